This design comes from an exercise in tuning for small area on the open sky130 flow, not from production work. RTL that was checked went through simulation tests only; none was proved equivalent to the original. The runs stand in the order in which they began. Some may have run side by side, so a run need not build on the results above it, and the first need not be the original design. Not every run is shown, and edits may drop behaviour that the tests do not exercise. Function not checked in run 1: the RTL went through the layout flow alone. The clock cells of runs 11 to 13 come from the design's own scripts or RTL, not from TritonCTS. No driver is modelled on the clock port, so clock power and skew are understated where the tree is cut down; a real chip needs a root buffer or a tree. Power is estimated from default activity; no workload was simulated.

[flow/config.mk]
export PLATFORM = sky130hd
export DESIGN_NAME = nunchuk_driver_top
export DESIGN_NICKNAME = nunchuk_driver_top
export VERILOG_FILES = /design/flow/design.v
export SDC_FILE = /design/flow/constraint.sdc
export NUM_CORES = 4
export LEC_CHECK = 0
export CAP_MARGIN = 20
export CORE_MARGIN = 2
export CORE_UTILIZATION = 40
export SLEW_MARGIN = 20
[flow/constraint.sdc]
create_clock -name core_clock -period 12.0 [get_ports {clk}]
set_input_delay 2.4000 -clock core_clock [delete_from_list [all_inputs] [get_ports {clk}]]
set_output_delay 2.4000 -clock core_clock [all_outputs]
set_load 0.01 [all_outputs]
[flow/design.v]
module IOBuffer(
	input in,
	input enable,
	output out,
	output pad_out,
	output pad_oe,
	input pad_in
);
	assign pad_out = in;
	assign pad_oe = enable;
	assign out = ~enable ? pad_in : 1'b0;
endmodule
module clockDivider #(BASE_SPEED=50000000, SPEED=100) (
	input inClock,
	input reset,
	output reg outClock
);
	reg outClock_d;
	reg [31:0] counter;
	reg [31:0] counter_d;
	localparam [31:0] threshold = BASE_SPEED / SPEED;
	always@(posedge inClock) begin
		counter <= counter_d;
		outClock <= outClock_d;
	end
	always_comb begin
		if (reset || counter == (threshold / 2) - 1) begin
			counter_d = 0;
		end else begin
			counter_d = counter + 1;
		end
		if (reset) begin
			outClock_d = 0;
		end else if (counter == (threshold / 2) - 1 || counter == threshold) begin
			outClock_d = ~outClock;
		end else begin
			outClock_d = outClock;
		end
	end
endmodule
module i2c_driver_new(
	input clk, 								  
	input rst,								  
	input polling_clk, 					  
	input [47:0] commands,				  
	input [47:0] data_write,			  
	output reg done,						  
	output reg [47:0] data_read,		  
	output reg scl,						  
	output sda_o,							  
	output sda_oe,							  
	input sda_i								  
);
	reg  sda_in;
	wire sda_out;
	reg  sda_write_enable;
	IOBuffer sdaTristateBuffer(sda_in, sda_write_enable, sda_out, sda_o, sda_oe, sda_i);
	localparam IDLE       = 0;
	localparam RUNNING    = 1;
	reg state;
	reg next_state;
	localparam IDLE_CMD       = 0;
	localparam START          = 1;
	localparam STOP           = 2;
	localparam WRITE_BYTE     = 3;
	localparam READ_BYTE_ACK  = 4;
	localparam READ_BYTE_NACK = 5;
	localparam NACK_STOP      = 6;
	reg [2:0] current_command;
	reg [2:0] next_command;
	reg [3:0] commands_done;
	reg [3:0] commands_done_d;
	reg [1:0] polling_clk_sr;
	reg [1:0] subbit;
	reg [1:0] subbit_d;
	reg [2:0] bytes_written;
	reg [2:0] bytes_written_d;
	reg [8:0] current_byte_to_write;
	reg [2:0] bytes_read;
	reg [2:0] bytes_read_d;
	reg [7:0] current_byte_being_read;
	reg bit_ready;
	reg byte_read;
	reg [3:0] bit_cnt;
	reg [3:0] bit_cnt_d;
	reg [1:0] state_sr;
	reg failed;
	reg failed_d;
	reg acked;
	reg acked_d;
	always @(posedge clk) begin
		if (rst) begin
			subbit <= 0;
			polling_clk_sr <= 2'b00;
			state <= IDLE;
			state_sr <= 2'b00;
			commands_done <= 0;
			current_command <= START;
			bit_cnt <= 0;
			bytes_written <= 0;
			acked <= 0;
			bytes_read <= 0;
			failed <= 0;
		end else begin
		subbit <= subbit_d;
		polling_clk_sr <= { polling_clk_sr[0], polling_clk };
		state <= next_state;
		state_sr <= { state_sr[0], next_state };
		commands_done <= commands_done_d;
		current_command <= next_command;
		bit_cnt <= bit_cnt_d;
		bytes_written <= bytes_written_d;
		acked <= acked_d;
		bytes_read <= bytes_read_d;
		failed <= failed_d;
		end
		if (bit_ready) begin
			current_byte_being_read[bit_cnt - 1] <= sda_out;
		end
		if (rst) begin
			data_read <= 0;
		end else if (byte_read) begin
			data_read[8*bytes_read +: 8] <= current_byte_being_read;
		end
	end
	always_comb begin	
		if (state == IDLE || current_command == IDLE_CMD) subbit_d = 0;
		else subbit_d = subbit + 1;
		done = state_sr[1] == RUNNING && state_sr[0] == IDLE && ~failed;
		scl = (subbit == 1 || subbit == 2);
		current_byte_to_write = data_write[8*bytes_written +: 8];
		bit_ready =
			state == RUNNING &&
			(current_command == READ_BYTE_ACK || current_command == READ_BYTE_NACK) &&
			subbit == 2 &&
			bit_cnt != 0;
		byte_read = 
			state == RUNNING &&
			(current_command == READ_BYTE_ACK || current_command == READ_BYTE_NACK) &&
			subbit == 3 &&
			bit_cnt == 0;
		if (state == IDLE) begin
			acked_d = 0;
			commands_done_d = 0;
			sda_in = 1;
			sda_write_enable = 0;
			bit_cnt_d = 0;
			bytes_written_d = 0;
			bytes_read_d = 0;
			next_command = START;
			if (polling_clk_sr == 2'b01) begin
				next_state = RUNNING;
				failed_d = 0;
			end else begin
				next_state = state;
				failed_d = failed;
			end
		end else begin
			if (current_command == IDLE_CMD) next_state = IDLE;
			else next_state = state;
			case (current_command)
				IDLE_CMD: begin
					acked_d = acked;
					commands_done_d = 0;
					next_command = IDLE_CMD;
					bit_cnt_d = 0;
					bytes_written_d = 0;
					bytes_read_d = 0;
					sda_in = 1;
					sda_write_enable = 0;
					failed_d = failed;
				end
				START: begin
					acked_d = acked;
					bytes_written_d = bytes_written;
					bytes_read_d = bytes_read;
					failed_d = failed;
					sda_write_enable = 1;
					if (subbit == 0 || subbit == 1) begin
						sda_in = 1;
					end else begin
						sda_in = 0;
					end
					if (subbit == 3) begin
						commands_done_d = commands_done + 1;
						next_command = commands[3*commands_done_d +: 3];
						if (
							next_command == WRITE_BYTE ||
							next_command == READ_BYTE_ACK ||
							next_command == READ_BYTE_NACK
						) begin
							bit_cnt_d = 8;
						end else begin
							bit_cnt_d = bit_cnt;
						end
					end else begin
						next_command = current_command;
						commands_done_d = commands_done;
						bit_cnt_d = bit_cnt;
					end
				end
				STOP: begin
					acked_d = acked;					
					bytes_written_d = bytes_written;
					bytes_read_d = bytes_read;
					failed_d = failed;
					sda_write_enable = 1;
					if (subbit == 0 || subbit == 1) begin
						sda_in = 0;
					end else begin
						sda_in = 1;
					end
					if (subbit == 3) begin
						commands_done_d = commands_done + 1;
						next_command = commands[3*commands_done_d +: 3];
						if (
							next_command == WRITE_BYTE ||
							next_command == READ_BYTE_ACK ||
							next_command == READ_BYTE_NACK
						) begin
							bit_cnt_d = 8;
						end else begin
							bit_cnt_d = bit_cnt;
						end
					end else begin
						next_command = current_command;
						commands_done_d = commands_done;
						bit_cnt_d = bit_cnt;
					end
				end
				WRITE_BYTE: begin
					bytes_read_d = bytes_read;
					if (bit_cnt == 0) begin
						sda_write_enable = 0;
					end else begin
						sda_write_enable = 1;
					end
					sda_in = current_byte_to_write[bit_cnt - 1];
					if (subbit == 2 && bit_cnt == 0) begin
						acked_d = (sda_out == 0);
					end else begin
						acked_d = acked;
					end
					if (subbit == 3) begin
						if (bit_cnt == 0) begin
							commands_done_d = commands_done + 1;
							bytes_written_d = bytes_written + 1;
							if (acked) begin
								next_command = commands[3*(commands_done + 1) +: 3];
								failed_d = failed;
								if (
									next_command == WRITE_BYTE ||
									next_command == READ_BYTE_ACK ||
									next_command == READ_BYTE_NACK
								) begin
									bit_cnt_d = 8;
								end else begin
									bit_cnt_d = bit_cnt;
								end
							end else begin
								bit_cnt_d = 0;
								next_command = STOP;
								failed_d = 1;
							end
						end else begin
							bit_cnt_d = bit_cnt - 1;
							bytes_written_d = bytes_written;
							commands_done_d = commands_done;
							next_command = current_command;
							failed_d = failed;
						end
					end else begin
						bit_cnt_d = bit_cnt;
						commands_done_d = commands_done;
						next_command = current_command;
						bytes_written_d = bytes_written;
						failed_d = failed;
					end
				end
				READ_BYTE_ACK: begin
					acked_d = acked;
					bytes_written_d = bytes_written;
					failed_d = failed;
					if (bit_cnt == 0) begin
						sda_write_enable = 1;
					end else begin
						sda_write_enable = 0;
					end
					sda_in = 0;
					if (subbit == 3) begin
						if (bit_cnt == 0) begin
							commands_done_d = commands_done + 1;
							bytes_read_d = bytes_read + 1;
							next_command = commands[3*(commands_done + 1) +: 3];
							if (
								next_command == WRITE_BYTE ||
								next_command == READ_BYTE_ACK ||
								next_command == READ_BYTE_NACK
							) begin
								bit_cnt_d = 8;
							end else begin
								bit_cnt_d = bit_cnt;
							end
						end else begin
							bit_cnt_d = bit_cnt - 1;
							bytes_read_d = bytes_read;
							commands_done_d = commands_done;
							next_command = current_command;
						end
					end else begin
						bit_cnt_d = bit_cnt;
						commands_done_d = commands_done;
						next_command = current_command;
						bytes_read_d = bytes_read;
					end
				end
				READ_BYTE_NACK: begin
					acked_d = acked;
					if (bit_cnt == 0) begin
						sda_write_enable = 1;
					end else begin
						sda_write_enable = 0;
					end
					sda_in = 1;
					bytes_written_d = bytes_written;
					failed_d = failed;
					if (subbit == 3) begin
						if (bit_cnt == 0) begin
							bit_cnt_d = bit_cnt;
							next_command = STOP;
							commands_done_d = commands_done + 1;
							bytes_read_d = bytes_read + 1;
						end else begin
							bit_cnt_d = bit_cnt - 1;
							bytes_read_d = bytes_read;
							commands_done_d = commands_done;
							next_command = current_command;
						end
					end else begin
						bit_cnt_d = bit_cnt;
						commands_done_d = commands_done;
						next_command = current_command;
						bytes_read_d = bytes_read;
					end
				end
				default: begin
					acked_d = acked;
					commands_done_d = 0;
					next_command = commands[2:0];
					sda_in = 1;
					sda_write_enable = 0;
					bit_cnt_d = 0;
					bytes_written_d = 0;
					bytes_read_d = 0;
					failed_d = 0;
				end
			endcase
		end
	end
endmodule
module nunchuk_driver(
	input clk,
	input rst,
	input polling_clk,
	output reg [47:0] data_read_regs,  
	output scl,
	output sda_o,
	output sda_oe,
	input sda_i
);
	localparam IDLE = 0;
	localparam HANDSHAKE1 = 1;
	localparam HANDSHAKE2 = 2;
	localparam READING = 3;
	localparam DUMMY_WRITING = 4;
	localparam [2:0] IDLE_CMD       = 0;
	localparam [2:0] START          = 1;
	localparam [2:0] STOP           = 2;
	localparam [2:0] WRITE_BYTE     = 3;
	localparam [2:0] READ_BYTE_ACK  = 4;
	localparam [2:0] READ_BYTE_NACK = 5;
	localparam [7:0] DEVICE_ADDR_WRITE = { 7'h52, 1'b0 };
	localparam [7:0] DEVICE_ADDR_READ = { 7'h52, 1'b1 };
	reg [2:0] state;
	reg [2:0] next_state;
	reg [47:0] commands;
	reg [47:0] data_write;
	wire done;
	wire [47:0] data_read;
	i2c_driver_new I2C(
		clk,
		rst,
		polling_clk,
		commands,
		data_write,
		done,
		data_read,
		scl,
		sda_o,
		sda_oe,
		sda_i
	);
	always @(posedge clk) begin
		if (rst) begin
			state <= HANDSHAKE1;
			data_read_regs <= 0;
		end else if (done) begin
			state <= next_state;
			data_read_regs <= data_read;
		end
	end
	always_comb begin
		case (state)
			HANDSHAKE1: begin
				next_state = HANDSHAKE2;
				commands =
					{ IDLE_CMD, IDLE_CMD, IDLE_CMD, IDLE_CMD, IDLE_CMD, IDLE_CMD, IDLE_CMD,
					  IDLE_CMD, IDLE_CMD, IDLE_CMD, IDLE_CMD, STOP, WRITE_BYTE, WRITE_BYTE, WRITE_BYTE, START };
				data_write = { 8'd0, 8'd0, 8'h00, 8'h55, 8'hF0, DEVICE_ADDR_WRITE };
			end
			HANDSHAKE2: begin
				next_state = DUMMY_WRITING;
				commands =
					{ IDLE_CMD, IDLE_CMD, IDLE_CMD, IDLE_CMD, IDLE_CMD, IDLE_CMD, IDLE_CMD,
					  IDLE_CMD, IDLE_CMD, IDLE_CMD, IDLE_CMD, STOP, WRITE_BYTE, WRITE_BYTE, WRITE_BYTE, START };
				data_write = { 8'd0, 8'd0, 8'd0, 8'h00, 8'hFB, DEVICE_ADDR_WRITE };
			end
			READING: begin
				next_state = DUMMY_WRITING;
				commands =
					{ IDLE_CMD, IDLE_CMD, IDLE_CMD, IDLE_CMD, IDLE_CMD, IDLE_CMD, IDLE_CMD,
					  STOP, READ_BYTE_NACK, READ_BYTE_ACK, READ_BYTE_ACK, READ_BYTE_ACK,
					  READ_BYTE_ACK, READ_BYTE_ACK, WRITE_BYTE, START };
				data_write = { 8'd0, 8'd0, 8'd0, 8'd0, 8'd0, DEVICE_ADDR_READ };
			end
			DUMMY_WRITING: begin
				next_state = READING;
				commands =
					{ IDLE_CMD, IDLE_CMD, IDLE_CMD, IDLE_CMD, IDLE_CMD, IDLE_CMD, IDLE_CMD, IDLE_CMD,
					  IDLE_CMD, IDLE_CMD, IDLE_CMD, IDLE_CMD, STOP, WRITE_BYTE, WRITE_BYTE, START };
				data_write = { 8'd0, 8'd0, 8'd0, 8'd0, 8'h00, DEVICE_ADDR_WRITE };
			end
			default: begin
				next_state = IDLE;
				commands =
					{ IDLE_CMD, IDLE_CMD, IDLE_CMD, IDLE_CMD, IDLE_CMD, IDLE_CMD, IDLE_CMD, IDLE_CMD,
					  IDLE_CMD, IDLE_CMD, IDLE_CMD, IDLE_CMD, IDLE_CMD, IDLE_CMD, IDLE_CMD, IDLE_CMD };
				data_write = { 8'd0, 8'd0, 8'd0, DEVICE_ADDR_READ, 8'h00, DEVICE_ADDR_WRITE };
			end
		endcase
	end
endmodule
module nunchuck_translator(data_in, stick_x, stick_y, accel_x, accel_y, accel_z, z, c);
	input[47:0] data_in;  
	output[7:0] stick_x, stick_y;
	output[9:0] accel_x, accel_y, accel_z;
	output z, c;
	wire [7:0] b0 = data_in[7:0];
	wire [7:0] b1 = data_in[15:8];
	wire [7:0] b2 = data_in[23:16];
	wire [7:0] b3 = data_in[31:24];
	wire [7:0] b4 = data_in[39:32];
	wire [7:0] b5 = data_in[47:40];
	assign stick_x = b0;
	assign stick_y = b1;
	assign accel_x[9:2] = b2;
	assign accel_x[1:0] = b5[1:0];
	assign accel_y[9:2] = b3;
	assign accel_y[1:0] = b5[5:4];
	assign accel_z[9:2] = b4;
	assign accel_z[1:0] = b5[3:2];
	assign z = ~b5[1];
	assign c = ~b5[0];
endmodule
module sevenSegDigit(input [3:0] decimalNum, input onSwitch, input [7:0] extra, output reg [7:0] dispBits);
	always_comb begin
		if (onSwitch) begin
			dispBits = 8'b11111111;
		end
		else if (extra != 8'b0) begin
			dispBits = extra;
		end
		else begin
			case (decimalNum)
				4'b0000: begin
					dispBits = 8'b11000000;
				end
				4'b0001: begin
					dispBits = 8'b11111001;
				end
				4'b0010: begin
					dispBits = 8'b10100100;
				end
				4'b0011: begin
					dispBits = 8'b10110000;
				end
				4'b0100: begin
					dispBits = 8'b10011001;
				end
				4'b0101: begin
					dispBits = 8'b10010010;
				end
				4'b0110: begin
					dispBits = 8'b10000010;
				end
				4'b0111: begin
					dispBits = 8'b11111000;
				end
				4'b1000: begin
					dispBits = 8'b10000000;
				end
				4'b1001: begin
					dispBits = 8'b10010000;
				end
				4'b1010: begin
					dispBits = 8'b10001000;
				end
				4'b1011: begin
					dispBits = 8'b10000011;
				end
				4'b1100: begin
					dispBits = 8'b11000110;
				end
				4'b1101: begin
					dispBits = 8'b10100001;
				end
				4'b1110: begin
					dispBits = 8'b10000110;
				end
				4'b1111: begin
					dispBits = 8'b10001110;
				end
				default: begin
					dispBits = 8'b11111111;
				end
			endcase
		end
	end
endmodule
module nunchuk_driver_top(
	input clk,             
	input rst,             
	output scl,
	output sda_o,          
	output sda_oe,         
	input sda_i,           
	output [7:0] stick_x,
	output [7:0] stick_y,
	output [9:0] accel_x,
	output [9:0] accel_y,
	output [9:0] accel_z,
	output z,
	output c,
	output [47:0] segs
);
	wire polling_clock;
	clockDivider #(400000, 100) cd2(clk, rst, polling_clock);
	wire [47:0] data_read_regs;
	nunchuk_driver nd(
		clk,
		rst,
		polling_clock,
		data_read_regs,
		scl,
		sda_o,
		sda_oe,
		sda_i
	);
	nunchuck_translator nt(data_read_regs, stick_x, stick_y, accel_x, accel_y, accel_z, z, c);
	sevenSegDigit s1( (stick_x / 100) % 10, 1'b0, 8'd0, segs[47:40] );
	sevenSegDigit s2( (stick_x / 10) % 10, 1'b0, 8'd0, segs[39:32] );
	sevenSegDigit s3( (stick_x) % 10, 1'b0, 8'd0, segs[31:24] );
	sevenSegDigit s4( (stick_y / 100) % 10, 1'b0, 8'd0, segs[23:16] );
	sevenSegDigit s5( (stick_y / 10) % 10, 1'b0, 8'd0, segs[15:8] );
	sevenSegDigit s6( (stick_y) % 10, 1'b0, 8'd0, segs[7:0] );
endmodule
[flow/run.sh]
#!/bin/bash
# synth_recipe.tcl (not shown) runs the flow's synth.tcl, then flattens the netlist and writes it again
# the make line also repeats each setting of config.mk as NAME=value (left out here)
make -C /OpenROAD-flow-scripts/flow DESIGN_CONFIG=/design/flow/config.mk WORK_HOME=/design/flow/orfs CLKGATE_MAP_FILE= SYNTH_SCRIPT=/design/flow/synth_recipe.tcl finish
==> results of run 1 <==
[per-layer routing]
metal	wire length, um	vias up	part of all wire, %
met5	0	-	0
met4	675	0	2.3
met3	1192	51	4.1
met2	13110	270	45
met1	14200	4981	49
li1	-	5421	-
[critical path, cell delays in order (launching register included)]
cell and delay, ns:
dfxtp_1 0.77, inv_1 0.40, ha_1 0.32, nor2b_1 0.55, o21ai_0 0.17, ha_1 0.38, nand2b_1 0.22, nor4_1 0.43
or3_4 0.28, mux2_1 0.32, or4_1 0.63, nor4_4 0.75, o2111ai_1 0.25, a211oi_1 0.36, nor2_1 0.09, ha_1 0.32
a21oi_1 0.69, nor3b_1 0.18, or3_1 0.38, clkdlybuf4s50_1 0.48
[cell type report]
cell class	instances	area (um2)	share of cell area, %
Clock buffer	19	432.9	3.307
Clock inverter	13	117.6	0.8985
Inverter	77	289.0	2.208
Multi-Input combinational cell	1184	7486	57.19
Sequential cell	161	3303	25.23
Tap cell	384	480.5	3.670
Timing Repair Buffer	100	980.9	7.494
[synthesized netlist by cell type, drive strengths merged, types with 26 or more instances]
library cell,instances
inv,75
nand2,193
a32oi,26
nor3,42
buf,33
xor2,26
o21ai,68
clkbuf,68
dfxtp,153
nor2,193
ha,73
a22oi,29
nand3,47
xnor2,35
a21oi,120
[stage by stage]
step           std cells  utilization (%)  hold slack, ns  instance area (um2)  worst slack [ns]
6_report            1938            45.98          0.4524                13090             1.201
5_1_grt             1938            45.98          0.4679                13090            0.4793
4_1_cts             1938            45.97          0.4558                13090             1.262
3_5_place_dp        1906            44.04          0.4441                12540             1.733
3_3_place_gp        1906            44.04          0.4427                12540             1.938
2_1_floorplan       1523                -          0.4315                11520             3.698
[cell families (layout without fill, tap and decap cells)]
kind of cell / after synthesis / in the layout / synth area share (%)
AO/OA/AOI/OAI: 383 / 383 / 22.63
AND/OR/NAND/NOR: 618 / 618 / 25.32
other: 2 / 8 / 0.06533
multiplexers: 40 / 40 / 3.788
buffers and inverters: 178 / 209 / 6.411
XOR/XNOR: 61 / 61 / 5.007
adder cells (fa/ha/maj): 74 / 74 / 8.044
flip-flops: 161 / 161 / 28.74
[registers in the layout, summed over array words and instances (netlist names), 3 cells and up]
name	flops
nd.I2C.data_read	46
nd.data_read_regs	46
cd2.counter	32
nd.I2C.current_byte_being_read	8
nd.I2C.bit_cnt	4
nd.I2C.commands_done	4
nd.I2C.bytes_read	3
nd.I2C.bytes_written	3
nd.I2C.current_command	3
nd.state	3
[path summary, 6_finish.rpt]
kind	from	end	slack, ns	depth (start not counted)
max	nd.data_read_regs[4]	segs[32]	1.20	19
min	nd.I2C.data_read[7]	nd.data_read_regs[7]	0.45	2
max reg2reg	nd.I2C.commands_done[0]	nd.I2C.bit_cnt[1]	7.19	15
min reg2reg	nd.I2C.data_read[7]	nd.data_read_regs[7]	0.45	2
==> out/metrics.yaml, run 1 <==
global_routing:
  gr-usage-met2_pct: 30.83
  first_global_vias: 9921
  grt_use_met1_pct: 26.33
  met3_usage_pct: 2.127
  grtUsageTotal_pct: 19.06
  grt_max_degree: 79
  top_usage_layer: "met2"
  antenna_found_initial: 0
  grt_pass1_wl_um: 48890
  overflow: 0
place:
  hpwl_um: 20480
  place_congestion: 0.8744
  io_buffer_count: 93
logic_synthesis:
  synth_ff_type: "dfxtp_1"
  yosys-top-cells-area: "dfxtp_1, ha_1, nand2_1"
  synth_cell_types: 102
  synth_top_area_share_pct: 26.65
  syn_area_per_cell_um2: 7.577
  synthDominantAreaCellType: "dfxtp_1"
  synth-async-reset-ratio_pct: 0
  yosys_register_bits: 161
  synth_edf_count: 8
  syn_inst: 1517
  ys_warn_count: 10
  synth_area_um2: 11490
  seq_area_frac_synth_pct: 28.74
clock_tree:
  insertion_delay_ns: 0.43
  cts_buffers: 17
  cts_max_level: 4
  ctsResizeCount: 0
  cts.sinks: 161
  clkTransAtPathRegs_ns: 0.07
  cts_hold_buffers: 0
  cts_setup_buffers: 0
  cts_tree: "built"
  cts_root_buffer: "clkbuf_16"
  clk_path_buf_depth: 2
timing:
  hold_violations: 0
  fmax_ghz: 0.09260
  setup-tns-final_ns: 0
  rsz0062_at_grt: "false"
  fin_crit_ns: 10.80
  slew-limit-headroom_pct: 34.17
  tightest_slew_ns: 0.9804
  slew_viol_final: 0
  setup-violations-final: 0
  finClkSkew_ns: 0.01019
  fin_crit_sh_pct: 89.99
worst_setup_path:
  endpoint_kind: "primary output"
  critical_path_arrival_ns: 8.40
  critPathKind: "flip-flop to primary output"
  critPathRequiredTime_ns: 9.60
  start_kind: "flip-flop"
  cp_max_fo: 21
detailed_routing:
  drt_iter0_drc: 714
  viasPerCell: 5.533
  wl_per_cell_um: 15.05
  drc: 0
  wl_um: 29180
  via_count: 10720
  ant_nets: 0
  firstDrtPassIters: 5
floorplan:
  dieArea_um2: 30110
  die_width_um: 173.5
  rows: 62
  io_pins: 102
  die_h_um: 173.5
  coreArea_um2: 28470
  start_util_pct: 40.38
cells_and_area:
  final_common_cell: "nand2_1"
  drive_above_1_share_pct: 6.692
  mostFrequentLayoutCells: "nand2_1, nor2_1, dfxtp_1"
  syn_to_final_growth_pct: 13.88
  fin_nets: 1617
  num_antenna_cells: 0
  fillers: 2899
flow_run:
  maxCapViolations: 0
outcome:
  outcome: "complete, no violations"
hold_path:
  hold_class: "flip-flop to flip-flop"
Power of run 1 is not shown: the default activity estimate is doubtful for this run.
==> run 2, diff against run 1 <==
==> flow/design.v (replaced) <==
module nunchuk_driver_top(
	input clk,             
	input rst,             
	output scl,
	output sda_o,          
	output sda_oe,         
	input sda_i,           
	output [7:0] stick_x,
	output [7:0] stick_y,
	output [9:0] accel_x,
	output [9:0] accel_y,
	output [9:0] accel_z,
	output z,
	output c,
	output [47:0] segs
);
	localparam [2:0] C_I = 3'd0, C_S = 3'd1, C_P = 3'd2, C_W = 3'd3, C_R = 3'd4, C_N = 3'd5;
	reg [1:0] step;
	reg [11:0] q;
	reg [3:0] idx;
	reg [3:0] b;
	reg failed;
	reg acked;
	reg [45:0] sh;     
	reg [45:0] dat;    
	wire [1:0] ph = q[1:0];
	wire poll = (q == 12'd3999);
	reg [2:0] rom;
	always_comb begin
		if (step[1] == 1'b0) begin
			case (idx)
				4'd0: rom = C_S;
				4'd1, 4'd2, 4'd3: rom = C_W;
				4'd4: rom = C_P;
				default: rom = C_I;
			endcase
		end else if (step[0] == 1'b0) begin
			case (idx)
				4'd0: rom = C_S;
				4'd1, 4'd2: rom = C_W;
				4'd3: rom = C_P;
				default: rom = C_I;
			endcase
		end else begin
			case (idx)
				4'd0: rom = C_S;
				4'd1: rom = C_W;
				4'd2, 4'd3, 4'd4, 4'd5, 4'd6: rom = C_R;
				4'd7: rom = C_N;
				4'd8: rom = C_P;
				default: rom = C_I;
			endcase
		end
	end
	wire [2:0] cmd = (b == 4'd9) ? C_P : rom;
	wire is_w = (cmd == C_W);
	wire is_rd = (cmd == C_R) || (cmd == C_N);
	wire is_byte = is_w || is_rd;
	wire is_i = (cmd == C_I);
	wire b0 = (b == 4'd0);
	wire ending = is_i && (idx != 4'd15) && !failed;
	reg [7:0] wbyte;
	always_comb begin
		case ({step, idx[1:0], failed})
			5'b00_01_0, 5'b01_01_0, 5'b10_01_0: wbyte = 8'hA4;
			5'b11_01_0: wbyte = 8'hA5;
			5'b00_10_0, 5'b00_11_1: wbyte = 8'hF0;
			5'b01_10_0, 5'b01_11_1: wbyte = 8'hFB;
			5'b00_11_0: wbyte = 8'h55;
			default: wbyte = 8'h00;
		endcase
	end
	wire [3:0] bm1 = b - 4'd1;
	wire wbit = wbyte[bm1[2:0]];
	assign scl = !is_i && (ph == 2'd1 || ph == 2'd2);
	assign sda_oe = (cmd == C_S) || (cmd == C_P) || (is_w && !b0) || (is_rd && b0);
	assign sda_o = (cmd == C_S) ? !ph[1] :
	               (cmd == C_P) ? ph[1] :
	               is_w ? wbit :
	               (cmd == C_N);
	always @(posedge clk) begin
		if (rst) begin
			q <= 12'd1998;
			idx <= 4'd15;
			b <= 4'd8;
			step <= 2'd0;
			dat <= 46'd0;
		end else begin
			q <= poll ? 12'd0 : q + 12'd1;
			if (ending && ph == 2'd1 && step == 2'd3)
				dat <= sh;
			if (poll) begin
				idx <= 4'd0;
				b <= 4'd8;
				failed <= 1'b0;
			end else if (ph == 2'd3) begin
				if (is_i) begin
					idx <= 4'd15;
					if (ending)
						step <= {step[1] | step[0], ~step[0]};
				end else if (is_byte && !b0) begin
					b <= b - 4'd1;
				end else begin
					idx <= idx + 4'd1;
					if (is_w && !acked) begin
						b <= 4'd9;
						failed <= 1'b1;
					end else begin
						b <= 4'd8;
					end
				end
			end
		end
		if (is_w && b0 && ph == 2'd2)
			acked <= !sda_i;
		if (is_rd && !b0 && ph == 2'd2 && !(cmd == C_N && (b == 4'd8 || b == 4'd7)))
			sh <= {sh[44:0], sda_i};
	end
	assign stick_x = dat[45:38];
	assign stick_y = dat[37:30];
	assign accel_x = {dat[29:22], dat[1:0]};
	assign accel_y = {dat[21:14], dat[5:4]};
	assign accel_z = {dat[13:6], dat[3:2]};
	assign z = ~dat[1];
	assign c = ~dat[0];
	function automatic [7:0] seg7(input [3:0] d);
		case (d)
			4'd0: seg7 = 8'b11000000;
			4'd1: seg7 = 8'b11111001;
			4'd2: seg7 = 8'b10100100;
			4'd3: seg7 = 8'b10110000;
			4'd4: seg7 = 8'b10011001;
			4'd5: seg7 = 8'b10010010;
			4'd6: seg7 = 8'b10000010;
			4'd7: seg7 = 8'b11111000;
			4'd8: seg7 = 8'b10000000;
			default: seg7 = 8'b10010000;
		endcase
	endfunction
	function automatic [9:0] bcd(input [7:0] v);
		reg [17:0] s;
		integer i;
		begin
			s = {10'd0, v};
			for (i = 0; i < 8; i = i + 1) begin
				if (s[11:8] >= 5) s[11:8] = s[11:8] + 3;
				if (s[15:12] >= 5) s[15:12] = s[15:12] + 3;
				s = s << 1;
			end
			bcd = s[17:8];
		end
	endfunction
	wire [9:0] bx = bcd(stick_x);
	wire [9:0] by = bcd(stick_y);
	assign segs = {seg7({2'b0, bx[9:8]}), seg7(bx[7:4]), seg7(bx[3:0]), seg7({2'b0, by[9:8]}), seg7(by[7:4]), seg7(by[3:0])};
endmodule
--- a/flow/config.mk
+++ b/flow/config.mk
@@ -6,4 +6,5 @@
 export NUM_CORES = 4
 export LEC_CHECK = 0
+export ABC_AREA = 1
 export CAP_MARGIN = 20
 export CORE_MARGIN = 2
==> out/metrics.yaml, run 2 <==
worst_setup_path:
  critPathRequiredTime_ns: 9.60  # about the same
  ff2ff_setup_slack_ns: 8.89  # +1.70 ns
  endpoint_kind: "primary output"
  max_stage_delay_ns: 0.52  # -0.25 ns
  critPathKind: "flip-flop to primary output"
  cp_max_fo: 5  # -76%
  critical_path_arrival_ns: 5.39  # -3.01 ns
  cp_slowest_cell: "clkdlybuf4s50_1"
  start_kind: "flip-flop"
detailed_routing:
  via_count: 5833  # -46%
  firstDrtPassIters: 5  # unchanged
  drt_iter0_drc: 232  # -68%
  viasPerCell: 4.719  # -15%
  wl_per_cell_um: 11.67  # -23%
  wl_um: 14420  # -51%
  drc: 0  # unchanged
  ant_nets: 0  # unchanged
cells_and_area:
  final_cell_count_no_fill: 1236  # -36%
  fin_nets: 1039  # -36%
  final_common_cell: "nand2_1"
  reg_top3: "dat: 46 flops, sh: 46 flops, q: 12 flops"
  mostFrequentLayoutCells: "nand2_1, inv_1, clkdlybuf4s50_1"
  num_antenna_cells: 0  # unchanged
  utilization_pct: 51.08  # +5.1 points
  drive_above_1_share_pct: 16.52  # +9.8 points
  syn_to_final_growth_pct: 24.71
  design_area_um2: 8835  # -33%
global_routing:
  grt_pass1_wl_um: 23960  # -51%
  gr-usage-met2_pct: 25.32  # -5.5 points
  overflow: 0  # unchanged
  antenna_found_initial: 0  # unchanged
  grt_use_met1_pct: 21.03  # -5.3 points
  grt_max_degree: 64  # -19%
  first_global_vias: 5254  # -47%
  grtUsageTotal_pct: 15.79  # -3.3 points
  met3_usage_pct: 3.852  # +1.7 points
  top_usage_layer: "met2"
floorplan:
  die_h_um: 137.1  # -21%
  coreArea_um2: 17300  # -39%
  io_pins: 102  # unchanged
  rows: 48  # -23%
  start_util_pct: 40.96  # +0.58 points
  dieArea_um2: 18790  # -38%
  die_width_um: 137.1  # -21%
timing:
  fin_crit_sh_pct: 64.93  # -25 points
  hold_violations: 0  # unchanged
  fin_crit_ns: 7.791  # -3.008 ns
  fin_ws_ns: 4.209  # +3.008 ns
  holdWs_ns: 0.4377  # -0.01464 ns
  rsz0062_at_grt: "false"
  tightest_slew_ns: 0.9857  # +0.005330 ns
  slew_viol_final: 0  # unchanged
  setup-violations-final: 0  # unchanged
  fmax_ghz: 0.1283  # +39%
  slew-limit-headroom_pct: 34.28  # +0.11 points
  finClkSkew_ns: 0.007091  # -0.003098 ns
  setup-tns-final_ns: 0  # unchanged
outcome:
  outcome: "complete, no violations"
clock_tree:
  insertion_delay_ns: 0.41  # -0.02 ns
  cts_buffers: 17  # unchanged
  ctsResizeCount: 0  # unchanged
  cts_setup_buffers: 0  # unchanged
  cts_tree: "built"
  cts_hold_buffers: 0  # unchanged
  clkTransAtPathRegs_ns: 0.06  # about the same
  cts_max_level: 4  # unchanged
  clk_path_buf_depth: 2  # unchanged
  cts.sinks: 119  # -26%
  cts_root_buffer: "clkbuf_16"
logic_synthesis:
  synth-async-reset-ratio_pct: 0  # unchanged
  synth_cell_types: 47  # -54%
  synthDominantAreaCellType: "edfxtp_1"
  ys_warn_count: 1  # -9
  syn_inst: 901  # -41%
  synth_edf_count: 48  # +40
  syn_area_per_cell_um2: 7.863  # +3.8%
  yosys-top-cells-area: "edfxtp_1, dfxtp_1, nand2_1"
  synth_area_um2: 7084  # -38%
  synth_ff_type: "dfxtp_1"
  synth_most_common_cell: "nand2_1"
  yosys_register_bits: 119  # -26%
  synth_common_cells: "nand2_1, inv_1, dfxtp_1"
  seq_area_frac_synth_pct: 40.41  # +12 points
  synth_top_area_share_pct: 20.35  # -6.3 points
place:
  place_area_um2: 8219  # -34%
  place_ws_ns: 4.579  # +2.847 ns
  place_congestion: 0.8286  # -5.2%
  io_buffer_count: 93  # unchanged
  dp_cells: 1204  # -37%
  hpwl_um: 10440  # -49%
flow_run:
  maxCapViolations: 0  # unchanged
hold_path:
  hold_class: "flip-flop to flip-flop"
pwr:
  report.power.total_mw: 0.9779
  peakVddDrop_mv: 0.07532
  p_leak_nw: 4.137
  power_density_nw_per_um2: 110.7
run 2: cell count changes in the layout (fill, tap and decap cells not counted), sizes merged, moves of 21 or more:
| cell | previous run | this run |
|---|---|---|
| a22oi | 29 | 0 |
| nor2 | 193 | 62 |
| nand3 | 47 | 70 |
| nor3 | 42 | 7 |
| xnor2 | 35 | 0 |
| edfxtp | 8 | 48 |
| mux2i | 21 | 0 |
| a32oi | 26 | 0 |
| nand2 | 193 | 289 |
| nor2b | 25 | 0 |
| a21oi | 120 | 57 |
| ha | 73 | 38 |
| inv | 83 | 125 |
| dfxtp | 153 | 71 |
run 2: power breakdown:
part,internal (mW),switching [mW],total [mW],leakage (nW)
clock,0.335,0.185,0.520,0.303
sequential,0.422,0.00399,0.426,1.00
combinational,0.0110,0.0213,0.0324,2.83
run 2: cells by family (layout without fill, tap and decap cells):
group	Yosys count	count (layout)	synth area share [%]
other	2	8	0.1060
buffers and inverters	149	253	8.566
and+or+nand+nor	454	454	32.07
xor gates and xnor gates	7	7	0.9714
AOI/OAI and AO/OA	132	132	11.16
adders and majority gates	38	38	6.711
DFF	119	119	40.41
run 2: area by class of cell:
class,instances,area [um2]
fill,1696,8462
tap,225,281.5
clock buffer,19,442.9
sequential,119,2863
inverter,124,471.7
timing repair buffer,97,960.9
clock inverter,13,172.7
multi-input combinational,639,3642
run 2: path summary, 6_finish.rpt:
| path | startpoint | to | cells after the start |
|---|---|---|---|
| max | dat[35] | segs[11] | 36 |
| min | sh[1] | sh[2] | 0 |
| max reg2reg | idx[0] | dat[3] | 12 |
| min reg2reg | sh[1] | sh[2] | 0 |
run 2: critical path: cells and delay by family (launching register included):
family,cells,cell delay [ns]
adders and majority gates,7,1.43
DFF,1,0.39
AOI/OAI and AO/OA,1,0.22
buffers and inverters,9,1.09
and+or+nand+nor,19,1.86
run 2: routing by layer:
metal	part of all wire (%)	vias to the layer above	wire length, um
li1	-	3118	-
met1	49	2617	7128
met2	46	88	6589
met3	4.0	10	573
met4	0.89	0	128
met5	0	-	0
==> run 3, diff against run 2 <==
--- a/flow/config.mk
+++ b/flow/config.mk
@@ -10,3 +10,4 @@
 export CORE_MARGIN = 2
 export CORE_UTILIZATION = 40
+export CTS_BUF_LIST = sky130_fd_sc_hd__clkbuf_4
 export SLEW_MARGIN = 20
==> out/metrics.yaml, run 3 <==
floorplan:
  coreArea_um2: 17300  # unchanged
  die_h_um: 137.1  # unchanged
  die_width_um: 137.1  # unchanged
  start_util_pct: 40.96  # unchanged
  io_pins: 102  # unchanged
  dieArea_um2: 18790  # unchanged
  rows: 48  # unchanged
clock_tree:
  cts_setup_buffers: 0  # unchanged
  cts.sinks: 119  # unchanged
  cts_hold_buffers: 0  # unchanged
  cts_buffers: 17  # unchanged
  cts_root_buffer: "clkbuf_4"
  cts_max_level: 4  # unchanged
  cts_tree: "built"
  clk_path_buf_depth: 2  # unchanged
  insertion_delay_ns: 0.50  # +0.09 ns
  ctsResizeCount: 0  # unchanged
  clkTransAtPathRegs_ns: 0.11  # +0.05 ns
worst_setup_path:
  critPathKind: "flip-flop to primary output"
  cp_max_fo: 5  # unchanged
  crit_path_start: "dat[35]"
  r2r-start: "idx[0]"
  critical_path_arrival_ns: 5.50  # +0.11 ns
  max_stage_delay_ns: 0.52  # about the same
  critPathRequiredTime_ns: 9.60  # about the same
  endpoint_kind: "primary output"
  start_kind: "flip-flop"
  cp_slowest_cell: "clkdlybuf4s50_1"
logic_synthesis:
  syn_inst: 901  # unchanged
  yosys_register_bits: 119  # unchanged
  synth-async-reset-ratio_pct: 0  # unchanged
  syn_area_per_cell_um2: 7.863  # unchanged
  synth_edf_count: 48  # unchanged
  ys_warn_count: 1  # unchanged
  yosys-top-cells-area: "edfxtp_1, dfxtp_1, nand2_1"
  synth_most_common_cell: "nand2_1"
  synthDominantAreaCellType: "edfxtp_1"
  synth_common_cells: "nand2_1, inv_1, dfxtp_1"
  synth_top_area_share_pct: 20.35  # unchanged
  synth_ff_type: "dfxtp_1"
  seq_area_frac_synth_pct: 40.41  # unchanged
  synth_area_um2: 7084  # unchanged
  synth_cell_types: 47  # unchanged
timing:
  slew-limit-headroom_pct: 58.76  # +24 points
  fin_crit_sh_pct: 65.80  # +0.87 points
  hold_violations: 0  # unchanged
  setup-violations-final: 0  # unchanged
  fin_crit_ns: 7.896  # +0.1049 ns
  setup-tns-final_ns: 0  # unchanged
  fmax_ghz: 0.1266  # -1.3%
  tightest_slew_ns: 0.6187  # -0.3671 ns
  slew_viol_final: 0  # unchanged
  rsz0062_at_grt: "false"
  finClkSkew_ns: 0.02070  # +0.01361 ns
  fin_ws_ns: 4.104  # -0.1049 ns
global_routing:
  first_global_vias: 5214  # -0.76%
  grtUsageTotal_pct: 15.65  # -0.14 points
  grt_max_degree: 64  # unchanged
  grt_pass1_wl_um: 23830  # -0.58%
  antenna_found_initial: 1  # +1
  overflow: 0  # unchanged
detailed_routing:
  wl_um: 14340  # -0.58%
  firstDrtPassIters: 4  # -1
  wl_per_cell_um: 11.58  # -0.74%
  ant_nets: 0  # unchanged
  drt_iter0_drc: 228  # -1.7%
  via_count: 5807  # -0.45%
  drc: 0  # unchanged
  viasPerCell: 4.691  # -0.61%
cells_and_area:
  mostFrequentLayoutCells: "nand2_1, inv_1, clkdlybuf4s50_1"
  final_cell_count_no_fill: 1238  # +0.16%
  reg_top3: "dat: 46 flops, sh: 46 flops, q: 12 flops"
  design_area_um2: 8561  # -3.1%
  final_common_cell: "nand2_1"
  utilization_pct: 49.49  # -1.6 points
  syn_to_final_growth_pct: 20.84
  fillers: 1736  # +2.4%
  fin_nets: 1040  # +0.096%
  drive_above_1_share_pct: 16.60  # +0.082 points
pwr:
  power_density_nw_per_um2: 89.10  # -20%
  p_leak_nw: 4.015  # -3.0%
  peakVddDrop_mv: 0.07819  # +3.8%
place:
  hpwl_um: 10440  # unchanged
  place_ws_ns: 4.579  # unchanged
  dp_cells: 1204  # unchanged
  place_congestion: 0.8286  # unchanged
  io_buffer_count: 93  # unchanged
  place_area_um2: 8219  # unchanged
outcome:
  outcome: "complete, no violations"
hold_path:
  hold_class: "flip-flop to flip-flop"
  min_from: "sh[21]"
flow_run:
  maxCapViolations: 0  # unchanged
## run 3: path summary, 6_finish.rpt
kind / end / slack [ns] / depth (start not counted)
setup reg to reg: dat[3] / 8.86 / 12
hold reg to reg: sh[22] / 0.45 / 0
setup / recovery: segs[11] / 4.10 / 36
hold / removal: sh[22] / 0.45 / 0
## run 3: kinds of logic after synthesis
| family | Yosys count | share of synthesized area (%) |
|---|---|---|
| flip-flops | 119 | 40.41 |
| adder cells (fa/ha/maj) | 38 | 6.711 |
| XOR/XNOR | 7 | 0.9714 |
| AO/OA/AOI/OAI | 132 | 11.16 |
| other | 2 | 0.1060 |
| AND/OR/NAND/NOR | 454 | 32.07 |
| buffers and inverters | 149 | 8.566 |
## run 3: area by class of cell
| type | instances | area (um2) | share of cell area [%] |
|---|---|---|---|
| Antenna cell | 1 | 2.502 | 0.02923 |
| Clock buffer | 18 | 135.1 | 1.578 |
| Clock inverter | 14 | 176.4 | 2.061 |
| Inverter | 124 | 471.7 | 5.510 |
| Multi-Input combinational cell | 639 | 3642 | 42.55 |
| Sequential cell | 119 | 2863 | 33.44 |
| Tap cell | 225 | 281.5 | 3.289 |
| Timing Repair Buffer | 98 | 988.4 | 11.55 |
## run 3: critical path: cells and delay by family, from the launching register on
kind            cells  cell delay (ns)
buf+inv             9             1.09
compound gates      1             0.22
simple gates       19             1.86
fa+ha+maj           7             1.43
flops               1             0.41
## run 3: metrics by stage
step	power (mW)	hold slack, ns
after floorplan	0.4590	0.4208
after global placement	0.4663	0.4302
after detailed placement	0.4666	0.4296
after CTS	0.7754	0.4526
after global routing	0.8001	0.4603
final	0.7627	0.4549
## run 3: power by group
| part | internal [mW] | switching, mW | leakage (nW) |
|---|---|---|---|
| logic | 0.0111 | 0.0212 | 2.84 |
| registers | 0.421 | 0.00394 | 1.00 |
| clock network | 0.149 | 0.156 | 0.170 |
| total | 0.582 | 0.181 | 4.02 |
## run 3: per-layer routing
metal | part of all wire (%) | vias to the layer above | global-route usage [%]
met4 | 0.47 | 0 | 4.296
met2 | 46 | 99 | 24.93
li1 | - | 3118 | -
met3 | 4.3 | 2 | 4.222
met1 | 49 | 2588 | 20.92
met5 | 0 | - | 0
==> run 4, diff against run 3 <==
--- a/flow/config.mk
+++ b/flow/config.mk
@@ -10,4 +10,5 @@
 export CORE_MARGIN = 2
 export CORE_UTILIZATION = 40
-export CTS_BUF_LIST = sky130_fd_sc_hd__clkbuf_4
+export CTS_BUF_LIST = sky130_fd_sc_hd__clkbuf_8
+export CTS_CLUSTER_SIZE = 30
 export SLEW_MARGIN = 20
==> out/metrics.yaml, run 4 <==
clock_tree:
  cts_setup_buffers: 0  # unchanged
  cts.sinks: 119  # unchanged
  cts_hold_buffers: 0  # unchanged
  clkTransAtPathRegs_ns: 0.07  # -0.04 ns
  clk_path_buf_depth: 2  # unchanged
  cts_buffers: 17  # unchanged
  cts_root_buffer: "clkbuf_8"
  insertion_delay_ns: 0.41  # -0.09 ns
  cts_max_level: 4  # unchanged
  ctsResizeCount: 0  # unchanged
  cts_tree: "built"
cells_and_area:
  syn_to_final_growth_pct: 22.39
  utilization_pct: 50.13  # +0.64 points
  reg_top3: "dat: 46 flops, sh: 46 flops, q: 12 flops"
  drive_above_1_share_pct: 16.60  # unchanged
  final_common_cell: "nand2_1"
  fillers: 1724  # -0.69%
  num_antenna_cells: 0  # -1
  design_area_um2: 8671  # +1.3%
  fin_nets: 1040  # unchanged
  regArea_um2: 2863  # unchanged
  mostFrequentLayoutCells: "nand2_1, inv_1, clkdlybuf4s50_1"
  multi_input_area_um2: 3642  # unchanged
place:
  place_area_um2: 8219  # unchanged
  io_buffer_count: 93  # unchanged
  place_congestion: 0.8286  # unchanged
  hpwl_um: 10440  # unchanged
pwr:
  peakVddDrop_mv: 0.07970  # +1.9%
  power_density_nw_per_um2: 96.23  # +8.0%
  clkPwrFrac_pct: 45.2  # +5.2 points
  power_switching_mw: 0.1887  # +4.2%
  p_int_mw: 0.6456  # +11%
  report.power.total_mw: 0.8344  # +9.4%
  p_sw_share_pct: 22.62  # -1.1 points
  pwr-share-comb_pct: 3.9  # -0.3 points
  p_leak_nw: 4.066  # +1.3%
  share_seq_of_total_power_pct: 51.0  # -4.7 points
worst_setup_path:
  endpoint_kind: "primary output"
  start_kind: "flip-flop"
  critPathRequiredTime_ns: 9.60  # about the same
  r2r-start: "idx[0]"
  cp_slowest_cell: "clkdlybuf4s50_1"
  critPathKind: "flip-flop to primary output"
  ff2ff_path_depth: 12  # unchanged
  reg2reg_to: "dat[4]"
  ff2ff_setup_slack_ns: 8.84  # -0.02 ns
  cp_max_fo: 5  # unchanged
  critical_path_arrival_ns: 5.41  # -0.09 ns
  max_stage_delay_ns: 0.52  # about the same
floorplan:
  die_h_um: 137.1  # unchanged
  dieArea_um2: 18790  # unchanged
  start_util_pct: 40.96  # unchanged
  coreArea_um2: 17300  # unchanged
  rows: 48  # unchanged
  die_width_um: 137.1  # unchanged
  io_pins: 102  # unchanged
detailed_routing:
  viasPerCell: 4.718  # +0.58%
  ant_nets: 0  # unchanged
  via_count: 5836  # +0.50%
  drc: 0  # unchanged
  wl_per_cell_um: 11.52  # -0.54%
  firstDrtPassIters: 4  # unchanged
  drt_iter0_drc: 195  # -14%
  wl_um: 14250  # -0.62%
hold_path:
  min_from: "sh[21]"
  holdPathStages: 0  # unchanged
  whs_endpoint: "sh[22]"
  hold_class: "flip-flop to flip-flop"
logic_synthesis:
  seq_area_frac_synth_pct: 40.41  # unchanged
  ys_warn_count: 1  # unchanged
  synth_cell_types: 47  # unchanged
  synth_most_common_cell: "nand2_1"
  yosys-top-cells-area: "edfxtp_1, dfxtp_1, nand2_1"
  synth_common_cells: "nand2_1, inv_1, dfxtp_1"
  syn_area_per_cell_um2: 7.863  # unchanged
  synth_area_um2: 7084  # unchanged
  synth_edf_count: 48  # unchanged
  synth_top_area_share_pct: 20.35  # unchanged
  synth-async-reset-ratio_pct: 0  # unchanged
  synth_ff_type: "dfxtp_1"
  synthDominantAreaCellType: "edfxtp_1"
  syn_inst: 901  # unchanged
  yosys_register_bits: 119  # unchanged
timing:
  slew_viol_final: 0  # unchanged
  tightest_slew_ns: 0.6199  # +0.001246 ns
  rsz0062_at_grt: "false"
  fin_crit_ns: 7.806  # -0.09072 ns
  hold_violations: 0  # unchanged
  fin_crit_sh_pct: 65.05  # -0.76 points
  setup-tns-final_ns: 0  # unchanged
  slew-limit-headroom_pct: 58.67  # -0.083 points
  setup-violations-final: 0  # unchanged
  fmax_ghz: 0.1281  # +1.2%
  finClkSkew_ns: 0.007098  # -0.01361 ns
outcome:
  outcome: "complete, no violations"
global_routing:
  grt_max_degree: 64  # unchanged
  grt_pass1_wl_um: 23820  # about the same
  first_global_vias: 5214  # unchanged
  antenna_found_initial: 0  # -1
  grtUsageTotal_pct: 15.63  # -0.024 points
  overflow: 0  # unchanged
flow_run:
  maxCapViolations: 0  # unchanged
==> run 4: cell counts after synthesis <==
Identical to the previous run, type by type.
==> run 4: worst max path at each step <==
stage            start  endpoint  slack, ns
4_1_cts        dat[35]  segs[11]       4.11
2_1_floorplan  dat[43]  segs[35]       5.37
5_1_grt        dat[35]  segs[13]       3.56
3_5_place_dp   dat[35]  segs[11]       4.58
6_report       dat[35]  segs[11]       4.19
3_3_place_gp   dat[35]  segs[11]       4.70
==> run 4: worst max-delay path, delay by kind of cell (launching register included) <==
kind / cells / cell delay [ns]
DFF: 1 / 0.40
AOI/OAI and AO/OA: 1 / 0.14
adders and majority gates: 7 / 1.33
buffers and inverters: 9 / 1.07
and+or+nand+nor: 19 / 2.04
==> run 4: through the flow <==
stage / std cells / worst slack [ns] / hold WS (ns)
after detailed placement: 1204 / 4.579 / 0.4296
after CTS: 1236 / 4.108 / 0.4458
after global placement: 1204 / 4.696 / 0.4302
after floorplan: 907 / 5.372 / 0.4208
after global routing: 1237 / 3.560 / 0.4523
final: 1237 / 4.194 / 0.4472
==> run 4: logic make-up after synthesis <==
group,synth area share (%)
and+or+nand+nor,32.07
buffers and inverters,8.566
AOI/OAI and AO/OA,11.16
DFF,40.41
adders and majority gates,6.711
xor gates and xnor gates,0.9714
other,0.1060
==> run 4: cell type report <==
type                       count  area share, %
clock buffer                  18          2.857
clock inverter                14          2.035
inverter                     124          5.440
multi-input combinational    639          42.01
sequential                   119          33.02
tap                          225          3.247
timing repair buffer          98          11.40
==> run 4: power by group through the flow <==
stage	Sequential [mW]	Clock [mW]	Combinational [mW]
after CTS	0.425	0.390	0.0326
after floorplan	0.433	0	0.0258
after global routing	0.426	0.409	0.0371
after detailed placement	0.434	0	0.0324
after global placement	0.434	0	0.0322
final	0.425	0.377	0.0322
==> run 4: per-layer routing <==
| metal | wire length (um) | GRT usage (%) | part of all wire, % | vias to the layer above |
|---|---|---|---|---|
| li1 | - | - | - | 3122 |
| met4 | 129 | 4.811 | 0.91 | 0 |
| met3 | 620 | 3.778 | 4.4 | 13 |
| met1 | 7072 | 20.87 | 50 | 2600 |
| met2 | 6423 | 24.99 | 45 | 101 |
| met5 | 0 | 0 | 0 | - |
==> run 5, diff against run 4 <==
--- a/flow/config.mk
+++ b/flow/config.mk
@@ -10,5 +10,6 @@
 export CORE_MARGIN = 2
 export CORE_UTILIZATION = 40
-export CTS_BUF_LIST = sky130_fd_sc_hd__clkbuf_8
-export CTS_CLUSTER_SIZE = 30
+export CTS_BUF_LIST = sky130_fd_sc_hd__clkbuf_4
+export CTS_CLUSTER_DIAMETER = 60
+export CTS_CLUSTER_SIZE = 20
 export SLEW_MARGIN = 20
==> out/metrics.yaml, run 5 <==
outcome:
  outcome: "complete, no violations"
pwr:
  power_switching_mw: 0.1812  # -4.0%
  share_seq_of_total_power_pct: 55.7  # +4.7 points
  power_density_nw_per_um2: 89.10  # -7.4%
  p_int_mw: 0.5816  # -9.9%
  p_leak_nw: 4.015  # -1.2%
  peakVddDrop_mv: 0.07819  # -1.9%
  clkPwrFrac_pct: 40.0  # -5.2 points
  pwr-share-comb_pct: 4.2  # +0.3 points
  p_sw_share_pct: 23.75  # +1.1 points
logic_synthesis:
  synth_cell_types: 47  # unchanged
  syn_inst: 901  # unchanged
  yosys_register_bits: 119  # unchanged
  synth_ff_type: "dfxtp_1"
  synth_most_common_cell: "nand2_1"
  syn_area_per_cell_um2: 7.863  # unchanged
  synthDominantAreaCellType: "edfxtp_1"
  synth-async-reset-ratio_pct: 0  # unchanged
  synth_edf_count: 48  # unchanged
  ys_warn_count: 1  # unchanged
  synth_common_cells: "nand2_1, inv_1, dfxtp_1"
  synth_top_area_share_pct: 20.35  # unchanged
  synth_area_um2: 7084  # unchanged
  yosys-top-cells-area: "edfxtp_1, dfxtp_1, nand2_1"
  seq_area_frac_synth_pct: 40.41  # unchanged
detailed_routing:
  drt_iter0_drc: 228  # +17%
  wl_per_cell_um: 11.58  # +0.54%
  firstDrtPassIters: 4  # unchanged
  drc: 0  # unchanged
  ant_nets: 0  # unchanged
  viasPerCell: 4.691  # -0.58%
  via_count: 5807  # -0.50%
  wl_um: 14340  # +0.62%
hold_path:
  holdPathStages: 0  # unchanged
  hold_class: "flip-flop to flip-flop"
timing:
  slew-limit-headroom_pct: 58.76  # +0.083 points
  hold_violations: 0  # unchanged
  tightest_slew_ns: 0.6187  # -0.001246 ns
  finClkSkew_ns: 0.02070  # +0.01361 ns
  setup-violations-final: 0  # unchanged
  rsz0062_at_grt: "false"
  fmax_ghz: 0.1266  # -1.1%
  setup-tns-final_ns: 0  # unchanged
  fin_crit_sh_pct: 65.80  # +0.76 points
  fin_ws_ns: 4.104  # -0.09072 ns
  fin_crit_ns: 7.896  # +0.09072 ns
  slew_viol_final: 0  # unchanged
worst_setup_path:
  max_stage_delay_ns: 0.52  # about the same
  cp_max_fo: 5  # unchanged
  start_kind: "flip-flop"
  cp.depth: 36  # unchanged
  cp_top_family: "simple AND/OR/NAND/NOR gates"
  critical_path_arrival_ns: 5.50  # +0.09 ns
  endpoint_kind: "primary output"
  critPathKind: "flip-flop to primary output"
  ff2ff_path_depth: 12  # unchanged
  cp_slowest_cell: "clkdlybuf4s50_1"
  path_buf_inv: 9  # unchanged
  critPathRequiredTime_ns: 9.60  # about the same
global_routing:
  grt_max_degree: 64  # unchanged
  antenna_found_initial: 1  # +1
  overflow: 0  # unchanged
  grt_pass1_wl_um: 23830  # about the same
  first_global_vias: 5214  # unchanged
  grtUsageTotal_pct: 15.65  # +0.024 points
place:
  place_ws_ns: 4.579  # unchanged
  place_congestion: 0.8286  # unchanged
  io_buffer_count: 93  # unchanged
  dp_cells: 1204  # unchanged
  hpwl_um: 10440  # unchanged
  place_area_um2: 8219  # unchanged
cells_and_area:
  multi_input_area_um2: 3642  # unchanged
  fillers: 1736  # +0.70%
  design_area_um2: 8561  # -1.3%
  regArea_um2: 2863  # unchanged
  drive_above_1_share_pct: 16.60  # unchanged
  reg_top3: "dat: 46 flops, sh: 46 flops, q: 12 flops"
  final_common_cell: "nand2_1"
  fin_nets: 1040  # unchanged
  syn_to_final_growth_pct: 20.84
  mostFrequentLayoutCells: "nand2_1, inv_1, clkdlybuf4s50_1"
  final_cell_count_no_fill: 1238  # +0.081%
floorplan:
  io_pins: 102  # unchanged
  die_h_um: 137.1  # unchanged
  rows: 48  # unchanged
  start_util_pct: 40.96  # unchanged
  dieArea_um2: 18790  # unchanged
  die_width_um: 137.1  # unchanged
  coreArea_um2: 17300  # unchanged
clock_tree:
  ctsResizeCount: 0  # unchanged
  cts_buffers: 17  # unchanged
  cts_hold_buffers: 0  # unchanged
  cts_max_level: 4  # unchanged
  insertion_delay_ns: 0.50  # +0.09 ns
  cts.sinks: 119  # unchanged
  cts_tree: "built"
  cts_root_buffer: "clkbuf_4"
  cts_setup_buffers: 0  # unchanged
  clkTransAtPathRegs_ns: 0.11  # +0.04 ns
  clk_path_buf_depth: 2  # unchanged
flow_run:
  maxCapViolations: 0  # unchanged
[run 5: layout make-up]
cell class,count,share of cell area (%)
clock buffers,18,1.578
well taps,225,3.289
inverters,124,5.510
repair buffers,98,11.55
multi-input cells,639,42.55
flip-flops and latches,119,33.44
diodes,1,0.02923
clock inverters,14,2.061
[run 5: routing by layer]
layer	routed length, um	GRT usage (%)	vias to the layer above
met1	7078	20.92	2588
li1	-	-	3118
met2	6567	24.93	99
met3	622	4.222	2
met5	0	0	-
met4	68	4.296	0
[run 5: cells by family (layout without fill, tap and decap cells)]
group                    count (synthesis)  after routing  synth area share [%]
adder cells (fa/ha/maj)                 38             38                 6.711
XOR/XNOR                                 7              7                0.9714
buffers and inverters                  149            254                 8.566
AO/OA/AOI/OAI                          132            132                 11.16
AND/OR/NAND/NOR                        454            454                 32.07
flip-flops                             119            119                 40.41
other                                    2              9                0.1060
[run 5: path summary, 6_finish.rpt]
check / from / slack [ns] / to
max: dat[35] / 4.10 / segs[11]
max reg2reg: idx[0] / 8.86 / dat[3]
min: sh[21] / 0.45 / sh[22]
min reg2reg: sh[21] / 0.45 / sh[22]
[run 5: metrics by stage]
step                      hold WS, ns  util, %  total power [mW]
after CTS                      0.4526    49.32            0.7754
after floorplan                0.4208        -            0.4590
after global routing           0.4603    49.49            0.8001
final                          0.4549    49.49            0.7627
after detailed placement       0.4296    47.52            0.4666
after global placement         0.4302    47.52            0.4663
[run 5: power groups by stage]
stage                     clock [mW]  sequential, mW  combinational (mW)
after floorplan                    0           0.433              0.0258
after global placement             0           0.434              0.0322
after global routing           0.337           0.426              0.0371
after CTS                      0.318           0.425              0.0326
final                          0.305           0.425              0.0323
after detailed placement           0           0.434              0.0324
==> run 6, diff against run 5 <==
==> flow/flow/run.sh (new file) <==
#!/bin/bash
# Own layout flow: the standard synthesis, then an area-only re-mapping of the
# combinational logic between the (untouched) registers, then the standard
# ORFS layout with minimum-size port buffers and a clock tree of clkbuf_4.
# Each tool's output goes to a log file of its own in the work folder.
set -euo pipefail
W=$(pwd)
R=$W/orfs/results/${FLOW_PLATFORM:-sky130hd}/nunchuk_driver_top/base
export LIB=$FLOW_HOME/platforms/sky130hd/lib/sky130_fd_sc_hd__tt_025C_1v80.lib

# 1. standard synthesis (unchanged)
bash standard.sh synth > $W/run_synth.log 2>&1

# 2. re-map the combinational logic for area, registers kept as they are
cp $R/1_2_yosys.v $W/std_synth.v
export REMAP_IN=$W/std_synth.v REMAP_OUT=$W/remap.v REMAP_ABC=$W/flow/remap.abc
yosys -c $W/flow/remap.tcl > $W/run_remap.log 2>&1
cp $W/remap.v $R/1_2_yosys.v
rm -f $R/1_synth.odb $R/1_synth.sdc

# 3. the rest of the standard layout
export BUFFER_PORTS_ARGS="-buffer_cell sky130_fd_sc_hd__buf_1"
export CTS_ARGS="-sink_clustering_enable -repair_clock_nets -buf_list sky130_fd_sc_hd__clkbuf_4"
bash standard.sh > $W/run_layout.log 2>&1
==> flow/flow/remap.abc (new file) <==
strash
dch -f
map -a
topo
strash
dch -f
map -a
topo
strash
dch -f
map -a
topo
strash
dch -f
map -a
topo
==> flow/flow/remap.tcl (new file) <==
# Re-map the combinational cells of the standard synthesis for area.
# Registers (flip-flop cells) are kept as they are (not flattened), so their names and
# cell types stay those of the standard synthesis.
yosys read_liberty -ignore_miss_func $::env(LIB)
yosys read_verilog $::env(REMAP_IN)
yosys hierarchy -top nunchuk_driver_top
yosys setattr -mod -set keep_hierarchy 1 sky130_fd_sc_hd__*df*
yosys flatten
yosys opt_clean -purge nunchuk_driver_top
set f [open $::env(LIB) r]
set text [read $f]
close $f
set dont_use {}
foreach {m name} [regexp -all -inline {cell\s*\(\s*"?([A-Za-z0-9_]+)"?\s*\)} $text] {
  if {[string match *probe* $name] || [string match *lpflow* $name]} {
    lappend dont_use -dont_use $name
  }
}
yosys abc -script $::env(REMAP_ABC) -liberty $::env(LIB) {*}$dont_use nunchuk_driver_top
yosys opt_clean -purge nunchuk_driver_top
# cell modules back to plain library cells
yosys delete sky130_fd_sc_hd__*
yosys read_liberty -lib -ignore_miss_func $::env(LIB)
yosys hilomap -singleton -hicell sky130_fd_sc_hd__conb_1 HI -locell sky130_fd_sc_hd__conb_1 LO nunchuk_driver_top
yosys insbuf -buf sky130_fd_sc_hd__buf_1 A X nunchuk_driver_top
yosys splitnets nunchuk_driver_top
yosys opt_clean -purge nunchuk_driver_top
yosys stat -liberty $::env(LIB)
yosys check -assert nunchuk_driver_top
yosys select -module nunchuk_driver_top
yosys write_verilog -selected -noattr -nohex -nodec $::env(REMAP_OUT)
==> flow/standard.sh (new file) <==
#!/bin/bash
# synth_recipe.tcl (not shown) runs the flow's synth.tcl, then flattens the netlist and writes it again
# the make line also repeats each setting of config.mk as NAME=value (left out here)
make -C /OpenROAD-flow-scripts/flow DESIGN_CONFIG=/design/flow/config.mk WORK_HOME=/design/flow/orfs CLKGATE_MAP_FILE= SYNTH_SCRIPT=/design/flow/synth_recipe.tcl "${@:-finish}"
--- a/flow/config.mk
+++ b/flow/config.mk
@@ -10,6 +10,3 @@
 export CORE_MARGIN = 2
 export CORE_UTILIZATION = 40
-export CTS_BUF_LIST = sky130_fd_sc_hd__clkbuf_4
-export CTS_CLUSTER_DIAMETER = 60
-export CTS_CLUSTER_SIZE = 20
 export SLEW_MARGIN = 20
removed: flow/run.sh
==> out/metrics.yaml, run 6 <==
outcome:
  outcome: "complete, no violations"
logic_synthesis:
  synth_area_um2: 5403  # -24%
  syn_area_per_cell_um2: 7.609  # -3.2%
  syn_inst: 710  # -21%
  ys_warn_count: 1  # unchanged
detailed_routing:
  via_count: 4666  # -20%
  ant_nets: 0  # unchanged
  viasPerCell: 4.850  # +3.4%
  firstDrtPassIters: 5  # +1
  wl_um: 11480  # -20%
  drt_iter0_drc: 275  # +21%
  drc: 0  # unchanged
  wl_per_cell_um: 11.93  # +3.1%
worst_setup_path:
  critPathKind: "flip-flop to primary output"
  critPathRequiredTime_ns: 9.60  # about the same
  start_kind: "flip-flop"
  cp_slowest_cell: "dfxtp_1"
  crit_top_cell: "clkinv_1"
  endpoint_kind: "primary output"
  path_buf_inv: 10  # +1
  cp_max_fo: 5  # unchanged
  r2r-start: "step[0]"
  ff2ff_path_depth: 14  # +2
  crit_path_start: "dat[35]"
  max_stage_delay_ns: 0.35  # -0.17 ns
  cp_top_family: "compound AO/OA/AOI/OAI gates"
  crit_end: "segs[11]"
  ff2ff_setup_slack_ns: 8.58  # -0.28 ns
  reg2reg_to: "dat[37]"
  cp.depth: 31  # -14%
  critical_path_arrival_ns: 5.36  # -0.14 ns
pwr:
  power_switching_mw: 0.1571  # -13%
  share_seq_of_total_power_pct: 60.5  # +4.8 points
  report.power.total_mw: 0.7009  # -8.1%
  p_sw_share_pct: 22.41  # -1.3 points
  pwr-share-comb_pct: 4.0  # -0.2 points
  power_density_nw_per_um2: 115.9  # +30%
  p_leak_nw: 2.157  # -46%
  p_int_mw: 0.5438  # -6.5%
  peakVddDrop_mv: 0.1067  # +37%
  clkPwrFrac_pct: 35.5  # -4.5 points
cells_and_area:
  mostFrequentLayoutCells: "nand2_1, nor2_1, clkinv_1"
  utilization_pct: 45.68  # -3.8 points
  final_common_cell: "nand2_1"
  drive_above_1_share_pct: 4.580  # -12 points
  num_antenna_cells: 0  # -1
  reg_top3: "dat: 46 flops, sh: 46 flops, q: 12 flops"
  fin_nets: 776  # -25%
  syn_to_final_growth_pct: 11.97
timing:
  tightest_slew_ns: 0.9526  # +0.3339 ns
  setup-tns-final_ns: 0  # unchanged
  setup-violations-final: 0  # unchanged
  fmax_ghz: 0.1289  # +1.7%
  finClkSkew_ns: 0.01505  # -0.005657 ns
  rsz0062_at_grt: "false"
  slew_viol_final: 0  # unchanged
  slew-limit-headroom_pct: 36.40  # -22 points
  fin_ws_ns: 4.239  # +0.1356 ns
  holdWs_ns: 0.4481  # -0.006807 ns
  fin_crit_ns: 7.761  # -0.1356 ns
  hold_violations: 0  # unchanged
  fin_crit_sh_pct: 64.67  # -1.1 points
floorplan:
  io_pins: 102  # unchanged
  dieArea_um2: 14450  # -23%
  die_width_um: 120.2  # -12%
  rows: 42  # -13%
  start_util_pct: 40.80  # -0.16 points
  die_h_um: 120.2  # -12%
  coreArea_um2: 13240  # -23%
global_routing:
  grtUsageTotal_pct: 16.17  # +0.52 points
  grt_pass1_wl_um: 19000  # -20%
  antenna_found_initial: 0  # -1
  first_global_vias: 4240  # -19%
  grt_max_degree: 64  # unchanged
  overflow: 0  # unchanged
clock_tree:
  cts_buffers: 17  # unchanged
  cts_tree: "built"
  cts_setup_buffers: 0  # unchanged
  cts_root_buffer: "clkbuf_4"
  cts.sinks: 119  # unchanged
  clk_path_buf_depth: 2  # unchanged
  cts_hold_buffers: 0  # unchanged
  cts_max_level: 4  # unchanged
  ctsResizeCount: 0  # unchanged
  clkTransAtPathRegs_ns: 0.09  # -0.02 ns
  insertion_delay_ns: 0.49  # about the same
place:
  place_congestion: 0.9070  # +9.5%
  hpwl_um: 8059  # -23%
  place_ws_ns: 4.846  # +0.2664 ns
  io_buffer_count: 93  # unchanged
flow_run:
  maxCapViolations: 0  # unchanged
hold_path:
  hold_class: "flip-flop to flip-flop"
-- run 6: through the flow --
| stage | std cells | area (um2) |
|---|---|---|
| 2_1_floorplan | 716 | 5425 |
| 3_3_place_gp | 930 | 5812 |
| 3_5_place_dp | 930 | 5812 |
| 4_1_cts | 962 | 6050 |
| 5_1_grt | 962 | 6050 |
| 6_report | 962 | 6050 |
-- run 6: power by group through the flow --
stage	Clock, mW	Combinational (mW)	Sequential (mW)
floorplan	0	0.0208	0.432
global placement	0	0.0271	0.433
detailed placement	0	0.0277	0.433
CTS	0.257	0.0279	0.424
global route	0.274	0.0325	0.425
finish	0.249	0.0279	0.424
-- run 6: layer usage --
layer,global-route usage (%),vias up,share of wire (%)
li1,-,2400,-
met1,20.08,2147,46
met2,27.38,103,48
met3,4.434,16,4.8
met4,5.160,0,1.2
met5,0,-,0
-- run 6: worst min-delay path by stage --
stage               startpoint  endpoint  slack, ns  cells past startpoint
global route            sh[33]    sh[34]       0.46                      0
global placement        sh[31]    sh[32]       0.43                      0
detailed placement      sh[33]    sh[34]       0.43                      0
floorplan                q[11]     q[11]       0.41                      1
finish                  sh[33]    sh[34]       0.45                      0
CTS                     sh[33]    sh[34]       0.45                      0
-- run 6: cell type report --
cell class                 count  area [um2]
clock buffer                  24       180.2
clock inverter                 8       57.56
fill                        1328        7193
inverter                     105       394.1
multi-input combinational    434        1963
sequential                   119        2863
tap                          176       220.2
timing repair buffer          96       371.6
==> run 7, diff against run 6 <==
--- a/flow/flow/run.sh
+++ b/flow/flow/run.sh
@@ -21,4 +21,4 @@
 # 3. the rest of the standard layout
 export BUFFER_PORTS_ARGS="-buffer_cell sky130_fd_sc_hd__buf_1"
-export CTS_ARGS="-sink_clustering_enable -repair_clock_nets -buf_list sky130_fd_sc_hd__clkbuf_4"
+export CTS_ARGS="-sink_clustering_enable -repair_clock_nets -buf_list sky130_fd_sc_hd__clkbuf_4 -dont_use_dummy_load"
 bash standard.sh > $W/run_layout.log 2>&1
==> flow/flow/remap.abc (replaced) <==
strash
dch -f
amap -F 4 -A 8
topo
strash
dch -f
amap -F 4 -A 8
topo
strash
dch -f
amap -F 4 -A 8
topo
strash
dch -f
amap -F 4 -A 8
topo
==> out/metrics.yaml, run 7 <==
logic_synthesis:
  ys_warn_count: 1  # unchanged
  syn_inst: 613  # -14%
  syn_area_per_cell_um2: 8.422  # +11%
  synth_area_um2: 5162  # -4.4%
clock_tree:
  ctsResizeCount: 0  # unchanged
  cts.sinks: 119  # unchanged
  cts_root_buffer: "clkbuf_4"
  cts_max_level: 4  # unchanged
  clk_path_buf_depth: 2  # unchanged
  cts_hold_buffers: 0  # unchanged
  cts_tree: "built"
  insertion_delay_ns: 0.52  # +0.03 ns
  clkTransAtPathRegs_ns: 0.09  # about the same
  cts_buffers: 17  # unchanged
  cts_setup_buffers: 0  # unchanged
timing:
  fin_crit_ns: 7.840  # +0.07918 ns
  finClkSkew_ns: 0.05410  # +0.03906 ns
  slew_viol_final: 0  # unchanged
  tightest_slew_ns: 0.7296  # -0.2231 ns
  rsz0062_at_grt: "false"
  setup-violations-final: 0  # unchanged
  setup-tns-final_ns: 0  # unchanged
  hold_violations: 0  # unchanged
  slew-limit-headroom_pct: 50.99  # +15 points
  fin_crit_sh_pct: 65.33  # +0.66 points
  fmax_ghz: 0.1276  # -1.0%
  fin_ws_ns: 4.160  # -0.07918 ns
global_routing:
  first_global_vias: 4010  # -5.4%
  grt_pass1_wl_um: 18200  # -4.2%
  antenna_found_initial: 0  # unchanged
  grt_max_degree: 57  # -11%
  overflow: 0  # unchanged
  grtUsageTotal_pct: 16.04  # -0.13 points
pwr:
  peakVddDrop_mv: 0.05955  # -44%
  p_sw_share_pct: 22.30  # -0.12 points
  p_leak_nw: 2.001  # -7.2%
  p_int_mw: 0.4946  # -9.1%
  clkPwrFrac_pct: 28.6  # -6.9 points
  share_seq_of_total_power_pct: 66.7  # +6.2 points
  power_density_nw_per_um2: 111.5  # -3.7%
  pwr-share-comb_pct: 4.7  # +0.7 points
  power_switching_mw: 0.1419  # -9.7%
cells_and_area:
  regArea_um2: 2863  # unchanged
  drive_above_1_share_pct: 3.556  # -1.0 points
  multi_input_area_um2: 1853  # -5.6%
  mostFrequentLayoutCells: "nor2_1, buf_1, dfxtp_1"
  reg_top3: "dat: 46 flops, sh: 46 flops, q: 12 flops"
  syn_to_final_growth_pct: 10.54
  fillers: 1287  # -3.1%
  num_antenna_cells: 0  # unchanged
  fin_nets: 680  # -12%
  final_common_cell: "nor2_1"
floorplan:
  die_h_um: 117.6  # -2.2%
  io_pins: 102  # unchanged
  rows: 41  # -2.4%
  coreArea_um2: 12620  # -4.7%
  start_util_pct: 40.91  # +0.11 points
  die_width_um: 117.6  # -2.2%
  dieArea_um2: 13830  # -4.3%
worst_setup_path:
  start_kind: "flip-flop"
  critPathRequiredTime_ns: 9.60  # about the same
  cp_max_fo: 6  # +1
  critical_path_arrival_ns: 5.44  # +0.08 ns
  critPathKind: "flip-flop to primary output"
  endpoint_kind: "primary output"
detailed_routing:
  wl_per_cell_um: 13.14  # +10%
  firstDrtPassIters: 5  # unchanged
  via_count: 4338  # -7.0%
  viasPerCell: 5.122  # +5.6%
  ant_nets: 0  # unchanged
  drc: 0  # unchanged
  drt_iter0_drc: 251  # -8.7%
  wl_um: 11130  # -3.0%
flow_run:
  maxCapViolations: 0  # unchanged
hold_path:
  hold_class: "flip-flop to flip-flop"
place:
  hpwl_um: 7526  # -6.6%
  io_buffer_count: 93  # unchanged
  place_congestion: 0.7926  # -13%
  place_ws_ns: 4.748  # -0.09739 ns
outcome:
  outcome: "complete, no violations"
run 7: cell types whose count changed in the layout (fill, tap and decap cells not counted), sizes merged, moves of 4 or more:
cell / before / now
o21ai: 56 / 62
o22ai: 4 / 46
nor2b: 0 / 4
and3: 0 / 4
nor3: 7 / 11
clkbuf: 24 / 18
clkinv: 111 / 68
nand2: 121 / 36
a21oi: 84 / 41
run 7: worst paths after layout:
| kind | from | to | slack [ns] | cells past startpoint |
|---|---|---|---|---|
| worst min register to register | sh[35] | sh[36] | 0.44 | 0 |
| worst min-delay path | sh[35] | sh[36] | 0.44 | 0 |
| worst max-delay path | dat[35] | segs[14] | 4.16 | 23 |
| worst max register to register | b[0] | flip-flop | 8.45 | 12 |
run 7: per-layer routing:
layer  vias up  global-route usage, %  share of wire [%]
li1       2217                      -                  -
met2       105                  26.16                 46
met3        16                  4.651                4.7
met5         -                      0                  0
met4         0                  4.970                1.3
met1      2000                  20.59                 48
run 7: through the flow:
step                instances  total power [mW]  hold slack, ns  cell area [um2]  utilization, %
detailed placement        829            0.4632          0.4335             5559           44.05
floorplan                 619            0.4546          0.4208             5185               -
finish                    847            0.6365          0.4425             5707           45.22
global placement          829            0.4624          0.4295             5559           44.05
CTS                       846            0.6455          0.4390             5687           45.06
global route              847            0.6652          0.4404             5707           45.22
run 7: cell type report:
cell class | instances | share of cell area [%]
inverter | 68 | 4.473
sequential | 119 | 50.16
multi-input combinational | 374 | 32.47
clock buffer | 17 | 2.236
timing repair buffer | 97 | 6.884
tap | 172 | 3.771
run 7: power groups by stage:
stage / Clock (mW) / Sequential (mW) / Combinational, mW
floorplan: 0 / 0.433 / 0.0215
global placement: 0 / 0.434 / 0.0285
detailed placement: 0 / 0.434 / 0.0291
CTS: 0.191 / 0.425 / 0.0296
global route: 0.206 / 0.426 / 0.0339
finish: 0.182 / 0.425 / 0.0296
run 7: worst max-delay path, stage by stage, from the launching register on:
cell and delay, ns:
dfxtp_1 0.36, o21ai_0 0.30, clkinv_1 0.22, a21oi_1 0.32
nor2_1 0.06, o21ai_0 0.20, clkinv_1 0.14, a21oi_1 0.20
nand2_1 0.11, a21oi_1 0.27, nor2_1 0.09, a21oi_1 0.24
nor2b_1 0.22, o21ai_0 0.20, o21ai_0 0.30, nand2_1 0.11
nand2_1 0.13, clkinv_1 0.13, o22ai_1 0.26, clkinv_1 0.16
o21ai_0 0.30, clkinv_1 0.15, a211oi_1 0.26, buf_1 0.20
==> run 8, diff against run 7 <==
==> flow/design.v (replaced) <==
module nunchuk_driver_top(
	input clk,             
	input rst,             
	output scl,
	output sda_o,          
	output sda_oe,         
	input sda_i,           
	output [7:0] stick_x,
	output [7:0] stick_y,
	output [9:0] accel_x,
	output [9:0] accel_y,
	output [9:0] accel_z,
	output z,
	output c,
	output [47:0] segs
);
	localparam [6:0] X = 7'd100;
	reg [1:0] ph;
	reg [3:0] lo;
	reg [6:0] hi;
	reg jumped;
	reg [1:0] step;    
	reg failed;        
	reg [45:0] sh;     
	reg [45:0] dat;    
	wire s3 = (ph == 2'b10);
	wire s2 = (ph == 2'b11);
	wire rd = (step == 2'd3);
	wire ovr = (lo == 4'd15);
	wire ack = lo[3];
	wire [6:0] hp = rd ? 7'd8 : step[1] ? 7'd3 : 7'd4;
	wire at_p = (hi == hp);
	wire is_s = (hi == 7'd0) && ack;
	wire is_p = ovr || (at_p && lo == 4'd0);
	wire is_i = at_p && lo == 4'd1;
	wire is_w = !ovr && ((hi == 7'd1) || (!step[1] && (hi == 7'd2 || hi == 7'd3)) || (step == 2'd2 && hi == 7'd2));
	wire is_n = !ovr && rd && (hi == 7'd7);
	wire is_rd = !ovr && rd && (hi >= 7'd2 && hi <= 7'd7);
	wire jump = s3 && is_w && ack && failed && ((hi == 7'd1) || (!step[1] && hi == 7'd2));
	wire [3:0] wrap = ovr ? 4'd15 : (hi == X) ? (jumped ? 4'd7 : 4'd9) : 4'd8;
	reg [7:0] wbyte;
	always_comb begin
		case ({step, hi[1:0], failed})
			5'b00_01_0, 5'b01_01_0, 5'b10_01_0: wbyte = 8'hA4;
			5'b11_01_0: wbyte = 8'hA5;
			5'b00_10_0, 5'b00_11_1: wbyte = 8'hF0;
			5'b01_10_0, 5'b01_11_1: wbyte = 8'hFB;
			5'b00_11_0: wbyte = 8'h55;
			default: wbyte = 8'h00;
		endcase
	end
	wire wbit = wbyte[~lo[2:0]];
	assign scl = (is_s || is_p || is_w || is_rd) && ph[0];
	assign sda_oe = is_s || is_p || (is_w && !ack) || (is_rd && ack);
	assign sda_o = is_s ? !ph[1] :
	               is_p ? ph[1] :
	               is_w ? wbit :
	               is_n;
	always @(posedge clk) begin
		if (rst) begin
			ph <= 2'b11;
			lo <= 4'd3;
			hi <= 7'd56;
			jumped <= 1'b0;
			step <= 2'd0;
			failed <= 1'b1;
			dat <= 46'd0;
		end else begin
			ph <= {ph[0], ~ph[1]};
			if (is_i && ph == 2'b01 && !failed && rd)
				dat <= sh;
			if (s3) begin
				if (jump) begin
					lo <= 4'd15;
					hi <= hi + 7'd1;
					jumped <= 1'b1;
				end else if (lo == wrap) begin
					lo <= 4'd0;
					if (hi == X && jumped && !ovr)
						jumped <= 1'b0;
					else
						hi <= (hi == 7'd110) ? 7'd0 : hi + 7'd1;
				end else begin
					lo <= lo + 4'd1;
				end
				if (is_s)
					failed <= 1'b0;
				if (hi == X && lo == 4'd0 && !failed)
					step <= {step[1] | step[0], ~step[0]};
			end
		end
		if (is_w && ack && s2 && sda_i)
			failed <= 1'b1;
		if (is_rd && !ack && s2 && !(is_n && lo[2:1] == 2'b00))
			sh <= {sh[44:0], sda_i};
	end
	assign stick_x = dat[45:38];
	assign stick_y = dat[37:30];
	assign accel_x = {dat[29:22], dat[1:0]};
	assign accel_y = {dat[21:14], dat[5:4]};
	assign accel_z = {dat[13:6], dat[3:2]};
	assign z = ~dat[1];
	assign c = ~dat[0];
	function automatic [7:0] seg7(input [3:0] d);
		case (d)
			4'd0: seg7 = 8'b11000000;
			4'd1: seg7 = 8'b11111001;
			4'd2: seg7 = 8'b10100100;
			4'd3: seg7 = 8'b10110000;
			4'd4: seg7 = 8'b10011001;
			4'd5: seg7 = 8'b10010010;
			4'd6: seg7 = 8'b10000010;
			4'd7: seg7 = 8'b11111000;
			4'd8: seg7 = 8'b10000000;
			default: seg7 = 8'b10010000;
		endcase
	endfunction
	function automatic [9:0] bcd(input [7:0] v);
		reg [17:0] s;
		integer i;
		begin
			s = {10'd0, v};
			for (i = 0; i < 8; i = i + 1) begin
				if (s[11:8] >= 5) s[11:8] = s[11:8] + 3;
				if (s[15:12] >= 5) s[15:12] = s[15:12] + 3;
				s = s << 1;
			end
			bcd = s[17:8];
		end
	endfunction
	wire [9:0] bx = bcd(stick_x);
	wire [9:0] by = bcd(stick_y);
	assign segs = {seg7({2'b0, bx[9:8]}), seg7(bx[7:4]), seg7(bx[3:0]), seg7({2'b0, by[9:8]}), seg7(by[7:4]), seg7(by[3:0])};
endmodule
--- a/flow/flow/run.sh
+++ b/flow/flow/run.sh
@@ -21,4 +21,4 @@
 # 3. the rest of the standard layout
 export BUFFER_PORTS_ARGS="-buffer_cell sky130_fd_sc_hd__buf_1"
-export CTS_ARGS="-sink_clustering_enable -repair_clock_nets -buf_list sky130_fd_sc_hd__clkbuf_4 -dont_use_dummy_load"
+export CTS_ARGS="-sink_clustering_enable -repair_clock_nets -buf_list sky130_fd_sc_hd__clkbuf_8 -dont_use_dummy_load"
 bash standard.sh > $W/run_layout.log 2>&1
==> out/metrics.yaml, run 8 <==
floorplan:
  start_util_pct: 40.90  # about the same
  rows: 40  # -2.4%
  coreArea_um2: 11960  # -5.2%
  io_pins: 102  # unchanged
  die_h_um: 114.6  # -2.6%
  dieArea_um2: 13130  # -5.1%
  die_width_um: 114.6  # -2.6%
worst_setup_path:
  start_kind: "flip-flop"
  cp.depth: 28  # +22%
  critical_path_arrival_ns: 5.17  # -0.27 ns
  crit_top_cell: "nor2_1"
  endpoint_kind: "primary output"
  ff2ff_setup_slack_ns: 8.14  # -0.31 ns
  crit_end: "segs[3]"
  critPathRequiredTime_ns: 9.60  # about the same
  reg2reg_to: "hi[6]"
  ff2ff_path_depth: 19  # +7
  path_buf_inv: 7  # +1
  r2r-start: "lo[0]"
  max_stage_delay_ns: 0.37  # about the same
  cp_slowest_cell: "dfxtp_1"
  crit_path_start: "dat[35]"
  cp_top_family: "compound AO/OA/AOI/OAI gates"
  cp_max_fo: 7  # +1
  critPathKind: "flip-flop to primary output"
global_routing:
  grt_pass1_wl_um: 17860  # -1.9%
  antenna_found_initial: 0  # unchanged
  grtUsageTotal_pct: 16.72  # +0.68 points
  grt_max_degree: 55  # -3.5%
  first_global_vias: 3855  # -3.9%
  overflow: 0  # unchanged
clock_tree:
  ctsResizeCount: 0  # unchanged
  cts_buffers: 9  # -8
  cts_tree: "built"
  insertion_delay_ns: 0.36  # -0.16 ns
  cts_root_buffer: "clkbuf_8"
  cts_max_level: 3  # -1
  clk_path_buf_depth: 2  # unchanged
  cts_hold_buffers: 0  # unchanged
  cts_setup_buffers: 0  # unchanged
  clkTransAtPathRegs_ns: 0.10  # about the same
  cts.sinks: 109  # -8.4%
timing:
  fin_crit_ns: 7.566  # -0.2743 ns
  fin_crit_sh_pct: 63.05  # -2.3 points
  fmax_ghz: 0.1322  # +3.6%
  hold_violations: 0  # unchanged
  rsz0062_at_grt: "false"
  finClkSkew_ns: 0.03421  # -0.01989 ns
  setup-violations-final: 0  # unchanged
  slew_viol_final: 0  # unchanged
  setup-tns-final_ns: 0  # unchanged
  tightest_slew_ns: 0.8946  # +0.1650 ns
  slew-limit-headroom_pct: 39.81  # -11 points
  fin_ws_ns: 4.434  # +0.2743 ns
cells_and_area:
  reg_top3: "dat: 46 flops, sh: 46 flops, hi: 7 flops"
  syn_to_final_growth_pct: 10.51  # about the same
  multi_input_area_um2: 1824  # -1.6%
  drive_above_1_share_pct: 2.473  # -1.1 points
  fin_nets: 652  # -4.1%
  final_common_cell: "nor2_1"
  fillers: 1177  # -8.5%
  mostFrequentLayoutCells: "nor2_1, buf_1, clkinv_1"
  regArea_um2: 2643  # -7.7%
  num_antenna_cells: 0  # unchanged
pwr:
  power_switching_mw: 0.1204  # -15%
  power_density_nw_per_um2: 106.6  # -4.4%
  clkPwrFrac_pct: 30.1  # +1.5 points
  peakVddDrop_mv: 0.04772  # -20%
  pwr-share-comb_pct: 2.8  # -1.9 points
  p_int_mw: 0.4560  # -7.8%
  share_seq_of_total_power_pct: 67.0  # +0.3 points
  p_leak_nw: 1.833  # -8.4%
  p_sw_share_pct: 20.89  # -1.4 points
place:
  hpwl_um: 7552  # +0.35%
  place_ws_ns: 4.946  # +0.1983 ns
  io_buffer_count: 93  # unchanged
  place_congestion: 0.8609  # +8.6%
outcome:
  outcome: "complete, no violations"
logic_synthesis:
  synth_area_um2: 4892  # -5.2%
  syn_inst: 593  # -3.3%
  syn_area_per_cell_um2: 8.250  # -2.0%
  ys_warn_count: 1  # unchanged
detailed_routing:
  viasPerCell: 5.300  # +3.5%
  drt_iter0_drc: 221  # -12%
  ant_nets: 0  # unchanged
  wl_um: 11010  # -1.1%
  wl_per_cell_um: 13.87  # +5.5%
  firstDrtPassIters: 5  # unchanged
  via_count: 4208  # -3.0%
  drc: 0  # unchanged
flow_run:
  maxCapViolations: 0  # unchanged
hold_path:
  hold_class: "flip-flop to flip-flop"
  holdPathStages: 0  # unchanged
-- run 8: layout make-up --
type | count | share of cell area, %
clock buffer | 9 | 2.291
inverter | 67 | 4.652
multi-input combinational | 365 | 33.74
sequential | 109 | 48.88
tap | 147 | 3.402
timing repair buffer | 97 | 7.035
-- run 8: worst register-to-register path, delay by kind of cell (launching register included) --
| kind | cells | cell delay [ns] |
|---|---|---|
| and+or+nand+nor | 11 | 1.84 |
| AOI/OAI and AO/OA | 5 | 0.95 |
| DFF | 1 | 0.50 |
| buffers and inverters | 3 | 0.46 |
-- run 8: per-layer routing --
metal	up-vias	routed length [um]	track usage, %
li1	2124	-	-
met1	1952	5157	21.56
met2	119	5217	28.40
met3	13	542	3.600
met4	0	94	4.553
met5	-	0	0
-- run 8: how the worst min path moves through the flow --
stage / start / to / slack (ns)
CTS: sh[33] / sh[34] / 0.44
finish: sh[34] / sh[35] / 0.43
floorplan: ph[1] / ph[0] / 0.39
detailed placement: ph[1] / ph[0] / 0.42
global placement: ph[1] / ph[0] / 0.41
global route: sh[34] / sh[35] / 0.45
-- run 8: metrics by stage --
| stage | power [mW] | util [%] | std cells | hold WS [ns] | cell area, um2 |
|---|---|---|---|---|---|
| final | 0.5765 | 45.20 | 794 | 0.4330 | 5406 |
| after global routing | 0.5993 | 45.20 | 794 | 0.4476 | 5406 |
| after CTS | 0.5837 | 45.20 | 794 | 0.4393 | 5406 |
| after detailed placement | 0.4112 | 44.16 | 785 | 0.4207 | 5283 |
| after global placement | 0.4111 | 44.16 | 785 | 0.4117 | 5283 |
| after floorplan | 0.4053 | - | 599 | 0.3939 | 4915 |
-- run 8: power groups by stage --
stage               logic [mW]  registers, mW  clock network [mW]
floorplan               0.0110          0.394                   0
global placement        0.0161          0.395                   0
detailed placement      0.0162          0.395                   0
CTS                     0.0163          0.386               0.181
global route            0.0184          0.387               0.194
finish                  0.0163          0.387               0.174
==> run 9, diff against run 8 <==
--- a/flow/design.v
+++ b/flow/design.v
@@ -15,5 +15,5 @@
 	output [47:0] segs
 );
-	localparam [6:0] X = 7'd100;
+	localparam [6:0] X = 7'd64;
 	reg [1:0] ph;
 	reg [3:0] lo;
@@ -38,5 +38,6 @@
 	wire is_rd = !ovr && rd && (hi >= 7'd2 && hi <= 7'd7);
 	wire jump = s3 && is_w && ack && failed && ((hi == 7'd1) || (!step[1] && hi == 7'd2));
-	wire [3:0] wrap = ovr ? 4'd15 : (hi == X) ? (jumped ? 4'd7 : 4'd9) : 4'd8;
+	wire [3:0] wrap = ovr ? 4'd15 : (hi[6:1] == X[6:1] && jumped) ? 4'd11 :
+	                  (hi[6:3] == 4'd0) ? 4'd8 : (hi[6] && hi[5]) ? 4'd6 : 4'd7;
 	reg [7:0] wbyte;
 	always_comb begin
@@ -61,5 +62,5 @@
 			ph <= 2'b11;
 			lo <= 4'd3;
-			hi <= 7'd56;
+			hi <= 7'd62;
 			jumped <= 1'b0;
 			step <= 2'd0;
@@ -77,8 +78,7 @@
 				end else if (lo == wrap) begin
 					lo <= 4'd0;
-					if (hi == X && jumped && !ovr)
+					hi <= hi + 7'd1;
+					if (hi == X + 7'd1)
 						jumped <= 1'b0;
-					else
-						hi <= (hi == 7'd110) ? 7'd0 : hi + 7'd1;
 				end else begin
 					lo <= lo + 4'd1;
==> out/metrics.yaml, run 9 <==
floorplan:
  coreArea_um2: 11910  # -0.42%
  die_width_um: 114.2  # -0.31%
  start_util_pct: 40.81  # -0.091 points
  io_pins: 102  # unchanged
  dieArea_um2: 13050  # -0.62%
  die_h_um: 114.2  # -0.31%
  rows: 40  # unchanged
place:
  place_congestion: 0.8831  # +2.6%
  place_ws_ns: 5.038  # +0.09112 ns
  place_area_um2: 5250  # -0.62%
  dp_cells: 774  # -1.4%
  hpwl_um: 7390  # -2.1%
  io_buffer_count: 93  # unchanged
clock_tree:
  cts_hold_buffers: 0  # unchanged
  clkTransAtPathRegs_ns: 0.09  # about the same
  cts_buffers: 9  # unchanged
  cts_root_buffer: "clkbuf_8"
  cts_setup_buffers: 0  # unchanged
  cts_max_level: 3  # unchanged
  cts_tree: "built"
  insertion_delay_ns: 0.37  # about the same
  clk_path_buf_depth: 2  # unchanged
  cts.sinks: 109  # unchanged
  ctsResizeCount: 0  # unchanged
pwr:
  report.power.total_mw: 0.5805  # +0.70%
  p_int_mw: 0.4576  # +0.35%
  power_density_nw_per_um2: 108.0  # +1.3%
  share_seq_of_total_power_pct: 66.7  # -0.3 points
  power_switching_mw: 0.1229  # +2.0%
  clkPwrFrac_pct: 29.9  # -0.2 points
  peakVddDrop_mv: 0.04701  # -1.5%
  pwr-share-comb_pct: 3.4  # +0.6 points
  p_sw_share_pct: 21.17  # +0.28 points
  p_leak_nw: 1.797  # -1.9%
cells_and_area:
  fin_nets: 641  # -1.7%
  design_area_um2: 5374  # -0.60%
  regArea_um2: 2643  # unchanged
  mostFrequentLayoutCells: "nor2_1, buf_1, clkinv_1"
  multi_input_area_um2: 1799  # -1.4%
  utilization_pct: 45.12  # -0.083 points
  num_antenna_cells: 0  # unchanged
  reg_top3: "dat: 46 flops, sh: 46 flops, hi: 7 flops"
  syn_to_final_growth_pct: 10.55  # about the same
  final_cell_count_no_fill: 783  # -1.4%
  final_common_cell: "nor2_1"
  drive_above_1_share_pct: 2.516  # +0.043 points
  fillers: 1194  # +1.4%
logic_synthesis:
  ys_warn_count: 1  # unchanged
  syn_inst: 582  # -1.9%
  synth_area_um2: 4861  # -0.64%
  syn_area_per_cell_um2: 8.352  # +1.2%
worst_setup_path:
  crit_end: "segs[35]"
  critPathKind: "flip-flop to primary output"
  critPathRequiredTime_ns: 9.60  # about the same
  endpoint_kind: "primary output"
  cp.depth: 27  # -3.6%
  max_stage_delay_ns: 0.36  # about the same
  cp_top_family: "compound AO/OA/AOI/OAI gates"
  path_buf_inv: 8  # +1
  cp_slowest_cell: "o21ai_0"
  ff2ff_setup_slack_ns: 7.87  # -0.27 ns
  cp_max_fo: 5  # -2
  critical_path_arrival_ns: 5.03  # -0.14 ns
  reg2reg_to: "hi[6]"
  ff2ff_path_depth: 15  # -4
  start_kind: "flip-flop"
  crit_path_start: "dat[43]"
  r2r-start: "hi[5]"
  crit_top_cell: "clkinv_1"
timing:
  fmax_ghz: 0.1345  # +1.8%
  slew-limit-headroom_pct: 41.05  # +1.2 points
  rsz0062_at_grt: "false"
  fin_crit_sh_pct: 61.94  # -1.1 points
  setup-violations-final: 0  # unchanged
  tightest_slew_ns: 0.8720  # -0.02262 ns
  fin_crit_ns: 7.432  # -0.1334 ns
  slew_viol_final: 0  # unchanged
  hold_violations: 0  # unchanged
  setup-tns-final_ns: 0  # unchanged
  finClkSkew_ns: 0.03583  # +0.001619 ns
  fin_ws_ns: 4.568  # +0.1334 ns
  holdWs_ns: 0.4392  # +0.006217 ns
global_routing:
  antenna_found_initial: 0  # unchanged
  grt_max_degree: 58  # +5.5%
  overflow: 0  # unchanged
  first_global_vias: 3822  # -0.86%
  grt_pass1_wl_um: 17610  # -1.4%
  grtUsageTotal_pct: 16.67  # -0.049 points
detailed_routing:
  viasPerCell: 5.318  # +0.34%
  drc: 0  # unchanged
  ant_nets: 0  # unchanged
  via_count: 4164  # -1.0%
  drt_iter0_drc: 268  # +21%
  firstDrtPassIters: 5  # unchanged
  wl_um: 10770  # -2.2%
  wl_per_cell_um: 13.76  # -0.80%
flow_run:
  maxCapViolations: 0  # unchanged
outcome:
  outcome: "complete, no violations"
hold_path:
  hold_class: "flip-flop to flip-flop"
  holdPathStages: 0  # unchanged
==> run 9: per-layer routing <==
layer / routed length [um] / GRT usage (%) / up-vias
li1: - / - / 2098
met1: 4959 / 21.07 / 1922
met2: 5070 / 28.10 / 116
met3: 467 / 2.912 / 28
met4: 276 / 7.236 / 0
met5: 0 / 0 / -
==> run 9: power by group through the flow <==
stage / clock, mW / sequential, mW / combinational, mW
finish: 0.174 / 0.387 / 0.0196
global route: 0.196 / 0.388 / 0.0226
CTS: 0.181 / 0.387 / 0.0195
detailed placement: 0 / 0.396 / 0.0195
global placement: 0 / 0.396 / 0.0193
floorplan: 0 / 0.395 / 0.0137
==> run 9: how the worst min path moves through the flow <==
stage	from	slack [ns]	endpoint
2_1_floorplan	ph[1]	0.42	ph[0]
3_3_place_gp	sh[34]	0.43	sh[35]
3_5_place_dp	sh[37]	0.43	sh[38]
4_1_cts	sh[31]	0.44	sh[32]
5_1_grt	sh[31]	0.44	sh[32]
6_report	sh[32]	0.44	sh[33]
==> run 9: area by class of cell <==
cell class / instances / area share [%]
sequential: 109 / 49.17
multi-input combinational: 356 / 33.48
timing repair buffer: 97 / 7.078
inverter: 65 / 4.540
tap: 147 / 3.423
clock buffer: 9 / 2.305
==> run 9: worst register-to-register path, cell delays in order (launching register included) <==
cell and delay, ns:
dfxtp_1 0.35, nor3_1 0.43, clkinv_1 0.17, or4_1 0.46
o21a_1 0.19, o32a_1 0.21, nor2_1 0.17, nor4b_1 0.74
nor2_1 0.16, nor2_1 0.23, nand2_1 0.12, nor3_1 0.31
nand2_1 0.12, nor2_1 0.16, o21ai_0 0.09, a21oi_1 0.14
==> run 10, diff against run 9 <==
--- a/flow/flow/run.sh
+++ b/flow/flow/run.sh
@@ -2,5 +2,5 @@
 # Own layout flow: the standard synthesis, then an area-only re-mapping of the
 # combinational logic between the (untouched) registers, then the standard
-# ORFS layout with minimum-size port buffers and a clock tree of clkbuf_4.
+# ORFS layout with minimum-size port buffers and a clock tree of clkbuf_8.
 # Each tool's output goes to a log file of its own in the work folder.
 set -euo pipefail
@@ -16,8 +16,11 @@
 export REMAP_IN=$W/std_synth.v REMAP_OUT=$W/remap.v REMAP_ABC=$W/flow/remap.abc
 yosys -c $W/flow/remap.tcl > $W/run_remap.log 2>&1
-cp $W/remap.v $R/1_2_yosys.v
+# 2b. flip-flop inputs of the form "reset over a 2:1 mux" as one a22o cell
+python3 $W/flow/fixmux.py $W/remap.v $W/remap_mux.v > $W/run_fixmux.log 2>&1
+cp $W/remap_mux.v $R/1_2_yosys.v
 rm -f $R/1_synth.odb $R/1_synth.sdc
 
-# 3. the rest of the standard layout
+# 3. the rest of the standard layout; one tie cell per constant value
+export SKIP_REPAIR_TIE_FANOUT=1
 export BUFFER_PORTS_ARGS="-buffer_cell sky130_fd_sc_hd__buf_1"
 export CTS_ARGS="-sink_clustering_enable -repair_clock_nets -buf_list sky130_fd_sc_hd__clkbuf_8 -dont_use_dummy_load"
==> flow/flow/fixmux.py (new file) <==
#!/usr/bin/env python3
"""Rewrite "nor2(rst, o22ai(a, ~l, b, l))" (a flip-flop input that is a
synchronous reset over a 2:1 mux) as "a22o(a, l & ~rst, b, ~l & ~rst)",
sharing the two select terms between all such muxes with the same select.
usage: fixmux.py in.v out.v"""
import re, sys, collections

src = open(sys.argv[1]).read()
cell_re = re.compile(r'^(\s*)(sky130_fd_sc_hd__\w+)\s+(\S+)\s*\((.*?)\);\n', re.S | re.M)
cells = []
for m in cell_re.finditer(src):
    pins = dict((k, v.strip()) for k, v in re.findall(r'\.(\w+)\(([^()]*)\)', m.group(4)))
    cells.append(dict(m=m, type=m.group(2), name=m.group(3), pins=pins))
OUT = ('Y', 'X', 'Q', 'Q_N', 'HI', 'LO', 'SUM', 'COUT')
drv, fan = {}, collections.Counter()
for c in cells:
    for p, n in c['pins'].items():
        if p in OUT:
            drv[n] = c
        else:
            fan[n] += 1
for port in re.findall(r'^\s*output\s+(?:\[[^\]]*\]\s*)?(.*?);', src, re.M):
    pass  # outputs are never the internal nets matched below
RST = 'rst'
repl, sel_terms, new_cells = {}, {}, []
uid = [0]
def q(n):
    return n + ' ' if n.startswith('\\') else n
def newnet():
    uid[0] += 1
    return f'fixmux_n{uid[0]}'
def inv_of(n):
    c = drv.get(n)
    if c and c['type'] in ('sky130_fd_sc_hd__clkinv_1', 'sky130_fd_sc_hd__inv_1'):
        return c['pins']['A']
    return None
for c in cells:
    if c['type'] != 'sky130_fd_sc_hd__nor2_1':
        continue
    a, b = c['pins']['A'], c['pins']['B']
    x = b if a == RST else a if b == RST else None
    if x is None or fan[x] != 1 or x not in drv:
        continue
    o = drv[x]
    if o['type'] != 'sky130_fd_sc_hd__o22ai_1':
        continue
    p = o['pins']
    l = None
    if inv_of(p['A2']) == p['B2']:
        l, da, db = p['B2'], p['A1'], p['B1']
    elif inv_of(p['B2']) == p['A2']:
        l, da, db = p['A2'], p['B1'], p['A1']
    if l is None:
        continue
    if l not in sel_terms:
        t, k = newnet(), newnet()
        nl = p['A2'] if l == p['B2'] else p['B2']
        new_cells.append(f" sky130_fd_sc_hd__nor2_1 fixmux_t{len(sel_terms)} (.A({q(nl)}), .B({RST}), .Y({t}));\n")
        new_cells.append(f" sky130_fd_sc_hd__nor2_1 fixmux_k{len(sel_terms)} (.A({q(l)}), .B({RST}), .Y({k}));\n")
        sel_terms[l] = (t, k)
    t, k = sel_terms[l]
    y = c['pins']['Y']
    repl[c['name']] = f" sky130_fd_sc_hd__a22o_1 {q(c['name'])} (.A1({q(da)}), .A2({t}), .B1({q(db)}), .B2({k}), .X({q(y)}));\n"
    repl[o['name']] = ''
out, pos = [], 0
for c in cells:
    m = c['m']
    if c['name'] in repl:
        out.append(src[pos:m.start()])
        out.append(repl[c['name']])
        pos = m.end()
out.append(src[pos:])
res = ''.join(out)
wires = ''.join(f"  wire {n};\n" for t, k in sel_terms.values() for n in (t, k))
i = res.index('\n', res.index('module ')) + 1
# declarations must come before use: put wires after the port list
j = res.index(');', res.index('module ')) + 3
res = res[:j] + wires + res[j:]
k = res.rindex('endmodule')
res = res[:k] + ''.join(new_cells) + res[k:]
open(sys.argv[2], 'w').write(res)
print(f"fixmux: {len(repl) // 2} muxes rewritten, {len(sel_terms)} select(s)")
==> out/metrics.yaml, run 10 <==
outcome:
  outcome: "complete, no violations"
cells_and_area:
  fillers: 1187  # -0.59%
  drive_above_1_share_pct: 2.517  # about the same
  fin_nets: 601  # -6.2%
  final_cell_count_no_fill: 743  # -5.1%
  regArea_um2: 2643  # unchanged
  syn_to_final_growth_pct: 9.984
  multi_input_area_um2: 1740  # -3.3%
  final_common_cell: "buf_1"
  reg_top3: "dat: 46 flops, sh: 46 flops, hi: 7 flops"
  utilization_pct: 44.55  # -0.57 points
  mostFrequentLayoutCells: "buf_1, nor2_1, clkinv_1"
  design_area_um2: 5306  # -1.3%
  num_antenna_cells: 0  # unchanged
flow_run:
  maxCapViolations: 0  # unchanged
timing:
  slew_viol_final: 0  # unchanged
  hold_violations: 0  # unchanged
  rsz0062_at_grt: "false"
  fin_crit_sh_pct: 61.64  # -0.29 points
  slew-limit-headroom_pct: 48.11  # +7.1 points
  fin_crit_ns: 7.397  # -0.03531 ns
  fin_ws_ns: 4.603  # +0.03531 ns
  setup-violations-final: 0  # unchanged
  holdWs_ns: 0.4275  # -0.01177 ns
  setup-tns-final_ns: 0  # unchanged
  fmax_ghz: 0.1352  # +0.48%
  tightest_slew_ns: 0.7784  # -0.09360 ns
  finClkSkew_ns: 0.03573  # -0.00009840 ns
place:
  place_area_um2: 5182  # -1.3%
  place_ws_ns: 4.993  # -0.04467 ns
  hpwl_um: 7640  # +3.4%
  io_buffer_count: 93  # unchanged
  place_congestion: 0.8798  # -0.37%
  dp_cells: 734  # -5.2%
worst_setup_path:
  start_kind: "flip-flop"
  cp_slowest_cell: "o21ai_0"
  r2r-start: "hi[5]"
  max_stage_delay_ns: 0.38  # +0.02 ns
  critPathKind: "flip-flop to primary output"
  cp_max_fo: 5  # unchanged
  endpoint_kind: "primary output"
  ff2ff_path_depth: 15  # unchanged
  crit_top_cell: "clkinv_1"
  ff2ff_setup_slack_ns: 8.01  # +0.14 ns
  critPathRequiredTime_ns: 9.60  # about the same
  critical_path_arrival_ns: 5.00  # -0.03 ns
  reg2reg_to: "hi[6]"
clock_tree:
  cts_tree: "built"
  clkTransAtPathRegs_ns: 0.09  # about the same
  cts_buffers: 9  # unchanged
  cts_setup_buffers: 0  # unchanged
  ctsResizeCount: 0  # unchanged
  cts.sinks: 109  # unchanged
  clk_path_buf_depth: 2  # unchanged
  cts_root_buffer: "clkbuf_8"
  insertion_delay_ns: 0.36  # about the same
  cts_max_level: 3  # unchanged
  cts_hold_buffers: 0  # unchanged
global_routing:
  grtUsageTotal_pct: 16.50  # -0.16 points
  grt_pass1_wl_um: 17420  # -1.1%
  first_global_vias: 3679  # -3.7%
  overflow: 0  # unchanged
  grt_max_degree: 36  # -38%
  antenna_found_initial: 0  # unchanged
detailed_routing:
  drt_iter0_drc: 150  # -44%
  viasPerCell: 5.285  # -0.61%
  via_count: 3927  # -5.7%
  wl_um: 10590  # -1.7%
  wl_per_cell_um: 14.25  # +3.6%
  drc: 0  # unchanged
  firstDrtPassIters: 4  # -1
  ant_nets: 0  # unchanged
floorplan:
  io_pins: 102  # unchanged
  die_width_um: 113.8  # -0.36%
  dieArea_um2: 12960  # -0.72%
  rows: 40  # unchanged
  die_h_um: 113.8  # -0.36%
  coreArea_um2: 11910  # unchanged
  start_util_pct: 40.50  # -0.30 points
hold_path:
  min_from: "sh[33]"
  hold_class: "flip-flop to flip-flop"
  whs_endpoint: "sh[34]"
  holdPathStages: 0  # unchanged
logic_synthesis:
  synth_area_um2: 4825  # -0.75%
  syn_inst: 549  # -5.7%
  ys_warn_count: 1  # unchanged
  syn_area_per_cell_um2: 8.788  # +5.2%
pwr:
  report.power.total_mw: 0.5789  # -0.27%
  p_leak_nw: 1.787  # -0.59%
  power_density_nw_per_um2: 109.1  # +1.0%
  peakVddDrop_mv: 0.05372  # +14%
## run 10: final cells by class
class	count	area share, %
Tap cell	147	3.466
Clock buffer	9	2.334
Timing Repair Buffer	96	7.003
Inverter	65	4.598
Sequential cell	109	49.80
Multi-Input combinational cell	317	32.80
## run 10: metal layers
metal / track usage (%) / wire length [um] / share of wire [%] / up-vias
li1: - / - / - / 1998
met1: 22.54 / 5092 / 48 / 1844
met2: 26.75 / 5011 / 47 / 79
met3: 3.241 / 398 / 3.8 / 6
met4: 4.878 / 85 / 0.80 / 0
met5: 0 / 0 / 0 / -
## run 10: report_power, final
part           switching [mW]  leakage, nW  internal (mW)  total, mW
Clock                   0.104       0.0647         0.0677      0.171
Sequential            0.00261        0.922          0.385      0.388
Combinational          0.0151        0.800        0.00510     0.0202
Total                   0.121         1.79          0.458      0.579
## run 10: critical path, delay by kind of cell, from the launching register on
| kind | cells | cell delay, ns |
|---|---|---|
| AOI/OAI and AO/OA | 8 | 1.88 |
| and+or+nand+nor | 11 | 1.33 |
| buffers and inverters | 8 | 1.08 |
| DFF | 1 | 0.35 |
## run 10: how the worst max path moves through the flow
| stage | start | endpoint | slack, ns | cells past startpoint |
|---|---|---|---|---|
| floorplan | dat[43] | segs[35] | 5.73 | 26 |
| global placement | dat[36] | segs[13] | 5.30 | 26 |
| detailed placement | dat[44] | segs[35] | 4.99 | 27 |
| CTS | dat[44] | segs[35] | 4.60 | 27 |
| global route | dat[44] | segs[32] | 3.83 | 27 |
| finish | dat[43] | segs[35] | 4.60 | 27 |
==> run 11, diff against run 10 <==
--- a/flow/flow/run.sh
+++ b/flow/flow/run.sh
@@ -2,5 +2,5 @@
 # Own layout flow: the standard synthesis, then an area-only re-mapping of the
 # combinational logic between the (untouched) registers, then the standard
-# ORFS layout with minimum-size port buffers and a clock tree of clkbuf_8.
+# ORFS layout with minimum-size port buffers and a one-level clock tree.
 # Each tool's output goes to a log file of its own in the work folder.
 set -euo pipefail
@@ -24,4 +24,12 @@
 export SKIP_REPAIR_TIE_FANOUT=1
 export BUFFER_PORTS_ARGS="-buffer_cell sky130_fd_sc_hd__buf_1"
-export CTS_ARGS="-sink_clustering_enable -repair_clock_nets -buf_list sky130_fd_sc_hd__clkbuf_8 -dont_use_dummy_load"
+bash standard.sh place > $W/run_place.log 2>&1
+
+# 4. clock tree: the clock port drives four clkbuf_16, each at the centre of
+# a quarter of the flip-flops (2 x 2 grid) and driving that quarter
+export MYCTS_RESULTS=$R MYCTS_LIB=$LIB MYCTS_PLATFORM_DIR=$FLOW_HOME/platforms/sky130hd
+export MYCTS_TREE=$W/flow/cts_tree.tcl MYCTS_GX=2 MYCTS_GY=2 MYCTS_BUF=sky130_fd_sc_hd__clkbuf_16
+openroad -no_init -exit $W/flow/cts.tcl > $W/run_cts.log 2>&1
+
+# 5. routing and the rest of the standard layout
 bash standard.sh > $W/run_layout.log 2>&1
==> flow/flow/cts.tcl (new file) <==
# Replacement for ORFS's CTS step: a one-level clock tree (cts_tree.tcl),
# then legal placement, written where ORFS's CTS step writes its results.
set R $::env(MYCTS_RESULTS)
read_liberty $::env(MYCTS_LIB)
read_db $R/3_place.odb
read_sdc $R/3_place.sdc
source $::env(MYCTS_PLATFORM_DIR)/setRC.tcl
source $::env(MYCTS_TREE)
set_placement_padding -global -left 0 -right 0
detailed_placement
check_placement -verbose
estimate_parasitics -placement
set_propagated_clock [all_clocks]
report_clock_skew
report_worst_slack -max
report_worst_slack -min
unset_propagated_clock [all_clocks]
write_db $R/4_1_cts.odb
write_sdc -no_timestamp $R/4_cts.sdc
==> flow/flow/cts_tree.tcl (new file) <==
# Manual clock tree: the clock port drives GX*GY buffers directly; each
# drives the flip-flops of one cell of a GX x GY grid over the flip-flops
# (columns of equal count by x, then rows of equal count by y), placed at
# the centre of its flip-flops.
set gx $::env(MYCTS_GX)
set gy $::env(MYCTS_GY)
set bufm $::env(MYCTS_BUF)
set block [ord::get_db_block]
set db [ord::get_db]
set clk_net [$block findNet clk]
set sinks {}
foreach it [$clk_net getITerms] {
  set inst [$it getInst]
  set bb [$inst getBBox]
  lappend sinks [list $it [expr {([$bb xMin] + [$bb xMax]) / 2}] [expr {([$bb yMin] + [$bb yMax]) / 2}]]
}
set n [llength $sinks]
puts "mytree: $n clock sinks"
set master [$db findMaster $bufm]
set src_net $clk_net
if {[info exists ::env(MYCTS_ROOT)] && $::env(MYCTS_ROOT) ne ""} {
  set sx 0; set sy 0
  foreach s $sinks { set sx [expr {$sx + [lindex $s 1]}]; set sy [expr {$sy + [lindex $s 2]}] }
  set rinst [odb::dbInst_create $block [$db findMaster $::env(MYCTS_ROOT)] "clkbuf_my_root"]
  set src_net [odb::dbNet_create $block "clknet_my_root"]
  $src_net setSigType CLOCK
  [$rinst findITerm A] connect $clk_net
  [$rinst findITerm X] connect $src_net
  $rinst setLocation [expr {$sx / $n}] [expr {$sy / $n}]
  $rinst setPlacementStatus PLACED
}
set sorted [lsort -integer -index 1 $sinks]
set k 0
for {set i 0} {$i < $gx} {incr i} {
  set col [lrange $sorted [expr {$i * $n / $gx}] [expr {($i + 1) * $n / $gx - 1}]]
  set col [lsort -integer -index 2 $col]
  set m [llength $col]
  for {set j 0} {$j < $gy} {incr j} {
    set grp [lrange $col [expr {$j * $m / $gy}] [expr {($j + 1) * $m / $gy - 1}]]
    set sx 0; set sy 0
    foreach s $grp { set sx [expr {$sx + [lindex $s 1]}]; set sy [expr {$sy + [lindex $s 2]}] }
    set cx [expr {$sx / [llength $grp]}]; set cy [expr {$sy / [llength $grp]}]
    set inst [odb::dbInst_create $block $master "clkbuf_my_$k"]
    set net [odb::dbNet_create $block "clknet_my_$k"]
    $net setSigType CLOCK
    [$inst findITerm A] connect $src_net
    [$inst findITerm X] connect $net
    foreach s $grp { set it [lindex $s 0]; $it disconnect; $it connect $net }
    $inst setLocation $cx $cy
    $inst setPlacementStatus PLACED
    puts "mytree: buffer $k at $cx $cy drives [llength $grp] sinks"
    incr k
  }
}
==> out/metrics.yaml, run 11 <==
worst_setup_path:
  reg2reg_to: "hi[6]"
  ff2ff_path_depth: 15  # unchanged
  start_kind: "flip-flop"
  max_stage_delay_ns: 0.38  # about the same
  cp_top_family: "compound AO/OA/AOI/OAI gates"
  crit_top_cell: "clkinv_1"
  crit_end: "segs[35]"
  critPathRequiredTime_ns: 9.60  # about the same
  cp_slowest_cell: "o21ai_0"
  endpoint_kind: "primary output"
  critPathKind: "flip-flop to primary output"
  critical_path_arrival_ns: 4.82  # -0.18 ns
  r2r-start: "hi[4]"
  cp_max_fo: 5  # unchanged
  path_buf_inv: 8  # unchanged
  crit_path_start: "dat[43]"
  cp.depth: 27  # unchanged
  ff2ff_setup_slack_ns: 7.99  # -0.02 ns
cells_and_area:
  mostFrequentLayoutCells: "buf_1, nor2_1, clkinv_1"
  final_common_cell: "buf_1"
  num_antenna_cells: 0  # unchanged
  fin_nets: 596  # -0.83%
  regArea_um2: 2643  # unchanged
  fillers: 1185  # -0.17%
  drive_above_1_share_pct: 1.692  # -0.82 points
  reg_top3: "dat: 46 flops, sh: 46 flops, hi: 7 flops"
  syn_to_final_growth_pct: 9.492
  multi_input_area_um2: 1740  # unchanged
detailed_routing:
  wl_um: 10530  # -0.52%
  wl_per_cell_um: 14.27  # +0.15%
  met2WireLength_um: 5002  # -0.18%
  wirelength_met1_um: 5060  # -0.63%
  via_count: 3883  # -1.1%
  ant_nets: 0  # unchanged
  dr.max_layer_used: "met4"
  routed-wl-met3_um: 400  # +0.50%
  viasPerCell: 5.262  # -0.45%
  drt_iter0_drc: 162  # +8.0%
  firstDrtPassIters: 4  # unchanged
  drc: 0  # unchanged
place:
  io_buffer_count: 93  # unchanged
  place_congestion: 0.8798  # unchanged
  hpwl_um: 7640  # unchanged
pwr:
  power_density_nw_per_um2: 105.5  # -3.3%
  pwr-share-comb_pct: 3.6  # about the same
  clkPwrFrac_pct: 26.9  # -2.7 points
  power_switching_mw: 0.1061  # -13%
  report.power.total_mw: 0.5576  # -3.7%
  peakVddDrop_mv: 0.07481  # +39%
  p_int_mw: 0.4515  # -1.4%
  share_seq_of_total_power_pct: 69.5  # +2.6 points
  p_leak_nw: 1.771  # -0.86%
  p_sw_share_pct: 19.03  # -1.9 points
floorplan:
  rows: 40  # unchanged
  die_h_um: 113.8  # unchanged
  coreArea_um2: 11910  # unchanged
  die_width_um: 113.8  # unchanged
  start_util_pct: 40.50  # unchanged
  dieArea_um2: 12960  # unchanged
  io_pins: 102  # unchanged
outcome:
  outcome: "complete, no violations"
logic_synthesis:
  syn_area_per_cell_um2: 8.788  # unchanged
  synth_area_um2: 4825  # unchanged
  ys_warn_count: 1  # unchanged
  syn_inst: 549  # unchanged
timing:
  fin_crit_sh_pct: 60.13  # -1.5 points
  holdWs_ns: 0.4531  # +0.02566 ns
  slew_viol_final: 0  # unchanged
  setup-tns-final_ns: 0  # unchanged
  hold_violations: 0  # unchanged
  fmax_ghz: 0.1386  # +2.5%
  slew-limit-headroom_pct: 47.12  # -0.99 points
  fin_crit_ns: 7.215  # -0.1818 ns
  finClkSkew_ns: 0.01364  # -0.02209 ns
  tightest_slew_ns: 0.7932  # +0.01482 ns
  rsz0062_at_grt: "false"
  setup-violations-final: 0  # unchanged
global_routing:
  first_global_vias: 3642  # -1.0%
  grtUsageTotal_pct: 15.57  # -0.93 points
  grt_max_degree: 36  # unchanged
  overflow: 0  # unchanged
  grt_pass1_wl_um: 17230  # -1.1%
  antenna_found_initial: 0  # unchanged
clock_tree:
  clkTransAtPathRegs_ns: 0.11  # +0.02 ns
  insertion_delay_ns: 0.17  # -0.19 ns
flow_run:
  maxCapViolations: 0  # unchanged
hold_path:
  hold_class: "flip-flop to flip-flop"
-- run 11: cell types whose count changed in the layout (fill, tap and decap cells not counted) --
cell | before | now
clkbuf_16 | 0 | 4
clkbuf_8 | 9 | 0
-- run 11: area by class of cell --
type                            instances  share of cell area (%)
Multi-Input combinational cell        317                   32.95
Buffer                                  4                   1.895
Sequential cell                       109                   50.02
Tap cell                              147                   3.482
Timing Repair Buffer                   96                   7.035
Inverter                               65                   4.619
-- run 11: through the flow --
| step | worst slack (ns) | std cells | cell area, um2 | util (%) |
|---|---|---|---|---|
| after floorplan | 5.725 | 549 | 4825 | - |
| after global placement | 5.301 | 734 | 5182 | 43.51 |
| after detailed placement | 4.993 | 734 | 5182 | 43.51 |
| after global routing | 4.023 | 738 | 5283 | 44.35 |
| final | 4.785 | 738 | 5283 | 44.35 |
-- run 11: routing by layer --
metal	vias up	track usage [%]
met5	-	0
met4	0	1.870
met3	4	1.435
met2	71	26.87
met1	1816	22.07
li1	1992	-
-- run 11: power groups by stage --
stage / registers [mW] / logic [mW] / clock network [mW]
3_3_place_gp: 0.396 / 0.0198 / 0
6_report: 0.387 / 0.0202 / 0.150
5_1_grt: 0.388 / 0.0229 / 0.165
3_5_place_dp: 0.396 / 0.0202 / 0
2_1_floorplan: 0.395 / 0.0148 / 0
-- run 11: worst min-delay path by stage --
stage                       from      to  depth (start not counted)
final                      sh[1]   sh[2]                          0
after global routing      sh[33]  sh[34]                          0
after detailed placement   sh[1]   sh[2]                          0
after global placement    sh[33]  sh[34]                          0
after floorplan            ph[1]   ph[0]                          1
==> run 12, diff against run 11 <==
--- a/flow/flow/run.sh
+++ b/flow/flow/run.sh
@@ -14,6 +14,11 @@
 # 2. re-map the combinational logic for area, registers kept as they are
 cp $R/1_2_yosys.v $W/std_synth.v
+# (remap.abc ends with don't-care based resynthesis, mfs3; should ABC fail
+# on it, the plain mapping script remap_safe.abc is used instead)
 export REMAP_IN=$W/std_synth.v REMAP_OUT=$W/remap.v REMAP_ABC=$W/flow/remap.abc
-yosys -c $W/flow/remap.tcl > $W/run_remap.log 2>&1
+if ! yosys -c $W/flow/remap.tcl > $W/run_remap.log 2>&1; then
+  export REMAP_ABC=$W/flow/remap_safe.abc
+  yosys -c $W/flow/remap.tcl > $W/run_remap_safe.log 2>&1
+fi
 # 2b. flip-flop inputs of the form "reset over a 2:1 mux" as one a22o cell
 python3 $W/flow/fixmux.py $W/remap.v $W/remap_mux.v > $W/run_fixmux.log 2>&1
--- a/flow/flow/remap.abc
+++ b/flow/flow/remap.abc
@@ -15,2 +15,14 @@
 amap -F 4 -A 8
 topo
+mfs3 -aez -K 8 -H 6
+topo
+mfs3 -aez -K 8 -H 6
+topo
+mfs3 -aez -K 8 -H 6
+topo
+mfs3 -aez -K 8 -H 6
+topo
+mfs3 -aez -K 8 -H 6
+topo
+mfs3 -aez -K 8 -H 6
+topo
==> flow/flow/remap_safe.abc (new file) <==
strash
dch -f
amap -F 4 -A 8
topo
strash
dch -f
amap -F 4 -A 8
topo
strash
dch -f
amap -F 4 -A 8
topo
strash
dch -f
amap -F 4 -A 8
topo
==> out/metrics.yaml, run 12 <==
place:
  place_area_um2: 5077  # -2.0%
  place_congestion: 0.8887  # +1.0%
  io_buffer_count: 93  # unchanged
  place_ws_ns: 4.609  # -0.3842 ns
  dp_cells: 703  # -4.2%
  hpwl_um: 6922  # -9.4%
timing:
  setup-tns-final_ns: 0  # unchanged
  slew_viol_final: 0  # unchanged
  fin_crit_ns: 7.617  # +0.4016 ns
  holdWs_ns: 0.4501  # -0.003009 ns
  hold_violations: 0  # unchanged
  fin_ws_ns: 4.383  # -0.4016 ns
  rsz0062_at_grt: "false"
  finClkSkew_ns: 0.009448  # -0.004195 ns
  fmax_ghz: 0.1313  # -5.3%
  setup-violations-final: 0  # unchanged
  fin_crit_sh_pct: 63.47  # +3.3 points
  tightest_slew_ns: 0.6623  # -0.1309 ns
  slew-limit-headroom_pct: 55.57  # +8.5 points
worst_setup_path:
  reg2reg_to: "hi[6]"
  critical_path_arrival_ns: 5.22  # +0.40 ns
  ff2ff_path_depth: 17  # +2
  critPathKind: "flip-flop to primary output"
  cp.depth: 28  # +3.7%
  cp_slowest_cell: "a21boi_0"
  max_stage_delay_ns: 0.50  # +0.12 ns
  start_kind: "flip-flop"
  crit_path_start: "dat[44]"
  r2r-start: "lo[1]"
  cp_max_fo: 6  # +1
  crit_end: "segs[30]"
  path_buf_inv: 4  # -4
  critPathRequiredTime_ns: 9.60  # about the same
  endpoint_kind: "primary output"
  cp_top_family: "compound AO/OA/AOI/OAI gates"
  ff2ff_setup_slack_ns: 8.03  # +0.04 ns
cells_and_area:
  num_antenna_cells: 0  # unchanged
  fin_nets: 569  # -4.5%
  mostFrequentLayoutCells: "buf_1, nor2_1, dfxtp_1"
  syn_to_final_growth_pct: 9.587  # about the same
  design_area_um2: 5177  # -2.0%
  fillers: 1089  # -8.1%
  reg_top3: "dat: 46 flops, sh: 46 flops, hi: 7 flops"
  drive_above_1_share_pct: 1.773  # +0.081 points
  final_cell_count_no_fill: 707  # -4.2%
  final_common_cell: "buf_1"
  utilization_pct: 45.15  # +0.80 points
clock_tree:
  insertion_delay_ns: 0.16  # about the same
  clkTransAtPathRegs_ns: 0.11  # about the same
floorplan:
  start_util_pct: 41.20  # +0.70 points
  die_h_um: 112.7  # -1.0%
  coreArea_um2: 11470  # -3.7%
  dieArea_um2: 12700  # -2.0%
  rows: 39  # -2.5%
  io_pins: 102  # unchanged
  die_width_um: 112.7  # -1.0%
detailed_routing:
  ant_nets: 0  # unchanged
  drc: 0  # unchanged
  drt_iter0_drc: 159  # -1.9%
  via_count: 3693  # -4.9%
  firstDrtPassIters: 4  # unchanged
  wl_um: 9914  # -5.9%
  viasPerCell: 5.223  # -0.72%
  wl_per_cell_um: 14.02  # -1.7%
logic_synthesis:
  ys_warn_count: 1  # unchanged
  synth_area_um2: 4725  # -2.1%
  syn_inst: 522  # -4.9%
  syn_area_per_cell_um2: 9.051  # +3.0%
pwr:
  peakVddDrop_mv: 0.06252  # -16%
  report.power.total_mw: 0.5611  # +0.63%
  p_leak_nw: 1.790  # +1.0%
  power_density_nw_per_um2: 108.4  # +2.7%
global_routing:
  first_global_vias: 3410  # -6.4%
  grtUsageTotal_pct: 14.93  # -0.65 points
  antenna_found_initial: 0  # unchanged
  grt_pass1_wl_um: 16410  # -4.8%
  overflow: 0  # unchanged
  grt_max_degree: 47  # +31%
hold_path:
  hold_class: "flip-flop to flip-flop"
flow_run:
  maxCapViolations: 0  # unchanged
outcome:
  outcome: "complete, no violations"
==> run 12: cell count changes in the layout (fill, tap and decap cells not counted), sizes merged, moves of 3 or more <==
| cell | delta |
|---|---|
| and2 | +3 |
| clkinv | -21 |
| nand2 | +3 |
| nand2b | +6 |
| nor2 | -6 |
| nor3 | -4 |
| o21a | -3 |
| o21ai | -6 |
| o22ai | -6 |
==> run 12: how the worst min path moves through the flow <==
stage | slack (ns) | cells past startpoint | end | start
floorplan | 0.42 | 1 | ph[0] | ph[1]
global placement | 0.43 | 0 | sh[34] | sh[33]
detailed placement | 0.43 | 0 | sh[34] | sh[33]
global route | 0.46 | 0 | sh[34] | sh[33]
finish | 0.45 | 0 | sh[34] | sh[33]
==> run 12: routing by layer <==
layer / GRT usage (%) / vias up / part of all wire, % / routed length [um]
met5: 0 / - / 0 / 0
met2: 25.83 / 76 / 47 / 4652
met3: 1.026 / 8 / 3.7 / 364
li1: - / 1896 / - / -
met4: 1.789 / 0 / 1.1 / 114
met1: 21.29 / 1713 / 48 / 4782
==> run 12: area by class of cell <==
class	count	area, um2	share of cell area, %
inverters	44	165.2	3.190
repair buffers	96	371.6	7.177
multi-input cells	311	1719	33.20
flip-flops and latches	109	2643	51.04
plain buffers	4	100.1	1.933
well taps	143	178.9	3.456
==> run 12: power breakdown <==
group / internal (mW) / switching [mW]
logic: 0.00562 / 0.0155
clock network: 0.0617 / 0.0904
registers: 0.385 / 0.00298
==> run 13, diff against run 12 <==
--- a/flow/flow/run.sh
+++ b/flow/flow/run.sh
@@ -21,6 +21,7 @@
   yosys -c $W/flow/remap.tcl > $W/run_remap_safe.log 2>&1
 fi
-# 2b. flip-flop inputs of the form "reset over a 2:1 mux" as one a22o cell
-python3 $W/flow/fixmux.py $W/remap.v $W/remap_mux.v > $W/run_fixmux.log 2>&1
+# 2b. flip-flop inputs of the form "reset over a 2:1 mux" as one a22o cell,
+# with a pair of select terms per 12 such inputs
+FIXMUX_CHUNK=12 python3 $W/flow/fixmux.py $W/remap.v $W/remap_mux.v > $W/run_fixmux.log 2>&1
 cp $W/remap_mux.v $R/1_2_yosys.v
 rm -f $R/1_synth.odb $R/1_synth.sdc
--- a/flow/flow/fixmux.py
+++ b/flow/flow/fixmux.py
@@ -1,4 +1,5 @@
 #!/usr/bin/env python3
-"""Rewrite "nor2(rst, o22ai(a, ~l, b, l))" (a flip-flop input that is a
+"""Rewrite "nor2(rst, o22ai(a, ~l, b, l))" and "a21oi(~b, ~l, o21ai(a, ~l, ~rst))"
+(each a flip-flop input that is a
 synchronous reset over a 2:1 mux) as "a22o(a, l & ~rst, b, ~l & ~rst)",
 sharing the two select terms between all such muxes with the same select.
@@ -23,5 +24,13 @@
     pass  # outputs are never the internal nets matched below
 RST = 'rst'
+import os
+CHUNK = int(os.environ.get('FIXMUX_CHUNK', '1000'))
 repl, sel_terms, new_cells = {}, {}, []
+uses = collections.Counter()
+def key_of(l):
+    # a fresh pair of select terms every CHUNK muxes, to keep their fanout low
+    n = uses[l]
+    uses[l] += 1
+    return (l, n // CHUNK)
 uid = [0]
 def q(n):
@@ -53,13 +62,54 @@
     if l is None:
         continue
-    if l not in sel_terms:
+    kk = key_of(l)
+    if kk not in sel_terms:
         t, k = newnet(), newnet()
         nl = p['A2'] if l == p['B2'] else p['B2']
         new_cells.append(f" sky130_fd_sc_hd__nor2_1 fixmux_t{len(sel_terms)} (.A({q(nl)}), .B({RST}), .Y({t}));\n")
         new_cells.append(f" sky130_fd_sc_hd__nor2_1 fixmux_k{len(sel_terms)} (.A({q(l)}), .B({RST}), .Y({k}));\n")
-        sel_terms[l] = (t, k)
-    t, k = sel_terms[l]
+        sel_terms[kk] = (t, k)
+    t, k = sel_terms[kk]
     y = c['pins']['Y']
-    repl[c['name']] = f" sky130_fd_sc_hd__a22o_1 {q(c['name'])} (.A1({q(da)}), .A2({t}), .B1({q(db)}), .B2({k}), .X({q(y)}));\n"
+    repl[c['name']] = f" sky130_fd_sc_hd__a22o_1 fixmux_m{len(repl)} (.A1({q(da)}), .A2({t}), .B1({q(db)}), .B2({k}), .X({q(y)}));\n"
+    repl[o['name']] = ''
+# pattern 2: a21oi(~d, s, o21ai(a, s, ~rst)) = ~rst & (s ? d : a)
+for c in cells:
+    if c['type'] != 'sky130_fd_sc_hd__a21oi_1' or c['name'] in repl:
+        continue
+    x = c['pins']['B1']
+    if fan[x] != 1 or x not in drv:
+        continue
+    o = drv[x]
+    if o['type'] != 'sky130_fd_sc_hd__o21ai_0' or o['name'] in repl:
+        continue
+    if inv_of(o['pins']['B1']) != RST:
+        continue
+    a1, a2 = c['pins']['A1'], c['pins']['A2']
+    found = None
+    for sel, nd in ((a2, a1), (a1, a2)):
+        d = inv_of(nd)
+        if d is None:
+            continue
+        if o['pins']['A2'] == sel:
+            found = (sel, d, o['pins']['A1'])
+        elif o['pins']['A1'] == sel:
+            found = (sel, d, o['pins']['A2'])
+        if found:
+            break
+    if not found:
+        continue
+    sel, d, a = found
+    l = inv_of(sel)          # l = ~sel: l = 1 takes a, l = 0 keeps d
+    if l is None:
+        continue
+    kk = key_of(l)
+    if kk not in sel_terms:
+        t, k = newnet(), newnet()
+        new_cells.append(f" sky130_fd_sc_hd__nor2_1 fixmux_t{len(sel_terms)} (.A({q(sel)}), .B({RST}), .Y({t}));\n")
+        new_cells.append(f" sky130_fd_sc_hd__nor2_1 fixmux_k{len(sel_terms)} (.A({q(l)}), .B({RST}), .Y({k}));\n")
+        sel_terms[kk] = (t, k)
+    t, k = sel_terms[kk]
+    y = c['pins']['Y']
+    repl[c['name']] = f" sky130_fd_sc_hd__a22o_1 fixmux_m{len(repl)} (.A1({q(a)}), .A2({t}), .B1({q(d)}), .B2({k}), .X({q(y)}));\n"
     repl[o['name']] = ''
 out, pos = [], 0
==> out/metrics.yaml, run 13 <==
detailed_routing:
  drc: 0  # unchanged
  drt_iter0_drc: 213  # +34%
  wl_per_cell_um: 14.62  # +4.3%
  wl_um: 10240  # +3.2%
  firstDrtPassIters: 5  # +1
  viasPerCell: 5.337  # +2.2%
  ant_nets: 0  # unchanged
  via_count: 3736  # +1.2%
floorplan:
  start_util_pct: 41.28  # +0.076 points
  dieArea_um2: 12720  # +0.18%
  coreArea_um2: 11470  # unchanged
  rows: 39  # unchanged
  die_h_um: 112.8  # about the same
  die_width_um: 112.8  # about the same
  io_pins: 102  # unchanged
global_routing:
  overflow: 0  # unchanged
  grt_pass1_wl_um: 16780  # +2.3%
  first_global_vias: 3451  # +1.2%
  grt_max_degree: 47  # unchanged
  antenna_found_initial: 0  # unchanged
  grtUsageTotal_pct: 15.40  # +0.47 points
cells_and_area:
  final_cell_count_no_fill: 700  # -0.99%
  fin_nets: 562  # -1.2%
  utilization_pct: 45.05  # -0.098 points
  final_common_cell: "buf_1"
  mostFrequentLayoutCells: "buf_1, nor2_1, dfxtp_1"
  syn_to_final_growth_pct: 9.146
  drive_above_1_share_pct: 1.077  # -0.70 points
  reg_top3: "dat: 46 flops, sh: 46 flops, hi: 7 flops"
  num_antenna_cells: 0  # unchanged
  design_area_um2: 5166  # -0.22%
logic_synthesis:
  syn_inst: 517  # -0.96%
  synth_area_um2: 4733  # +0.19%
  syn_area_per_cell_um2: 9.155  # +1.2%
  ys_warn_count: 1  # unchanged
clock_tree:
  clkTransAtPathRegs_ns: 0.10  # about the same
  insertion_delay_ns: 0.16  # about the same
worst_setup_path:
  critPathRequiredTime_ns: 9.60  # about the same
  cp_top_family: "compound AO/OA/AOI/OAI gates"
  start_kind: "flip-flop"
  endpoint_kind: "primary output"
  path_buf_inv: 4  # unchanged
  critical_path_arrival_ns: 5.21  # about the same
  crit_top_cell: "o21ai_0"
  critPathKind: "flip-flop to primary output"
  max_stage_delay_ns: 0.48  # -0.02 ns
  cp_slowest_cell: "a21boi_0"
  cp_max_fo: 6  # unchanged
pwr:
  power_switching_mw: 0.1061  # -2.6%
  report.power.total_mw: 0.5576  # -0.62%
  peakVddDrop_mv: 0.08258  # +32%
  p_leak_nw: 1.797  # +0.43%
  pwr-share-comb_pct: 3.7  # about the same
  share_seq_of_total_power_pct: 69.6  # +0.5 points
  power_density_nw_per_um2: 107.9  # -0.40%
  clkPwrFrac_pct: 26.8  # -0.3 points
  p_sw_share_pct: 19.02  # -0.39 points
  p_int_mw: 0.4515  # -0.14%
timing:
  setup-tns-final_ns: 0  # unchanged
  fin_crit_sh_pct: 63.43  # about the same
  setup-violations-final: 0  # unchanged
  rsz0062_at_grt: "false"
  finClkSkew_ns: 0.009540  # +0.00009238 ns
  hold_violations: 0  # unchanged
  slew-limit-headroom_pct: 31.90  # -24 points
  tightest_slew_ns: 1.018  # +0.3555 ns
  fmax_ghz: 0.1314  # about the same
  slew_viol_final: 0  # unchanged
  fin_crit_ns: 7.612  # -0.004660 ns
place:
  io_buffer_count: 93  # unchanged
  hpwl_um: 7430  # +7.3%
  dp_cells: 696  # -1.0%
  place_congestion: 0.9017  # +1.5%
  place_area_um2: 5066  # -0.22%
flow_run:
  maxCapViolations: 0  # unchanged
outcome:
  outcome: "complete, no violations"
hold_path:
  hold_class: "flip-flop to flip-flop"
-- run 13: cell types whose count changed in the layout (fill, tap and decap cells not counted), sizes merged --
cell,delta
a21oi,-11
nor2,+6
buf,-2
a22o,+11
o21ai,-11
-- run 13: layout make-up --
cell class	count	area [um2]
Buffer	4	100.1
Fill cell	1112	6301
Inverter	44	165.2
Multi-Input combinational cell	306	1723
Sequential cell	109	2643
Tap cell	143	178.9
Timing Repair Buffer	94	356.6
-- run 13: routing by layer --
metal | up-vias | track usage [%] | share of wire [%]
met3 | 9 | 1.178 | 5.3
met2 | 99 | 26.47 | 45
met4 | 0 | 2.114 | 1.2
met5 | - | 0 | 0
met1 | 1753 | 21.97 | 48
li1 | 1875 | - | -
-- run 13: worst paths after layout --
check / startpoint / endpoint / slack (ns) / depth (start not counted)
max: dat[43] / segs[27] / 4.39 / 28
min reg2reg: sh[14] / sh[15] / 0.45 / 0
max reg2reg: lo[1] / hi[6] / 8.04 / 17
min: sh[14] / sh[15] / 0.45 / 0
-- run 13: through the flow --
stage | hold slack [ns] | setup WS, ns
2_1_floorplan | 0.4178 | 5.318
3_3_place_gp | 0.4302 | 4.845
3_5_place_dp | 0.4370 | 4.574
5_1_grt | 0.4685 | 3.440
6_report | 0.4505 | 4.388
-- run 13: power by group through the flow --
stage | logic, mW | registers, mW | clock network [mW]
after global placement | 0.0206 | 0.397 | 0
after global routing | 0.0231 | 0.389 | 0.166
after detailed placement | 0.0204 | 0.396 | 0
after floorplan | 0.0151 | 0.396 | 0
final | 0.0204 | 0.388 | 0.149

-- separate check: timing with driven ports --
How much do the figures lean on ideal ports? The routed layouts below were timed once more, with nothing changed but the port constraints. Step 1 (the two cells are an assumption about what drives the block):
set clk [get_ports {clk}]
set_driving_cell -lib_cell sky130_fd_sc_hd__clkbuf_16 $clk
set_driving_cell -lib_cell sky130_fd_sc_hd__buf_2 [delete_from_list [all_inputs] $clk]
Step 2 times the ports against the registers' clock, not the clock port: input delays grow and output delays shrink by t, the midpoint of the rising clock arrivals with the driver on. Slacks: no drivers / after step 1 / after step 2; pairs: no drivers / after step 1.
run | t, ns | setup WS [ns] | slew at the worst register clock pin (ns) | worst data-port slew with drivers (ns)
run 1 | 0.470 | 1.201 / 1.157 / 1.626 | 0.07 / 0.07 | 0.03
run 2 | 0.445 | 4.209 / 4.168 / 4.613 | 0.06 / 0.06 | 0.03
run 3 | 0.523 | 4.104 / 4.067 / 4.590 | 0.12 / 0.12 | 0.03
run 4 | 0.445 | 4.194 / 4.159 / 4.604 | 0.07 / 0.07 | 0.03
run 5 | 0.523 | 4.104 / 4.067 / 4.590 | 0.12 / 0.12 | 0.03
run 6 | 0.518 | 4.239 / 4.208 / 4.726 | 0.10 / 0.10 | 0.03
run 7 | 0.522 | 4.160 / 4.129 / 4.651 | 0.11 / 0.11 | 0.03
run 8 | 0.379 | 4.434 / 4.403 / 4.782 | 0.11 / 0.11 | 0.03
run 9 | 0.384 | 4.568 / 4.536 / 4.920 | 0.11 / 0.11 | 0.03
run 10 | 0.378 | 4.603 / 4.570 / 4.948 | 0.11 / 0.11 | 0.03
run 11 | 0.245 | 4.785 / 4.703 / 4.948 | 0.11 / 0.11 | 0.03
run 12 | 0.242 | 4.383 / 4.302 / 4.544 | 0.11 / 0.11 | 0.03
run 13 | 0.232 | 4.388 / 4.315 / 4.547 | 0.10 / 0.10 | 0.03
After both steps every run listed still meets setup and hold.
